Source: an optimization exercise on an open RTL-to-GDS flow (aim: small area). Production flows keep margins and buffers that such runs may drop.
In this exercise RTL edits were held to simulation tests only and were not proved equivalent to the original.
The runs stand in the order in which they began. Some may have run side by side, so a run need not build on the results above it, and the first need not be the original design.
The series may have gaps, and a smaller design here may also do less where the tests do not look.
The clock port is modelled as an ideal driver; clocking choices that lean on that would not hold on a real chip.
Power figures rest on the tool's default switching activity, not on a simulated workload.

[design/flow/config.mk]
export PLATFORM = sky130hd
export DESIGN_NAME = color_sharp_memory_display_driver
export DESIGN_NICKNAME = color_sharp_memory_display_driver
export VERILOG_FILES = /design/flow/design.v
export SDC_FILE = /design/flow/constraint.sdc
export NUM_CORES = 4
export LEC_CHECK = 0
export CAP_MARGIN = 20
export CORE_MARGIN = 2
export CORE_UTILIZATION = 40
export PLACE_DENSITY = 0.6
export SLEW_MARGIN = 20
[design/flow/constraint.sdc]
create_clock -name core_clock -period 10.0 [get_ports {clk_i}]
set_input_delay 2.0000 -clock core_clock [delete_from_list [all_inputs] [get_ports {clk_i}]]
set_output_delay 2.0000 -clock core_clock [all_outputs]
set_load 0.01 [all_outputs]
[design/flow/design.v]
module color_sharp_memory_display_driver #(
    parameter WIDTH = 240,
    parameter HEIGHT = 320,
    parameter HPADDING = 8,
    parameter VPADDING = 4,
    parameter CLKDIV = 16,
    parameter VCOM_CLKDIV = 200000,
    parameter MEM_DELAY = 1
) (
    input clk_i,
    input reset_i,
    output logic vsync_o,
    output logic [15:0] addr_o,
    output logic read_valid_o,
    input [15:0] pixel_data_i,
    output logic intb_o,
    output logic bsp_o,
    output logic bck_o,
    output logic gsp_o,
    output logic gck_o,
    output logic gen_o,
    output logic vcom_o,
    output logic vb_o,
    output logic va_o,
    output logic [1:0] r_o,
    output logic [1:0] g_o,
    output logic [1:0] b_o
);
    logic sending_reset_frame, reset_frame_started;
    localparam BCK_MAXVAL = ((WIDTH + HPADDING) >> 1) - 1;
    localparam GCK_MAXVAL = ((HEIGHT + VPADDING) << 1) - 1;
    localparam INTB_START_GCK_OFFSET = 397 / (BCK_MAXVAL + 1);
    localparam INTB_START_BCK_OFFSET = 397 % (BCK_MAXVAL + 1);
    localparam INTB_END_BCK_OFFSET = 30;
    localparam INTB_GCK_START = ((HEIGHT << 1) + 2 + INTB_START_GCK_OFFSET);
    localparam INTB_GCK_END = (GCK_MAXVAL);
    localparam GEN_STARTING_BCK_IDX = 20;
    logic [15:0] pixel_latch;
    logic next_pixel_is_in_active_region;
    logic pixel_fetch_pending;
    logic [$clog2(MEM_DELAY)+1:0] mem_dly_count;
    logic [15:0] bck_count, gck_count, bck_count_next;
    logic this_line_valid, prev_line_valid;
    logic sending_msb;
    logic [$clog2(CLKDIV)+1:0] clkcount;
    always_ff @(posedge clk_i) begin
        clkcount <= clkcount + 1;
        read_valid_o <= 0;
        if (clkcount == ((CLKDIV >> 1) - 1)) begin
            clkcount <= 0;
            if (!sending_reset_frame && next_pixel_is_in_active_region) begin
                read_valid_o <= 1;
                pixel_fetch_pending <= 1;
                mem_dly_count <= '0;
                addr_o <= bck_count_next + 256 * (gck_count - 1);
            end
            bck_o <= ~bck_count[0];
            bck_count <= bck_count_next;
        end
        if ((clkcount == 1) && this_line_valid) begin
            if (sending_msb) begin
                r_o <= {pixel_latch[13], pixel_latch[5]};
                g_o <= {pixel_latch[11], pixel_latch[3]};
                b_o <= {pixel_latch[9], pixel_latch[1]};
            end else begin
                r_o <= {pixel_latch[12], pixel_latch[4]};
                g_o <= {pixel_latch[10], pixel_latch[2]};
                b_o <= {pixel_latch[8], pixel_latch[0]};
            end
        end
        if (pixel_fetch_pending) mem_dly_count <= mem_dly_count + 1;
        if (pixel_fetch_pending && (mem_dly_count == MEM_DELAY)) begin
            pixel_latch <= pixel_data_i;
            pixel_fetch_pending <= 0;
        end
        if (gck_count == 1) reset_frame_started <= 1;
        if (gck_count == (HEIGHT << 1)) vsync_o <= 1;
        else vsync_o <= 0;
        if ((clkcount == 1) && (bck_count == (BCK_MAXVAL))) begin
            gck_o <= gck_count[0];
            gck_count <= (gck_count == GCK_MAXVAL) ? 0 : gck_count + 1;
            if ((gck_count == GCK_MAXVAL) && reset_frame_started) sending_reset_frame <= 0;
            sending_msb <= ~gck_count[0];
            this_line_valid <= ((gck_count >= 0) && (gck_count < (HEIGHT << 1)));
            prev_line_valid <= this_line_valid;
        end
        if ((bck_count == (BCK_MAXVAL >> 1)) && (gck_count == GCK_MAXVAL)) gsp_o <= 1;
        if ((bck_count == (BCK_MAXVAL >> 1)) && (gck_count == 1)) gsp_o <= 0;
        if ((bck_count == INTB_START_BCK_OFFSET) && (gck_count == INTB_GCK_START)) intb_o <= 0;
        if ((bck_count == INTB_END_BCK_OFFSET) && (gck_count == INTB_GCK_END)) intb_o <= 1;
        if ((clkcount == 2) && (bck_count == BCK_MAXVAL)) bsp_o <= 1;
        if ((clkcount == 2) && (bck_count == 1)) bsp_o <= 0;
        if (bck_count == GEN_STARTING_BCK_IDX) gen_o <= prev_line_valid;
        if (bck_count == (GEN_STARTING_BCK_IDX + (30 * 2))) gen_o <= 0;
        if (reset_i) begin
            sending_msb <= 1;
            sending_reset_frame <= 1;
            reset_frame_started <= 0;
            bck_count <= BCK_MAXVAL - 2;
            gck_count <= GCK_MAXVAL - 4;
            clkcount <= 0;
            {this_line_valid, prev_line_valid} <= 0;
            mem_dly_count <= 0;
            pixel_fetch_pending <= 0;
            pixel_latch <= '0;
            vsync_o <= '0;
            {addr_o, read_valid_o} <= '0;
            {intb_o, bsp_o, bck_o, gsp_o, gck_o, gen_o, r_o, g_o, b_o} <= '0;
        end
    end
    always_comb begin
        bck_count_next = (bck_count == BCK_MAXVAL) ? 0 : bck_count + 1;
        next_pixel_is_in_active_region = bck_count_next <= BCK_MAXVAL;
    end
    localparam VCOM_SUPPRESS_TIME = 1000;
    logic [15:0] vcom_suppress_counter;
    logic suppress_vcom;
    always_ff @(posedge clk_i) begin
        vcom_suppress_counter <= vcom_suppress_counter + 1;
        if (vcom_suppress_counter > VCOM_SUPPRESS_TIME) suppress_vcom <= 0;
        if (reset_i || sending_reset_frame) begin
            vcom_suppress_counter <= 0;
            suppress_vcom <= 1;
        end
    end
    logic [$clog2(VCOM_CLKDIV)+1:0] vcom_counter;
    always_ff @(posedge clk_i) begin
        logic va;
        vcom_counter <= vcom_counter + 1;
        if (vcom_counter == (VCOM_CLKDIV - 1)) begin
            vcom_counter <= 0;
        end
        va = (vcom_counter < (VCOM_CLKDIV >> 1)) ? 1 : 0;
        va_o <= va;
        vcom_o <= ~va;
        vb_o <= ~va;
        if (reset_i || suppress_vcom) begin
            vcom_counter <= 0;
            {va_o, vcom_o, vb_o} <= '0;
        end
    end
endmodule
[design/flow/run.sh]
#!/bin/bash
# synth_recipe.tcl (not shown) runs the flow's synth.tcl, then flattens the netlist and writes it again
# the make line also repeats each setting of config.mk as NAME=value (left out here)
make -C /OpenROAD-flow-scripts/flow DESIGN_CONFIG=/design/flow/config.mk WORK_HOME=/design/flow/orfs CLKGATE_MAP_FILE= SYNTH_SCRIPT=/design/flow/synth_recipe.tcl finish
==> impl_metrics.yaml, run 1 <==
status:
  status: "timing/DRC/antenna clean"
worst_setup_path:
  cp_top_family: "simple AND/OR/NAND/NOR gates"
  critPathKind: "flop to flop"
  path_cells: "ha_1, nand3_1, nor4_1, xor2_1, ha_1, o21ai_0, nand2b_1, a31oi_1, xnor2_1, a211oi_1"
  crit_top_cell: "ha_1"
  rr_endpoint: "addr_o[15]"
  critPathArrivalTime_ps: 3960
  crit_start: "bck_count[0]"
  r2r_slack_ps: 6370
  endpoint_kind: "flop"
  rr_startpoint: "bck_count[0]"
  cp-start-kind: "flop"
  cp_max_fo: 11
  worstRegToRegCells: 10
  crit_buf_inv: 0
  crit_path_max_incr_delay_ps: 760
  crit_slowest_cell: "nor4_1"
  critPathRequiredTime_ps: 10330
drt:
  routedWlPerCell_um: 14.95
  dr.first_iter.drc_count: 322
  dr_total_vias: 5395
  wirelength_um: 15280
  wl_met1_um: 7483
  firstDrtPassIters: 4
  avgViaCountPerCell: 5.279
  wl_met3_um: 578
  routed.top_layer: "met4"
  final_antenna_net_count: 0
  wl_met2_um: 6977
  drc: 0
die:
  die_h_um: 130.5
  rows: 46
  die_area_sq_um: 17030
  core_region_area_sq_um: 15770
  die_w_um: 130.5
  start_util_pct: 40.59
  num_io_pins: 51
synth:
  synthArstFlopShare_pct: 0
  synth_area_leaders: "dfxtp_1 (40%), xor2_1 (7.3%), nor2_1 (6.0%), nand2_1 (4.6%), xnor2_1 (4.4%)"
  synth_edf_count: 0
  synth_top_cell_by_area: "dfxtp_1"
  synth_flop_cell: "dfxtp_1"
  ys_warn_count: 1
  yosysSeqAreaShare_pct: 39.72
  syn_inst: 768
  synth.top_cell.area_share_pct: 39.72
  syn-num-nets: 809
  synthDistinctLibCells: 62
  post_synth.cell_area_avg_sq_um: 8.335
  synth_seq_cells: 127
  synth.cell_area_sq_um: 6401
power_and_ir_drop:
  leakage_nw: 2.782
  pwr-share-comb_pct: 1.8
  clkPwrFrac_pct: 53.9
  peakVddDrop_v: 0.0001213
  intPower_uw: 892.2
  cellPowerDensity_nw_per_um2: 152.1
  p_seq_share_pct: 44.3
  switching_share_pct: 22.36
  p_sw_uw: 256.9
  power.total_mw: 1.149
flow_run:
  timing.max_cap.violations: 0
global_route:
  grt_max_degree: 74
  gr-total-overflow: 0
  antenna_found_initial: 0
  grt_pass1_wl_um: 24670
  grt_pass1_vias: 5090
  track_usage_pct: 18.34
clock_network:
  clk_latency_ps: 420
  tritoncts: "yes"
  hold_buffers: 0
  cts_resized: 0
  clk_pin_slew_worst_paths_ps: 60
  clkSinkCount: 127
  cts.htree.levels: 4
  post_cts.repair.setup_buffers: 0
  clk_path_buf_depth: 2
  numCtsBuffers: 17
  cts_root_buf: "clkbuf_16"
timing:
  finalHoldViolCount: 0
  maxSlewHeadroom_pct: 46.73
  worst_slew_pin_slew_ps: 791.7
  fin_crit_ps: 3626
  period_share_pct: 36.26
  drv_slew: 0
  tns_ps: 0
  fin_skew_ps: 6.152
  clock.fmax_ghz: 0.2758
  rsz0062_at_grt: "false"
  setup_viol: 0
final_layout:
  antenna_cells: 0
  nets: 834
  syn_to_final_growth_pct: 18.04
  drive_gt1_share_pct: 6.576
min_path:
  hold-path-cell-count: 2
  hold_path.startpoint: "pixel_latch[2]"
  holdCritPathClass: "flop to flop"
  hold_end: "pixel_latch[2]"
placement:
  gp_congestion: 0.9078
  place.detailed.hpwl_um: 10570
  io_buffers: 46
==> logic make-up after synthesis <==
| logic type | count (synthesis) | synth area share [%] |
|---|---|---|
| DFF | 127 | 39.72 |
| and+or+nand+nor | 342 | 26.56 |
| muxes | 6 | 0.9383 |
| xor gates and xnor gates | 85 | 11.63 |
| AOI/OAI and AO/OA | 123 | 12.41 |
| buffers and inverters | 62 | 4.124 |
| adders and majority gates | 23 | 4.613 |
==> per-layer routing <==
layer / track usage [%] / vias to the layer above
li1: - / 2720
met1: 24.19 / 2554
met2: 29.41 / 102
met3: 3.664 / 19
met4: 7.697 / 0
met5: 0 / -
==> final cells by class <==
cell class / count / area, sq um
clock inverters: 14 / 156.4
fillers: 1532 / 8214
multi-input cells: 579 / 3595
clock buffers: 18 / 439.2
flip-flops and latches: 127 / 2542
well taps: 216 / 270.3
inverters: 18 / 67.56
repair buffers: 50 / 485.5
==> worst max path at each step <==
stage | slack [ps] | endpoint | cells after the start
finish | 6370 | addr_o[15] | 10
global route | 6110 | addr_o[15] | 10
CTS | 6420 | addr_o[14] | 13
detailed placement | 6230 | vcom_counter[7] | 6
global placement | 6280 | vcom_counter[8] | 6
floorplan | 6940 | gck_count[10] | 5
==> metrics by stage <==
stage	worst slack, ps	utilization [%]	instance area (sq um)	hold slack (ps)	std cells
global route	6114	47.91	7556	476.0	1022
floorplan	6942	-	6401	417.1	768
CTS	6417	47.91	7556	457.0	1022
finish	6374	47.91	7556	454.7	1022
detailed placement	6232	44.14	6960	448.4	990
global placement	6284	44.14	6960	442.4	990
==> cell usage in the layout (no fill, tap or decap), drive strengths merged, types with 18 or more instances in the layout <==
cell and count:
nor4 19, nand2 79, clkbuf 18, a21oi 52, nor2 102, clkdlybuf4s50 45, dfxtp 127, o21ai 26
ha 22, xor2 53, nand4 18, inv 22, nand3 41, xnor2 32, nor3 20
==> state kept, by name, summed over array words and instances, names as in the netlist, 2 cells and up <==
name,flops
bck_count,16
pixel_latch,12
r_o,2
vcom_counter,20
b_o,2
mem_dly_count,2
clkcount,6
gck_count,16
addr_o,16
vcom_suppress_counter,16
g_o,2
==> worst min-delay path, stage by stage (launching register included) <==
cell and delay [ps]:
dfxtp_1 310, nand2_1 50, a21oi_1 50
==> synthesized netlist by cell type (all sizes together), types with 2 or more instances <==
| master | number |
|---|---|
| a21boi | 2 |
| nand4 | 18 |
| inv | 17 |
| nor4 | 19 |
| o211a | 3 |
| nor3b | 3 |
| or4b | 2 |
| o311ai | 2 |
| a31oi | 4 |
| a311oi | 2 |
| a211o | 2 |
| o211ai | 11 |
| and2 | 8 |
| nor4b | 2 |
| o21ai | 26 |
| and3 | 14 |
| mux2i | 6 |
| o31a | 2 |
| nand3 | 41 |
| a21oi | 52 |
| nand2 | 79 |
| a211oi | 5 |
| or3 | 5 |
| or2 | 4 |
| and3b | 2 |
| o21bai | 2 |
| or4 | 7 |
| nand2b | 5 |
| xnor2 | 32 |
| buf | 16 |
| clkbuf | 28 |
| nor2 | 102 |
| nor2b | 4 |
| and4 | 5 |
| dfxtp | 127 |
| nor3 | 20 |
| ha | 22 |
| a21o | 4 |
| xor2 | 53 |
==> power groups by stage <==
stage	registers (mW)	logic, mW	clock network [mW]
after floorplan	0.520	0.0117	0
after global placement	0.520	0.0200	0
after detailed placement	0.520	0.0203	0
after CTS	0.509	0.0204	0.631
after global routing	0.509	0.0221	0.652
final	0.509	0.0203	0.620
==> run 2, diff against run 1 <==
==> design/flow/design.v (replaced) <==
module color_sharp_memory_display_driver (
    input clk_i,
    input reset_i,
    output logic vsync_o,
    output logic [15:0] addr_o,
    output logic read_valid_o,
    input [15:0] pixel_data_i,
    output logic intb_o,
    output logic bsp_o,
    output logic bck_o,
    output logic gsp_o,
    output logic gck_o,
    output logic gen_o,
    output logic vcom_o,
    output logic vb_o,
    output logic va_o,
    output logic [1:0] r_o,
    output logic [1:0] g_o,
    output logic [1:0] b_o
);
    logic [2:0] c;
    logic [6:0] b;
    logic [9:0] k;
    logic srf, started, sup;
    logic rd;
    logic [11:0] u;
    logic h;
    logic [5:0] cap;
    wire c0 = (c == 3'd0);
    wire c1 = (c == 3'd1);
    wire c7 = (c == 3'd7);
    wire b_last = (b == 7'd123);
    wire win = b_last && (c >= 3'd2);
    wire k646 = (k == 10'd646);
    wire k647 = (k == 10'd647);
    wire k_hi = k[9] && k[7];           
    always_ff @(posedge clk_i) begin
        c <= c + 3'd1;
        if (c7) begin
            b <= b_last ? 7'd0 : b + 7'd1;
            if (b_last) k <= k647 ? 10'd0 : k + 10'd1;
            bck_o <= ~b[0];
            if (!srf) rd <= 1'b1;
        end
        if (!k[9]) started <= 1'b1;
        if (c1 && b_last && k646 && started) srf <= 1'b0;
        if (srf) sup <= 1'b1;
        else if (c == 3'd4 && b == 7'd0 && k == 10'd0) sup <= 1'b0;
        if (c1) begin
            if (srf) cap <= 6'd0;
            else if (k[0] ^ b_last)
                cap <= {pixel_data_i[12], pixel_data_i[4], pixel_data_i[10],
                        pixel_data_i[2], pixel_data_i[8], pixel_data_i[0]};
            else
                cap <= {pixel_data_i[13], pixel_data_i[5], pixel_data_i[11],
                        pixel_data_i[3], pixel_data_i[9], pixel_data_i[1]};
            if (!k_hi) {r_o, g_o, b_o} <= cap;
        end
        if (b == 7'd61 && k646) gsp_o <= 1'b1;
        if (b == 7'd61 && k == 10'd0) gsp_o <= 1'b0;
        if (b == 7'd25 && k == 10'd644) intb_o <= 1'b0;
        if (b == 7'd30 && k646) intb_o <= 1'b1;
        if (b == 7'd20) gen_o <= (k != 10'd0) && !(k_hi && k[2:0] != 3'd0);
        if (b == 7'd80) gen_o <= 1'b0;
        if (sup) begin
            u <= 12'd0;
            h <= 1'b0;
        end else if (c == 3'd4 && b[1:0] == 2'd0) begin
            if (u == 12'd3124) begin
                u <= 12'd0;
                h <= ~h;
            end else begin
                u <= u + 12'd1;
            end
        end
        if (reset_i) begin
            c <= 3'd0;
            b <= 7'd121;
            k <= 10'd642;
            bck_o <= 1'b0;
            rd <= 1'b0;
            started <= 1'b0;
            srf <= 1'b1;
            sup <= 1'b1;
            {r_o, g_o, b_o} <= 6'd0;
            gsp_o <= 1'b0;
            intb_o <= 1'b0;
            gen_o <= 1'b0;
        end
    end
    always_comb begin
        read_valid_o = c0 && !srf;
        addr_o = rd ? {k[7:0] | {8{k647}}, 1'b0, b} : 16'd0;
        gck_o = k[0] ^ win;
        bsp_o = (b_last && c >= 3'd3) || (b == 7'd0) || (b == 7'd1 && c <= 3'd2);
        vsync_o = (k == 10'd638 && b_last && c >= 3'd3) ||
                  (k == 10'd639 && !(b_last && c >= 3'd3));
        va_o = !sup && !h;
        vcom_o = !sup && h;
        vb_o = !sup && h;
    end
endmodule
==> run 2 against run 1 <==
Largest cell class unchanged. Sequential power down 57%. First-iteration DRC count is 63% lower. Clock skew is 0.56 ps lower. Highest routed layer unchanged. Flip-flop and latch count fell by 74. Still clean. Global-route usage fell by 0.45 points. Cell area is 54% lower. Sequential share of layout area fell by 1.6 points. Hold slack improved by 2.8 ps.
==> impl_metrics.yaml, run 2 <==
status:
  status: "timing/DRC/antenna clean"
timing:
  clock.fmax_ghz: 0.2140
  maxSlewHeadroom_pct: 46.46
  fin_crit_ps: 4673
  drv_slew: 0
  rsz0062_at_grt: "false"
  setup_viol: 0
  period_share_pct: 46.73
  tns_ps: 0
  fin_skew_ps: 5.592
  worst_slew_pin_slew_ps: 800.1
  finalHoldViolCount: 0
synth:
  synth_top_cell_by_area: "dfxtp_1"
  synth_flop_cell: "dfxtp_1"
  synth_seq_cells: 53
  synthDistinctLibCells: 52
  synth_edf_count: 6
  ys_warn_count: 1
  synth.top_cell.area_share_pct: 32.22
  post_synth.cell_area_avg_sq_um: 8.249
  yosysSeqAreaShare_pct: 38.39
  syn-num-nets: 387
  syn_inst: 354
  synth.cell_area_sq_um: 2920
  synth_area_leaders: "dfxtp_1 (32%), nand3_1 (7.0%), ha_1 (6.4%), edfxtp_1 (6.2%), xnor2_1 (4.5%)"
  yosysMostFrequentCell: "dfxtp_1"
  synth_commonest_cells: "dfxtp_1 (47), nand3_1 (41), nor2_1 (30), nand2_1 (29), a21oi_1 (20)"
  synthArstFlopShare_pct: 0
worst_setup_path:
  endpoint_kind: "output port"
  critPathKind: "flop to output port"
  worstRegToRegCells: 6
  rr_endpoint: "b[5]"
  cp_max_fo: 17
  critPathArrivalTime_ps: 2670
  r2r_slack_ps: 7620
  rr_startpoint: "c[1]"
  cp-start-kind: "flop"
  critPathRequiredTime_ps: 8000
power_and_ir_drop:
  pwr-share-comb_pct: 4.9
  intPower_uw: 274.4
  clkPwrFrac_pct: 33.6
  leakage_nw: 1.226
  peakVddDrop_v: 0.00004927
  cellPowerDensity_nw_per_um2: 102.1
  power.total_uw: 357.0
  p_seq_share_pct: 61.5
  switching_share_pct: 23.15
  p_sw_uw: 82.63
clock_network:
  cts_root_buf: "clkbuf_8"
  cts.htree.levels: 2
  tritoncts: "yes"
  clk_path_buf_depth: 2
  cts_resized: 0
  hold_buffers: 0
  clk_latency_ps: 310
  clk_pin_slew_worst_paths_ps: 100
  numCtsBuffers: 5
  post_cts.repair.setup_buffers: 0
  clkSinkCount: 53
die:
  die_area_sq_um: 8000
  core_region_area_sq_um: 7176
  start_util_pct: 40.70
  die_h_um: 89.45
  rows: 31
  die_w_um: 89.45
  num_io_pins: 51
placement:
  gp_congestion: 0.8659
  place.detailed.hpwl_um: 4835
  io_buffers: 45
drt:
  routedWlPerCell_um: 13.91
  drc: 0
  final_antenna_net_count: 0
  dr.first_iter.drc_count: 120
  firstDrtPassIters: 5
  avgViaCountPerCell: 5.267
  dr_total_vias: 2560
  wirelength_um: 6762
min_path:
  hold-path-cell-count: 2
  hold_end: "b_o[1]"
  hold_path.startpoint: "b_o[1]"
  holdCritPathClass: "flop to flop"
final_layout:
  largest_register_ffs: 12
  utilization_pct: 48.74
  layout_commonest_cell: "dfxtp_1"
  layout_common_cells: "dfxtp_1 (47), clkdlybuf4s50_1 (45), nand3_1 (41)"
  nets: 419
  antenna_cells: 0
  top_regs: "u (12), k (10), b (7)"
  drive_gt1_share_pct: 3.876
  syn_to_final_growth_pct: 19.75
  largest-register: "u"
global_route:
  grt_pass1_vias: 2291
  grt_pass1_wl_um: 11160
  gr-total-overflow: 0
  use_met2_pct: 28.01
  top_usage_layer: "met2"
  antenna_found_initial: 0
  track_usage_pct: 17.89
  use_met3_pct: 3.139
  grt.met1_usage_pct: 25.56
  grt_max_degree: 24
flow_run:
  timing.max_cap.violations: 0
run 2: cell families (layout without fill, tap and decap cells):
family                   Yosys count  after routing  synth area share (%)
AO/OA/AOI/OAI                     49             49                 10.84
AND/OR/NAND/NOR                  177            177                 32.82
XOR/XNOR                          19             19                 5.698
adder cells (fa/ha/maj)           15             15                 6.427
buffers and inverters             40             73                 5.698
flip-flops                        53             53                 38.39
other                              1              1                0.1284
run 2: metal layers:
layer | part of all wire [%] | vias to the layer above | wire length, um
met5 | 0 | - | 0
met4 | 1.1 | 0 | 75
met3 | 2.4 | 5 | 162
met2 | 45 | 44 | 3065
met1 | 51 | 1201 | 3459
li1 | - | 1310 | -
run 2: power groups by stage:
| stage | Sequential (mW) | Combinational, mW | Clock, mW |
|---|---|---|---|
| final | 0.219 | 0.0176 | 0.120 |
| after global routing | 0.220 | 0.0195 | 0.132 |
| after CTS | 0.219 | 0.0179 | 0.126 |
| after detailed placement | 0.224 | 0.0176 | 0 |
| after global placement | 0.224 | 0.0175 | 0 |
| after floorplan | 0.224 | 0.00860 | 0 |
run 2: how the worst max path moves through the flow:
stage          from  endpoint  depth (start not counted)
2_1_floorplan  b[5]     gck_o                          6
6_report       b[3]     gck_o                          5
3_3_place_gp   b[3]     gck_o                          5
5_1_grt        b[3]     gck_o                          5
3_5_place_dp   b[3]     gck_o                          5
4_1_cts        b[3]     gck_o                          5
run 2: critical path: stages (launching register included):
cell and delay [ps]:
dfxtp_1 510, and4b_1 300, and3_1 610, o31ai_1 190
xnor2_1 180, clkdlybuf4s50_1 570
run 2: final cells by class:
type | instances | area, sq um
fill | 724 | 3679
multi-input combinational | 261 | 1633
sequential | 53 | 1121
timing repair buffer | 47 | 465.4
tap | 99 | 123.9
clock buffer | 5 | 68.82
inverter | 18 | 67.56
clock inverter | 3 | 17.52
run 2: metrics by stage:
step | worst slack (ps) | cell area (sq um) | cells | hold slack (ps)
6_report | 5327 | 3497 | 486 | 457.5
5_1_grt | 5109 | 3497 | 486 | 485.7
4_1_cts | 5310 | 3497 | 486 | 459.6
3_5_place_dp | 5658 | 3411 | 478 | 441.8
3_3_place_gp | 5702 | 3411 | 478 | 438.4
2_1_floorplan | 6613 | 2920 | 354 | 425.7
==> run 3, diff against run 2 <==
==> design/flow/design.v (replaced) <==
module color_sharp_memory_display_driver (
    input clk_i,
    input reset_i,
    output logic vsync_o,
    output logic [15:0] addr_o,
    output logic read_valid_o,
    input [15:0] pixel_data_i,
    output logic intb_o,
    output logic bsp_o,
    output logic bck_o,
    output logic gsp_o,
    output logic gck_o,
    output logic gen_o,
    output logic vcom_o,
    output logic vb_o,
    output logic va_o,
    output logic [1:0] r_o,
    output logic [1:0] g_o,
    output logic [1:0] b_o
);
    logic [2:0] c;
    logic [6:0] b;
    logic [9:0] k;
    logic srf, sup;
    logic [11:0] u;
    logic h;
    logic [5:0] cap;
    wire c1 = (c == 3'd1);
    wire c7 = (c == 3'd7);
    wire b_last = (b == 7'd123);
    wire win = b_last && (c >= 3'd2);
    wire k_hi = k[9] && k[7];                        
    wire k644 = k[9] && (k[7:0] == 8'd132);          
    wire k646 = k[9] && (k[7:0] == 8'd134);          
    wire k647 = k[9] && (k[7:0] == 8'd135);          
    wire k0 = (k == 10'd0);
    wire tick = (c == 3'd4) && (b[1:0] == 2'd0);
    wire [12:0] u_inc = {1'b0, u} + {12'd0, tick};
    always_ff @(posedge clk_i) begin
        c <= c + 3'd1;
        if (c7) begin
            b <= b_last ? 7'd0 : b + 7'd1;
            if (b_last) k <= k647 ? 10'd0 : k + 10'd1;
            bck_o <= ~b[0];
        end
        if (c1 && b_last && k646 && !k[8]) srf <= 1'b0;
        if (c1) begin
            if (k[0] ^ b_last)
                cap <= {pixel_data_i[12], pixel_data_i[4], pixel_data_i[10],
                        pixel_data_i[2], pixel_data_i[8], pixel_data_i[0]};
            else
                cap <= {pixel_data_i[13], pixel_data_i[5], pixel_data_i[11],
                        pixel_data_i[3], pixel_data_i[9], pixel_data_i[1]};
            if (!k_hi && !srf) {r_o, g_o, b_o} <= cap;
        end
        if (b == 7'd61 && k646) gsp_o <= 1'b1;
        if (b == 7'd61 && k0) gsp_o <= 1'b0;
        if (b == 7'd25 && k644) intb_o <= 1'b0;
        if (b == 7'd30 && k646) intb_o <= 1'b1;
        if (b == 7'd20) gen_o <= !k0 && !(k_hi && k[2:0] != 3'd0);
        if (b == 7'd80) gen_o <= 1'b0;
        if (srf) begin
            u <= 12'd4064;
            h <= 1'b1;
            sup <= 1'b1;
        end else begin
            u <= u_inc[11:0] | (u_inc[12] ? 12'd971 : 12'd0);
            h <= h ^ u_inc[12];
            if (u_inc[12]) sup <= 1'b0;
        end
        if (reset_i) begin
            c <= 3'd0;
            b <= 7'd121;
            k <= 10'd898;
            bck_o <= 1'b0;
            srf <= 1'b1;
            sup <= 1'b1;
            u <= 12'd4064;
            h <= 1'b1;
            {r_o, g_o, b_o} <= 6'd0;
            gsp_o <= 1'b0;
            intb_o <= 1'b0;
            gen_o <= 1'b0;
        end
    end
    always_comb begin
        read_valid_o = (c == 3'd0) && !srf;
        addr_o = (srf || (sup && win && !k[0])) ? 16'd0 :
                 {k[7:0] | {8{k647}}, 1'b0, b};
        gck_o = k[0] ^ win;
        bsp_o = (b_last && c >= 3'd3) || (b == 7'd0) || (b == 7'd1 && c <= 3'd2);
        vsync_o = (k[9:1] == 9'b100111111) && (k[0] ^ (b_last && c >= 3'd3));
        va_o = !sup && !h;
        vcom_o = !sup && h;
        vb_o = !sup && h;
    end
endmodule
==> design/flow/flow/run.sh (new file) <==
#!/bin/bash
# Own layout flow: the standard flow (standard.sh) with two changes.
#  1. Synthesis: the same ORFS synthesis script as the standard flow's (-nofsm -noshare,
#     flattened, $func$ nets renamed), but ORFS's adder cell mapping is
#     skipped and ABC maps the logic with an area-oriented script.  ABC does
#     not touch the flip-flops, so the registers (names and cell types) are
#     the standard synthesis's.
#  2. The port buffers are the smallest buffer cell (buf_1).
# Every tool's full output goes to standard.log here and to the ORFS logs
# under orfs/logs.
set -euo pipefail
W=$PWD
cat > $W/area.abc <<'EOT'
strash
ifraig
scorr
dc2
strash
dch -f
amap
topo
EOT
cat > $W/own_synth.tcl <<EOT
set ::env(ADDER_MAP_FILE) ""
proc synth {args} { yosys synth -nofsm -noshare {*}\$args }
proc abc {args} {
  set i [lsearch -exact \$args -script]
  if { \$i >= 0 } { set args [lreplace \$args \$i [expr {\$i + 1}] -script $W/area.abc] }
  set i [lsearch -exact \$args -D]
  if { \$i >= 0 } { set args [lreplace \$args \$i [expr {\$i + 1}]] }
  puts "own abc: \$args"
  yosys abc {*}\$args
}
source \$::env(SCRIPTS_DIR)/synth.tcl
# left out here: clear keep_hierarchy, flatten, clean up
yosys rename -hide {w:*\$func\$*}
write_verilog -noattr -nohex -nodec \$::env(RESULTS_DIR)/1_2_yosys.v
EOT
bash standard.sh finish SYNTH_SCRIPT=$W/own_synth.tcl \
  "BUFFER_PORTS_ARGS=-buffer_cell sky130_fd_sc_hd__buf_1" > standard.log 2>&1
==> design/flow/standard.sh (new file) <==
#!/bin/bash
# synth_recipe.tcl (not shown) runs the flow's synth.tcl, then flattens the netlist and writes it again
# the make line also repeats each setting of config.mk as NAME=value (left out here)
make -C /OpenROAD-flow-scripts/flow DESIGN_CONFIG=/design/flow/config.mk WORK_HOME=/design/flow/orfs CLKGATE_MAP_FILE= SYNTH_SCRIPT=/design/flow/synth_recipe.tcl "${@:-finish}"
removed: design/flow/run.sh
==> run 3 against run 2 <==
First-iteration DRC count decreased by 13%. Final cell count decreased by 16%. Largest cell class is now sequential cells. Highest routed layer unchanged. Cell area decreased by 25%. Combinational power decreased by 43%. Sequential power decreased by 4%. Clock skew increased by 1.1 ps.
==> impl_metrics.yaml, run 3 <==
clock_network:
  clk_pin_slew_worst_paths_ps: 90
  hold_buffers: 0
  tritoncts: "yes"
  clk_latency_ps: 300
  cts_root_buf: "clkbuf_8"
  numCtsBuffers: 5
  cts_resized: 0
  clk_path_buf_depth: 2
  clkSinkCount: 51
  cts.htree.levels: 2
  post_cts.repair.setup_buffers: 0
drt:
  final_antenna_net_count: 0
  wirelength_um: 5017
  dr_total_vias: 2070
  dr.first_iter.drc_count: 105
  drc: 0
  routedWlPerCell_um: 12.30
  firstDrtPassIters: 4
  avgViaCountPerCell: 5.074
worst_setup_path:
  rr_endpoint: "k[9]"
  critPathKind: "flop to output port"
  critPathRequiredTime_ps: 8000
  critPathArrivalTime_ps: 2660
  cp-start-kind: "flop"
  r2r_slack_ps: 6150
  worstRegToRegCells: 15
  cp_max_fo: 15
  endpoint_kind: "output port"
  timing.critical_path.to: "addr_o[14]"
  rr_startpoint: "b[0]"
  crit_start: "b[0]"
timing:
  period_share_pct: 46.59
  maxSlewHeadroom_pct: 46.45
  tns_ps: 0
  drv_slew: 0
  finalHoldViolCount: 0
  fin_skew_ps: 6.651
  fin_crit_ps: 4659
  clock.fmax_ghz: 0.2146
  rsz0062_at_grt: "false"
  worst_slew_pin_slew_ps: 797.2
  setup_viol: 0
placement:
  gp_congestion: 0.8179
  dpl-instance-area_sq_um: 2481
  io_buffers: 45
  place.detailed.hpwl_um: 3783
global_route:
  gr-total-overflow: 0
  track_usage_pct: 16.92
  grt_max_degree: 23
  grt_pass1_vias: 1799
  grt_pass1_wl_um: 8197
  antenna_found_initial: 0
power_and_ir_drop:
  clkPwrFrac_pct: 43.1
  p_sw_uw: 74.78
  power.total_uw: 387.9
  p_seq_share_pct: 54.3
  intPower_uw: 313.1
  pwr-share-comb_pct: 2.6
  leakage_nw: 0.9445
  switching_share_pct: 19.28
  cellPowerDensity_nw_per_um2: 148.4
  peakVddDrop_v: 0.00007183
final_layout:
  seqCellArea_sq_um: 1081
  layout_common_cells: "nor2_1 (74), dfxtp_1 (45), buf_1 (45)"
  fillCellCount: 586
  multi_input_area_sq_um: 1006
  layout_commonest_cell: "nor2_1"
  top_regs: "u (12), k (10), b (7)"
  drive_gt1_share_pct: 2.381
  largest_register_ffs: 12
  largest-register: "u"
  fin_area_sq_um: 2614
  antenna_cells: 0
  nets: 353
  syn_to_final_growth_pct: 17.23
synth:
  syn-num-nets: 302
  yosysSeqAreaShare_pct: 48.48
  yosysMostFrequentCell: "nor2_1"
  syn_inst: 284
  ys_warn_count: 1
  synthArstFlopShare_pct: 0
  synth_commonest_cells: "nor2_1 (74), dfxtp_1 (45), clkinv_1 (34), nand2_1 (24), nor3_1 (15)"
  synth_seq_cells: 51
  synth_edf_count: 6
  synth.cell_area_sq_um: 2230
  synth_flop_cell: "dfxtp_1"
  synth_area_leaders: "dfxtp_1 (40%), nor2_1 (12%), edfxtp_1 (8.1%), clkinv_1 (5.7%), nand2_1 (4.0%)"
  synthDistinctLibCells: 36
  synth.top_cell.area_share_pct: 40.40
  post_synth.cell_area_avg_sq_um: 7.851
  synth_top_cell_by_area: "dfxtp_1"
die:
  rows: 27
  start_util_pct: 40.99
  core_region_area_sq_um: 5439
  die_area_sq_um: 6187
  die_w_um: 78.66
  num_io_pins: 51
  die_h_um: 78.66
min_path:
  holdCritPathClass: "flop to flop"
status:
  status: "timing/DRC/antenna clean"
flow_run:
  timing.max_cap.violations: 0
[run 3: changes by cell type after synthesis, sizes merged, moves of 6 or more]
| cell | delta |
|---|---|
| nand4 | -15 |
| a22oi | +7 |
| inv | -18 |
| ha | -15 |
| clkinv | +34 |
| a21oi | -15 |
| a22o | +6 |
| clkbuf | -15 |
| o21a | -7 |
| and2 | -8 |
| nand3 | -33 |
| xnor2 | -15 |
| nor2 | +43 |
| nor3 | +9 |
[run 3: power groups by stage]
| stage | Combinational [mW] | Sequential (mW) | Clock (mW) |
|---|---|---|---|
| CTS | 0.0102 | 0.211 | 0.172 |
| detailed placement | 0.0101 | 0.216 | 0 |
| floorplan | 0.00551 | 0.215 | 0 |
| finish | 0.0100 | 0.211 | 0.167 |
| global placement | 0.0102 | 0.215 | 0 |
| global route | 0.0115 | 0.211 | 0.180 |
[run 3: area by class of cell]
| type | instances | share of cell area [%] |
|---|---|---|
| sequential | 51 | 41.36 |
| multi-input combinational | 197 | 38.49 |
| timing repair buffer | 46 | 6.750 |
| inverter | 34 | 4.883 |
| tap | 72 | 3.447 |
| clock buffer | 6 | 2.776 |
| clock inverter | 2 | 2.298 |
[run 3: routing by layer]
layer | share of wire, % | vias to the layer above | global-route usage, %
met5 | 0 | - | 0
met4 | 1.3 | 0 | 5.263
met3 | 4.2 | 5 | 3.908
met2 | 44 | 37 | 27.26
met1 | 50 | 937 | 22.47
li1 | - | 1091 | -
[run 3: kinds of logic (layout without fill, tap and decap cells)]
family	Yosys count	in the layout	synth area share, %
AO/OA/AOI/OAI	50	50	16.11
buffers and inverters	36	88	6.397
flip-flops	51	51	48.48
other	1	1	0.1682
AND/OR/NAND/NOR	146	146	28.84
[run 3: worst max-delay path, stage by stage (launching register included)]
cell and delay [ps]:
dfxtp_1 450, nand2_1 110, nor4_1 520, clkinv_1 300
nor2_1 220, a31o_1 510, a21oi_1 80, buf_1 150
[run 3: per-stage QoR]
stage | utilization [%] | setup slack, ps | hold WS (ps) | instances
3_3_place_gp | 45.62 | 5681 | 434.9 | 400
6_report | 48.06 | 5341 | 463.9 | 408
3_5_place_dp | 45.62 | 5672 | 446.0 | 400
2_1_floorplan | - | 6303 | 426.5 | 284
5_1_grt | 48.06 | 5071 | 487.8 | 408
4_1_cts | 48.06 | 5322 | 467.5 | 408
[run 3: worst min-delay path by stage]
stage / from / endpoint / slack (ps) / cells after the start
2_1_floorplan: c[0] / c[0] / 430 / 1
3_3_place_gp: c[0] / c[0] / 430 / 1
6_report: c[0] / c[0] / 460 / 1
3_5_place_dp: c[0] / c[0] / 450 / 1
5_1_grt: c[0] / c[0] / 490 / 1
4_1_cts: c[0] / c[0] / 470 / 1
==> run 4, diff against run 3 <==
--- a/design/flow/design.v
+++ b/design/flow/design.v
@@ -34,6 +34,7 @@
     wire k646 = k[9] && (k[7:0] == 8'd134);          
     wire k647 = k[9] && (k[7:0] == 8'd135);          
     wire k0 = (k == 10'd0);
+    wire p61 = (b > 7'd61) || (b == 7'd61 && c != 3'd0);
     wire tick = (c == 3'd4) && (b[1:0] == 2'd0);
     wire [12:0] u_inc = {1'b0, u} + {12'd0, tick};
     always_ff @(posedge clk_i) begin
@@ -41,7 +42,6 @@
         if (c7) begin
             b <= b_last ? 7'd0 : b + 7'd1;
             if (b_last) k <= k647 ? 10'd0 : k + 10'd1;
-            bck_o <= ~b[0];
         end
         if (c1 && b_last && k646 && !k[8]) srf <= 1'b0;
         if (c1) begin
@@ -53,12 +53,8 @@
                         pixel_data_i[3], pixel_data_i[9], pixel_data_i[1]};
             if (!k_hi && !srf) {r_o, g_o, b_o} <= cap;
         end
-        if (b == 7'd61 && k646) gsp_o <= 1'b1;
-        if (b == 7'd61 && k0) gsp_o <= 1'b0;
         if (b == 7'd25 && k644) intb_o <= 1'b0;
         if (b == 7'd30 && k646) intb_o <= 1'b1;
-        if (b == 7'd20) gen_o <= !k0 && !(k_hi && k[2:0] != 3'd0);
-        if (b == 7'd80) gen_o <= 1'b0;
         if (srf) begin
             u <= 12'd4064;
             h <= 1'b1;
@@ -72,24 +68,25 @@
             c <= 3'd0;
             b <= 7'd121;
             k <= 10'd898;
-            bck_o <= 1'b0;
             srf <= 1'b1;
             sup <= 1'b1;
             u <= 12'd4064;
             h <= 1'b1;
             {r_o, g_o, b_o} <= 6'd0;
-            gsp_o <= 1'b0;
             intb_o <= 1'b0;
-            gen_o <= 1'b0;
         end
     end
     always_comb begin
         read_valid_o = (c == 3'd0) && !srf;
         addr_o = (srf || (sup && win && !k[0])) ? 16'd0 :
                  {k[7:0] | {8{k647}}, 1'b0, b};
+        bck_o = b[0] && !(k[9] && k[8] && k[2:0] == 3'b010 && !b[1]);
         gck_o = k[0] ^ win;
+        gsp_o = (k646 && p61) || k647 || (k0 && !p61);
         bsp_o = (b_last && c >= 3'd3) || (b == 7'd0) || (b == 7'd1 && c <= 3'd2);
         vsync_o = (k[9:1] == 9'b100111111) && (k[0] ^ (b_last && c >= 3'd3));
+        gen_o = !k0 && !(k_hi && k[2:0] != 3'd0) &&
+                ((b == 7'd20 && c != 3'd0) || (b > 7'd20 && b < 7'd80) || (b == 7'd80 && c == 3'd0));
         va_o = !sup && !h;
         vcom_o = !sup && h;
         vb_o = !sup && h;
--- a/design/flow/flow/run.sh
+++ b/design/flow/flow/run.sh
@@ -6,6 +6,7 @@
 #     not touch the flip-flops, so the registers (names and cell types) are
 #     the standard synthesis's.
 #  2. The port buffers are the smallest buffer cell (buf_1).
+#  3. Clock tree synthesis adds no dummy load cells.
 # Every tool's full output goes to standard.log here and to the ORFS logs
 # under orfs/logs.
 set -euo pipefail
@@ -37,4 +38,5 @@
 write_verilog -noattr -nohex -nodec \$::env(RESULTS_DIR)/1_2_yosys.v
 EOT
 bash standard.sh finish SYNTH_SCRIPT=$W/own_synth.tcl \
-  "BUFFER_PORTS_ARGS=-buffer_cell sky130_fd_sc_hd__buf_1" > standard.log 2>&1
+  "BUFFER_PORTS_ARGS=-buffer_cell sky130_fd_sc_hd__buf_1" \
+  "CTS_ARGS=-sink_clustering_enable -repair_clock_nets -dont_use_dummy_load" > standard.log 2>&1
==> run 4 against run 3 <==
Synthesized cell count is 2.1% lower. Routed wire length fell by 1.6%. Critical path type unchanged. Still clean. Sequential power decreased by 6%. Global-route usage down 0.49 points. Final cell count decreased by 2.7%. Combinational power rose by 8%. Hold slack gained 13 ps. Highest routed layer unchanged. Maximum frequency grew 7.5%. First-iteration DRC count fell by 49%. Largest cell class unchanged. Cell area shrank 5.4%.
==> impl_metrics.yaml, run 4 <==
synth:
  synthArstFlopShare_pct: 0
  synth_simple_gate_area_share_pct: 27.18
  post_synth.cell_area_avg_sq_um: 7.750
  synth_seq_cells: 48
  synth.cell_area_sq_um: 2155
  ys_warn_count: 1
  synthDistinctLibCells: 34
  synth_compound_area_share_pct: 18.82
  synth_top_cell_by_area: "dfxtp_1"
  syn-num-nets: 296
  yosysMostFrequentCell: "nor2_1"
  syn_inst: 278
  synth_commonest_cells: "nor2_1 (75), dfxtp_1 (42), clkinv_1 (33), nand2_1 (17), o21ai_0 (17)"
  synth_top_family_by_area: "simple AND/OR/NAND/NOR gates"
  synthMuxAreaShare_pct: 0
  synth_flop_cell: "dfxtp_1"
  synth_area_leaders: "dfxtp_1 (39%), nor2_1 (13%), edfxtp_1 (8.4%), clkinv_1 (5.7%), o21ai_0 (3.9%)"
  synth_fa_ha_area_share_pct: 0
  synth.top_cell.area_share_pct: 39.02
  synth-xor-area-share_pct: 0
  yosysSeqAreaShare_pct: 47.39
  synth_edf_count: 6
final_layout:
  top_regs: "u (12), k (10), b (7)"
  nets: 347
  largest-register: "u"
  fin_area_sq_um: 2472
  layout_common_cells: "nor2_1 (75), buf_1 (45), dfxtp_1 (42)"
  largest_register_ffs: 12
  layout_commonest_cell: "nor2_1"
  drive_gt1_share_pct: 1.835
  antenna_cells: 0
  fillCellCount: 555
  syn_to_final_growth_pct: 14.75
timing:
  setup_ws_ps: 5667
  period_share_pct: 43.33
  tns_ps: 0
  worst_slew_pin_slew_ps: 809.8
  setup_viol: 0
  finalHoldViolCount: 0
  rsz0062_at_grt: "false"
  fin_skew_ps: 16.84
  clock.fmax_ghz: 0.2308
  fin_crit_ps: 4333
  maxSlewHeadroom_pct: 45.60
  drv_slew: 0
drt:
  wirelength_um: 4936
  final_antenna_net_count: 0
  firstDrtPassIters: 4
  routedWlPerCell_um: 12.43
  avgViaCountPerCell: 5.191
  dr_total_vias: 2061
  dr.first_iter.drc_count: 54
  drc: 0
die:
  start_util_pct: 41.92
  die_h_um: 77.39
  rows: 26
  die_w_um: 77.39
  die_area_sq_um: 5989
  num_io_pins: 51
  core_region_area_sq_um: 5140
flow_run:
  timing.max_cap.violations: 0
global_route:
  grt_pass1_wl_um: 8128
  gr-total-overflow: 0
  grt_max_degree: 22
  grt_pass1_vias: 1889
  track_usage_pct: 16.43
  antenna_found_initial: 0
worst_setup_path:
  critPathArrivalTime_ps: 2330
  critPathKind: "flop to output port"
  cp-start-kind: "flop"
  r2r_slack_ps: 7330
  cp_max_fo: 6
  critPathRequiredTime_ps: 8000
  endpoint_kind: "output port"
power_and_ir_drop:
  power.total_uw: 312.5
  cellPowerDensity_nw_per_um2: 126.4
  p_sw_uw: 65.66
  intPower_uw: 246.8
  p_seq_share_pct: 63.7
  pwr-share-comb_pct: 3.5
  switching_share_pct: 21.01
  clkPwrFrac_pct: 32.9
  leakage_nw: 0.8901
  peakVddDrop_v: 0.00005779
clock_network:
  cts.htree.levels: 2
  clkSinkCount: 48
  cts_root_buf: "clkbuf_8"
  clk_path_buf_depth: 2
  post_cts.repair.setup_buffers: 0
  hold_buffers: 0
  cts_resized: 0
  tritoncts: "yes"
  numCtsBuffers: 5
  clk_pin_slew_worst_paths_ps: 90
  clk_latency_ps: 300
placement:
  dpl-instance-area_sq_um: 2404
  io_buffers: 45
  gp_congestion: 0.8433
  place_ws_ps: 6024
  place.detailed.hpwl_um: 3713
status:
  status: "timing/DRC/antenna clean"
min_path:
  holdCritPathClass: "flop to flop"
## run 4: changes by cell type in the layout (fill, tap and decap cells not counted), moves of 2 or more
cell       before  now
nand2_1        24   17
a31oi_1         2    5
dfxtp_1        45   42
bufinv_16       2    0
or4_1           3    1
o21ai_0        10   17
a21oi_1         5    9
nand3_1         8    2
## run 4: logic make-up after synthesis
logic type	after synthesis
AOI/OAI and AO/OA	61
and+or+nand+nor	133
other	1
buffers and inverters	35
DFF	48
## run 4: cell type report
class / instances / area, sq um / share of cell area (%)
Tap cell: 70 / 87.58 / 3.543
Clock buffer: 5 / 68.82 / 2.783
Multi-Input combinational cell: 195 / 994.7 / 40.23
Inverter: 33 / 123.9 / 5.010
Timing Repair Buffer: 46 / 176.4 / 7.136
Sequential cell: 48 / 1021 / 41.30
## run 4: power by group through the flow
stage	Combinational, mW	Clock, mW	Sequential (mW)
floorplan	0.00615	0	0.203
global placement	0.0107	0	0.203
detailed placement	0.0109	0	0.203
CTS	0.0109	0.107	0.199
global route	0.0121	0.113	0.199
finish	0.0108	0.103	0.199
## run 4: path summary, 6_finish.rpt
kind / startpoint / depth (start not counted) / end
min: c[0] / 1 / c[0]
max: k[9] / 8 / addr_o[14]
min reg2reg: c[0] / 1 / c[0]
max reg2reg: b[0] / 11 / h
## run 4: metal layers
| metal | GRT usage, % | vias up | routed length [um] |
|---|---|---|---|
| met2 | 27.30 | 49 | 2226 |
| met5 | 0 | - | 0 |
| met3 | 3.140 | 6 | 191 |
| li1 | - | 1071 | - |
| met1 | 22.17 | 935 | 2479 |
| met4 | 3.750 | 0 | 39 |
## run 4: metrics by stage
step	instances	util (%)	hold slack, ps
floorplan	278	-	429.4
global placement	392	46.76	448.5
detailed placement	392	46.76	461.8
CTS	397	48.10	479.2
global route	397	48.10	496.6
finish	397	48.10	476.7
## run 4: critical path, cell delays in order, from the launching register on
cell      delay (ps)
dfxtp_1          370
clkinv_1         140
nor2_1           200
clkinv_1         110
or3_1            400
nor3_1           230
clkinv_1         230
a21oi_1          190
buf_1            170
==> run 5, diff against run 4 <==
--- a/design/flow/flow/run.sh
+++ b/design/flow/flow/run.sh
@@ -17,6 +17,9 @@
 scorr
 dc2
 strash
+&get -n
+&deepsyn -T 30
+&put
 dch -f
 amap
 topo
==> run 5 against run 4 <==
Maximum frequency is 6.2% lower. Largest power group unchanged. Via count is 2.1% lower. Worst setup slack worse by 290 ps. Critical path type is now input port to flop. Clock skew is 1.4 ps lower. Sequential power hardly changed.
==> impl_metrics.yaml, run 5 <==
placement:
  place.detailed.hpwl_um: 3671
  dp.cells: 381
  gp_congestion: 0.8597
  io_buffers: 45
clock_network:
  clk_pin_slew_worst_paths_ps: 90
  cts_resized: 0
  clk_latency_ps: 300
  tritoncts: "yes"
  hold_buffers: 0
  cts.htree.levels: 2
  post_cts.repair.setup_buffers: 0
  clkSinkCount: 48
  cts_root_buf: "clkbuf_8"
  numCtsBuffers: 5
  clk_path_buf_depth: 2
worst_setup_path:
  rr_startpoint: "b[4]"
  critical_path_depth: 6
  critPathArrivalTime_ps: 4810
  cp-start-kind: "input port"
  critPathRequiredTime_ps: 10200
  r2r_slack_ps: 6300
  cp_top_family: "simple AND/OR/NAND/NOR gates"
  critPathKind: "input port to flop"
  timing.critical_path.to: "r_o[0]"
  cp_max_fo: 14
  path_cells: "buf_1, nor2_1, clkinv_1, nor3_1, clkinv_1, a32o_1"
  crit_slowest_cell: "nor3_1"
  crit_top_cell: "clkinv_1"
  crit_buf_inv: 3
  rr_endpoint: "k[9]"
  crit_path_max_incr_delay_ps: 730
  crit_start: "reset_i"
  worstRegToRegCells: 15
  endpoint_kind: "flop"
synth:
  yosysSeqAreaShare_pct: 48.06
  synth_area_leaders: "dfxtp_1 (40%), nor2_1 (12%), edfxtp_1 (8.5%), clkinv_1 (6.4%), nor3_1 (3.1%)"
  synthDistinctLibCells: 30
  yosysMostFrequentCell: "nor2_1"
  syn_inst: 268
  synth_flop_cell: "dfxtp_1"
  ys_warn_count: 1
  syn-num-nets: 286
  synth_edf_count: 6
  synth.top_cell.area_share_pct: 39.58
  synth_top_cell_by_area: "dfxtp_1"
  synthArstFlopShare_pct: 0
  post_synth.cell_area_avg_sq_um: 7.927
  synth_commonest_cells: "nor2_1 (67), dfxtp_1 (42), clkinv_1 (36), nand2_1 (17), nor3_1 (13)"
  synth_seq_cells: 48
  synth.cell_area_sq_um: 2125
global_route:
  track_usage_pct: 17.23
  grt_pass1_vias: 1847
  grt_pass1_wl_um: 8293
  gr-total-overflow: 0
  antenna_found_initial: 0
  grt_max_degree: 16
timing:
  setup_viol: 0
  fin_crit_ps: 4619
  clock.fmax_ghz: 0.2165
  finalHoldViolCount: 0
  fin_skew_ps: 15.41
  period_share_pct: 46.19
  drv_slew: 0
  worst_slew_pin_slew_ps: 773.3
  rsz0062_at_grt: "false"
  maxSlewHeadroom_pct: 48.05
  tns_ps: 0
drt:
  wirelength_um: 4944
  drc: 0
  firstDrtPassIters: 4
  final_antenna_net_count: 0
  dr_total_vias: 2017
  avgViaCountPerCell: 5.225
  dr.first_iter.drc_count: 72
  routedWlPerCell_um: 12.81
final_layout:
  largest_register_ffs: 12
  nets: 336
  antenna_cells: 0
  drive_gt1_share_pct: 1.582
  largest-register: "u"
  layout_commonest_cell: "nor2_1"
  layout_common_cells: "nor2_1 (67), buf_1 (45), dfxtp_1 (42)"
  fin_cells: 386
  syn_to_final_growth_pct: 14.61
  top_regs: "u (12), k (10), b (7)"
die:
  die_w_um: 76.88
  start_util_pct: 41.60
  die_area_sq_um: 5911
  core_region_area_sq_um: 5107
  rows: 26
  die_h_um: 76.88
  num_io_pins: 51
min_path:
  holdCritPathClass: "flop to flop"
power_and_ir_drop:
  leakage_nw: 0.8579
  peakVddDrop_v: 0.00007414
  cellPowerDensity_nw_per_um2: 129.1
status:
  status: "timing/DRC/antenna clean"
flow_run:
  timing.max_cap.violations: 0
run 5: cell count changes in the layout (fill, tap and decap cells not counted), moves of 5 or more:
cell     before  now
a22o_1        6    0
a22oi_1       6    0
a32o_1        0    6
nor2_1       75   67
o21ai_0      17   12
o22a_1        0    6
run 5: worst min-delay path by stage:
stage / endpoint / cells after the start / from
finish: intb_o / 2 / intb_o
global route: intb_o / 2 / intb_o
CTS: intb_o / 2 / intb_o
detailed placement: intb_o / 2 / intb_o
global placement: b_o[0] / 1 / cap[0]
floorplan: b_o[0] / 1 / cap[0]
run 5: logic make-up after synthesis:
family                 count (synthesis)  share of synthesized area (%)
AO/OA/AOI/OAI                         58                          19.32
buffers and inverters                 38                          7.067
flip-flops                            48                          48.06
other                                  1                         0.1765
AND/OR/NAND/NOR                      123                          25.38
run 5: routing by layer:
layer | vias to the layer above | share of wire (%) | global-route usage (%)
li1 | 1038 | - | -
met1 | 911 | 48 | 22.51
met2 | 62 | 44 | 28.16
met3 | 6 | 6.4 | 4.706
met4 | 0 | 1.2 | 4.364
met5 | - | 0 | 0
run 5: worst min-delay path, cell delays in order, from the launching register on:
cell and delay [ps]:
dfxtp_1 320, nand2_1 50, a21oi_1 50
run 5: where the power goes:
part	internal, mW	switching [mW]
clock	0.0452	0.0586
sequential	0.198	0.00132
combinational	0.00380	0.00769
run 5: metrics by stage:
step | instance area [sq um] | worst slack (ps) | util [%] | power (mW) | hold slack, ps
6_report | 2435 | 5381 | 47.67 | 0.3144 | 455.1
5_1_grt | 2435 | 5066 | 47.67 | 0.3275 | 478.9
3_5_place_dp | 2366 | 5023 | 46.33 | 0.2151 | 447.5
4_1_cts | 2435 | 5330 | 47.67 | 0.3173 | 458.8
2_1_floorplan | 2125 | 6222 | - | 0.2103 | 432.4
3_3_place_gp | 2366 | 5086 | 46.33 | 0.2150 | 435.9
run 5: layout make-up:
type                    instances  area (sq um)
well taps                      70         87.58
inverters                      36         135.1
multi-input cells             182         953.4
flip-flops and latches         48          1021
fillers                       554          2673
clock buffers                   5         68.82
repair buffers                 45         168.9
==> run 6, diff against run 5 <==
--- a/design/flow/design.v
+++ b/design/flow/design.v
@@ -19,11 +19,15 @@
     output logic [1:0] b_o
 );
     logic [2:0] c;
-    logic [6:0] b;
-    logic [9:0] k;
+    logic [6:0] bn;
+    logic [9:0] kn;
+    wire [6:0] b = ~bn;
+    wire [9:0] k = ~kn;
     logic srf, sup;
-    logic [11:0] u;
-    logic h;
+    logic [11:0] un;
+    wire [11:0] u = ~un;
+    logic hn;
+    wire h = ~hn;
     logic [5:0] cap;
     wire c1 = (c == 3'd1);
     wire c7 = (c == 3'd7);
@@ -40,8 +44,8 @@
     always_ff @(posedge clk_i) begin
         c <= c + 3'd1;
         if (c7) begin
-            b <= b_last ? 7'd0 : b + 7'd1;
-            if (b_last) k <= k647 ? 10'd0 : k + 10'd1;
+            bn <= ~(b_last ? 7'd0 : b + 7'd1);
+            if (b_last) kn <= ~(k647 ? 10'd0 : k + 10'd1);
         end
         if (c1 && b_last && k646 && !k[8]) srf <= 1'b0;
         if (c1) begin
@@ -56,22 +60,22 @@
         if (b == 7'd25 && k644) intb_o <= 1'b0;
         if (b == 7'd30 && k646) intb_o <= 1'b1;
         if (srf) begin
-            u <= 12'd4064;
-            h <= 1'b1;
+            un <= ~12'd4064;
+            hn <= 1'b0;
             sup <= 1'b1;
         end else begin
-            u <= u_inc[11:0] | (u_inc[12] ? 12'd971 : 12'd0);
-            h <= h ^ u_inc[12];
+            un <= ~(u_inc[11:0] | (u_inc[12] ? 12'd971 : 12'd0));
+            hn <= ~(h ^ u_inc[12]);
             if (u_inc[12]) sup <= 1'b0;
         end
         if (reset_i) begin
             c <= 3'd0;
-            b <= 7'd121;
-            k <= 10'd898;
+            bn <= ~7'd121;
+            kn <= ~10'd898;
             srf <= 1'b1;
             sup <= 1'b1;
-            u <= 12'd4064;
-            h <= 1'b1;
+            un <= ~12'd4064;
+            hn <= 1'b0;
             {r_o, g_o, b_o} <= 6'd0;
             intb_o <= 1'b0;
         end
==> run 6 against run 5 <==
Routed wire length decreased by 10%. Global-route usage decreased by 1.2 points. Via count decreased by 6.4%. Maximum frequency decreased by 2.5%. Clock power about the same. Final cell count decreased by 1.6%. Total power decreased by 0.65%. Synthesized cell count decreased by 2.6%. Sequential share of layout area increased by 0.61 points. Largest cell class unchanged.
==> impl_metrics.yaml, run 6 <==
synth:
  synth_top_cell_by_area: "dfxtp_1"
  synthArstFlopShare_pct: 0
  synth_simple_gate_area_share_pct: 23.14
  syn_inst: 261
  synth_seq_cells: 48
  synth_compound_area_share_pct: 21.88
  synth_flop_cell: "dfxtp_1"
  synthMuxAreaShare_pct: 0
  synth_fa_ha_area_share_pct: 0
  synth.top_cell.area_share_pct: 40.38
  synth-xor-area-share_pct: 0
  yosysSeqAreaShare_pct: 49.04
  synth_commonest_cells: "nor2_1 (64), dfxtp_1 (42), clkinv_1 (28), nand2_1 (25), o21ai_0 (16)"
  synth.cell_area_sq_um: 2082
  syn-num-nets: 279
  synth_area_leaders: "dfxtp_1 (40%), nor2_1 (12%), edfxtp_1 (8.7%), clkinv_1 (5.0%), nand2_1 (4.5%)"
  synth_edf_count: 6
  yosysMostFrequentCell: "nor2_1"
  synthDistinctLibCells: 31
  synth_top_family_by_area: "simple AND/OR/NAND/NOR gates"
  post_synth.cell_area_avg_sq_um: 7.977
  ys_warn_count: 1
min_path:
  hold_path.startpoint: "un[6]"
  holdCritPathClass: "flop to flop"
  hold-path-cell-count: 2
final_layout:
  syn_to_final_growth_pct: 15.26
  antenna_cells: 0
  largest_register_ffs: 12
  layout_common_cells: "nor2_1 (64), buf_1 (45), dfxtp_1 (42)"
  top_regs: "un (12), kn (10), bn (7)"
  layout_commonest_cell: "nor2_1"
  multi_input_area_sq_um: 940.9
  largest-register: "un"
  drive_gt1_share_pct: 1.935
  nets: 330
  fillCellCount: 555
  seqCellArea_sq_um: 1021
worst_setup_path:
  worstRegToRegCells: 14
  path_cells: "or2_0, nor2_1, clkinv_1, nor4_1, clkinv_1, nor2_1, a31o_1, o21ai_0, buf_1"
  crit_path_max_incr_delay_ps: 520
  cp_top_family: "simple AND/OR/NAND/NOR gates"
  crit_buf_inv: 3
  cp-start-kind: "flop"
  r2r_slack_ps: 6410
  endpoint_kind: "output port"
  critPathArrivalTime_ps: 2740
  cp_max_fo: 14
  critical_path_depth: 9
  crit_slowest_cell: "a31o_1"
  critPathRequiredTime_ps: 8000
  rr_startpoint: "bn[3]"
  crit_start: "bn[3]"
  critPathKind: "flop to output port"
drt:
  final_antenna_net_count: 0
  wirelength_um: 4447
  firstDrtPassIters: 4
  avgViaCountPerCell: 4.968
  dr_total_vias: 1888
  dr.first_iter.drc_count: 74
  routedWlPerCell_um: 11.70
  drc: 0
timing:
  setup_viol: 0
  finalHoldViolCount: 0
  worst_slew_pin_slew_ps: 753.1
  rsz0062_at_grt: "false"
  tns_ps: 0
  fin_crit_ps: 4740
  clock.fmax_ghz: 0.2110
  setup_ws_ps: 5260
  maxSlewHeadroom_pct: 49.41
  drv_slew: 0
  fin_skew_ps: 20.02
  period_share_pct: 47.40
die:
  num_io_pins: 51
  start_util_pct: 41.03
  die_h_um: 76.15
  die_w_um: 76.15
  rows: 26
  die_area_sq_um: 5798
  core_region_area_sq_um: 5075
power_and_ir_drop:
  power.total_uw: 312.4
  leakage_nw: 0.7934
  peakVddDrop_v: 0.00005928
  cellPowerDensity_nw_per_um2: 130.2
placement:
  gp_congestion: 0.8146
  io_buffers: 45
  place_ws_ps: 5521
  place.detailed.hpwl_um: 3353
clock_network:
  post_cts.repair.setup_buffers: 0
  cts_root_buf: "clkbuf_8"
  clk_latency_ps: 300
  cts.htree.levels: 2
  numCtsBuffers: 5
  clk_path_buf_depth: 2
  tritoncts: "yes"
  clkSinkCount: 48
  clk_pin_slew_worst_paths_ps: 70
  cts_resized: 0
  hold_buffers: 0
flow_run:
  timing.max_cap.violations: 0
global_route:
  grt_pass1_vias: 1663
  grt_max_degree: 21
  track_usage_pct: 16.05
  gr-total-overflow: 0
  antenna_found_initial: 0
  grt_pass1_wl_um: 7624
status:
  status: "timing/DRC/antenna clean"
-- run 6: cell count changes in the layout (fill, tap and decap cells not counted), moves of 6 or more --
cell and change:
o22a_1 -6, nor3_1 -6, nand2_1 +8, clkinv_1 -8, and3_1 -10, a22o_1 +6
-- run 6: tightest hold or removal path, stage by stage, from the launching register on --
cell	delay, ps
dfxtp_1	310
nand2_1	50
a21oi_1	50
-- run 6: cell families (layout without fill, tap and decap cells) --
| family | after synthesis | after routing |
|---|---|---|
| compound gates | 67 | 67 |
| buf+inv | 30 | 79 |
| flops | 48 | 48 |
| other cells | 1 | 1 |
| simple gates | 115 | 115 |
-- run 6: per-layer routing --
| metal | vias up | GRT usage (%) | wire [um] |
|---|---|---|---|
| met5 | - | 0 | 0 |
| li1 | 1013 | - | - |
| met3 | 8 | 3.318 | 188 |
| met1 | 827 | 22.22 | 2221 |
| met4 | 0 | 5.636 | 60 |
| met2 | 40 | 25.00 | 1976 |
-- run 6: where the power goes --
part	switching [mW]	internal, mW
Combinational	0.00686	0.00399
Sequential	0.00132	0.198
Clock	0.0574	0.0452
-- run 6: area by class of cell --
cell class,instances,share of cell area [%]
inverters,28,4.380
well taps,70,3.650
clock buffers,5,2.868
flip-flops and latches,48,42.54
multi-input cells,183,39.21
repair buffers,46,7.351
-- run 6: final timing paths --
| path | to |
|---|---|
| max | addr_o[14] |
| min | un[6] |
| max reg2reg | kn[9] |
| min reg2reg | un[6] |
-- run 6: stage by stage --
stage	cells	utilization, %	hold WS (ps)	area, sq um
after floorplan	261	-	430.2	2082
after global placement	375	45.93	439.9	2331
after detailed placement	375	45.93	446.4	2331
after CTS	380	47.29	458.6	2400
after global routing	380	47.29	490.7	2400
final	380	47.29	458.3	2400
==> run 7, diff against run 6 <==
--- a/design/flow/design.v
+++ b/design/flow/design.v
@@ -48,13 +48,13 @@
             if (b_last) kn <= ~(k647 ? 10'd0 : k + 10'd1);
         end
         if (c1 && b_last && k646 && !k[8]) srf <= 1'b0;
+        if (k[0])
+            cap <= {pixel_data_i[12], pixel_data_i[4], pixel_data_i[10],
+                    pixel_data_i[2], pixel_data_i[8], pixel_data_i[0]};
+        else
+            cap <= {pixel_data_i[13], pixel_data_i[5], pixel_data_i[11],
+                    pixel_data_i[3], pixel_data_i[9], pixel_data_i[1]};
         if (c1) begin
-            if (k[0] ^ b_last)
-                cap <= {pixel_data_i[12], pixel_data_i[4], pixel_data_i[10],
-                        pixel_data_i[2], pixel_data_i[8], pixel_data_i[0]};
-            else
-                cap <= {pixel_data_i[13], pixel_data_i[5], pixel_data_i[11],
-                        pixel_data_i[3], pixel_data_i[9], pixel_data_i[1]};
             if (!k_hi && !srf) {r_o, g_o, b_o} <= cap;
         end
         if (b == 7'd25 && k644) intb_o <= 1'b0;
==> run 7 against run 6 <==
Synthesized cell count up 3.1%. Sequential share of layout area fell by 1.9 points. Total power fell by 2.0%. Critical endpoint is now addr_o[11]. Largest cell class unchanged. Largest power group unchanged.
==> impl_metrics.yaml, run 7 <==
status:
  status: "timing/DRC/antenna clean"
flow_run:
  timing.max_cap.violations: 0
power_and_ir_drop:
  cellPowerDensity_nw_per_um2: 129.5
  peakVddDrop_v: 0.00005810
  intPower_uw: 242.1
  pwr-share-comb_pct: 3.1
  clkPwrFrac_pct: 33.4
  p_seq_share_pct: 63.5
  power.total_uw: 306.1
  leakage_nw: 0.7866
  switching_share_pct: 20.89
  p_sw_uw: 63.95
synth:
  synth_top_cell_by_area: "dfxtp_1"
  syn-num-nets: 287
  post_synth.cell_area_avg_sq_um: 7.605
  synth.cell_area_sq_um: 2046
  syn_inst: 269
  synthDistinctLibCells: 28
  synth.top_cell.area_share_pct: 46.97
  synthArstFlopShare_pct: 0
  yosysMostFrequentCell: "nor2_1"
  ys_warn_count: 1
  synth_area_leaders: "dfxtp_1 (47%), nor2_1 (12%), clkinv_1 (6.4%), nand2_1 (4.6%), a21oi_1 (4.2%)"
  synth_commonest_cells: "nor2_1 (64), dfxtp_1 (48), clkinv_1 (35), nand2_1 (25), a21oi_1 (17)"
  synth_flop_cell: "dfxtp_1"
  yosysSeqAreaShare_pct: 46.97
  synth_seq_cells: 48
  synth_edf_count: 0
drt:
  wirelength_um: 4549
  final_antenna_net_count: 0
  avgViaCountPerCell: 4.969
  dr.first_iter.drc_count: 109
  dr_total_vias: 1928
  firstDrtPassIters: 4
  routedWlPerCell_um: 11.72
  drc: 0
die:
  die_area_sq_um: 5703
  core_region_area_sq_um: 5010
  die_h_um: 75.52
  rows: 26
  num_io_pins: 51
  start_util_pct: 40.83
  die_w_um: 75.52
worst_setup_path:
  cp-start-kind: "flop"
  endpoint_kind: "output port"
  critPathRequiredTime_ps: 8000
  cp_max_fo: 14
  critPathArrivalTime_ps: 2290
  critPathKind: "flop to output port"
timing:
  rsz0062_at_grt: "false"
  fin_skew_ps: 18.45
  clock.fmax_ghz: 0.2331
  period_share_pct: 42.89
  tns_ps: 0
  setup_viol: 0
  maxSlewHeadroom_pct: 47.23
  fin_crit_ps: 4289
  worst_slew_pin_slew_ps: 785.5
  finalHoldViolCount: 0
  drv_slew: 0
final_layout:
  syn_to_final_growth_pct: 15.54
  layout_common_cells: "nor2_1 (64), dfxtp_1 (48), buf_1 (45)"
  top_regs: "un (12), kn (10), bn (7)"
  layout_commonest_cell: "nor2_1"
  drive_gt1_share_pct: 1.887
  largest_register_ffs: 12
  multi_input_area_sq_um: 938.4
  fillCellCount: 541
  nets: 338
  seqCellArea_sq_um: 960.9
  antenna_cells: 0
  largest-register: "un"
clock_network:
  clk_pin_slew_worst_paths_ps: 90
  cts_resized: 0
  hold_buffers: 0
  post_cts.repair.setup_buffers: 0
  tritoncts: "yes"
  cts_root_buf: "clkbuf_8"
  cts.htree.levels: 2
  clk_latency_ps: 300
  numCtsBuffers: 5
  clkSinkCount: 48
  clk_path_buf_depth: 2
placement:
  io_buffers: 45
  place.detailed.hpwl_um: 3398
  gp_congestion: 0.8578
global_route:
  grt_pass1_wl_um: 7176
  grt_pass1_vias: 1628
  track_usage_pct: 16.49
  gr-total-overflow: 0
  antenna_found_initial: 0
  grt_max_degree: 20
min_path:
  holdCritPathClass: "flop to flop"
run 7: cell types whose count changed after synthesis, moves of 2 or more:
| cell | previous run | this run |
|---|---|---|
| nand4_1 | 1 | 5 |
| a31oi_1 | 5 | 2 |
| a21oi_1 | 15 | 17 |
| clkinv_1 | 28 | 35 |
| dfxtp_1 | 42 | 48 |
| edfxtp_1 | 6 | 0 |
| nand3_1 | 7 | 3 |
| nor3_1 | 7 | 12 |
run 7: power by group through the flow:
| stage | clock network [mW] | registers [mW] | logic (mW) |
|---|---|---|---|
| detailed placement | 0 | 0.199 | 0.00960 |
| CTS | 0.106 | 0.194 | 0.00964 |
| finish | 0.102 | 0.194 | 0.00960 |
| global placement | 0 | 0.199 | 0.00958 |
| global route | 0.113 | 0.195 | 0.0111 |
| floorplan | 0 | 0.199 | 0.00543 |
run 7: final timing paths:
check	cells past startpoint	slack, ps	end	start
max	8	5710	addr_o[11]	bn[0]
min	1	440	r_o[1]	cap[5]
max reg2reg	17	6430	hn	bn[0]
min reg2reg	1	440	r_o[1]	cap[5]
run 7: through the flow:
step	utilization [%]	hold slack (ps)	setup WS (ps)	instances	area, sq um
final	47.18	443.5	5711	388	2364
after global routing	47.18	470.9	5392	388	2364
after CTS	47.18	448.1	5657	388	2364
after detailed placement	45.80	426.1	5498	383	2295
after global placement	45.80	421.0	5517	383	2295
after floorplan	-	416.3	6425	269	2046
run 7: cell families after synthesis:
group | Yosys count | share of synthesized area (%)
AND/OR/NAND/NOR | 119 | 24.71
AO/OA/AOI/OAI | 64 | 20.98
flip-flops | 48 | 46.97
buffers and inverters | 37 | 7.156
other | 1 | 0.1833
run 7: layer usage:
layer / GRT usage, % / routed length (um) / up-vias
met2: 26.96 / 2095 / 37
met1: 22.02 / 2236 / 862
met3: 3.571 / 159 / 7
met5: 0 / 0 / -
li1: - / - / 1022
met4: 4.678 / 58 / 0
run 7: layout make-up:
cell class | count | area share, %
Tap cell | 70 | 3.706
Clock buffer | 5 | 2.912
Timing Repair Buffer | 46 | 7.464
Sequential cell | 48 | 40.66
Inverter | 35 | 5.558
Multi-Input combinational cell | 184 | 39.70
run 7: critical path: stages, from the launching register on:
cell	delay [ps]
dfxtp_1	390
clkinv_1	90
nand4_1	130
nor3_1	220
nand2_1	170
nor2_1	190
a31o_1	500
o21ai_0	160
buf_1	150
==> run 8, diff against run 7 <==
--- a/design/flow/design.v
+++ b/design/flow/design.v
@@ -36,7 +36,7 @@
     wire k_hi = k[9] && k[7];                        
     wire k644 = k[9] && (k[7:0] == 8'd132);          
     wire k646 = k[9] && (k[7:0] == 8'd134);          
-    wire k647 = k[9] && (k[7:0] == 8'd135);          
+    wire k647 = k[9] && k[8] && k[6];                
     wire k0 = (k == 10'd0);
     wire p61 = (b > 7'd61) || (b == 7'd61 && c != 3'd0);
     wire tick = (c == 3'd4) && (b[1:0] == 2'd0);
@@ -45,7 +45,7 @@
         c <= c + 3'd1;
         if (c7) begin
             bn <= ~(b_last ? 7'd0 : b + 7'd1);
-            if (b_last) kn <= ~(k647 ? 10'd0 : k + 10'd1);
+            if (b_last) kn <= ~(k646 ? 10'd1023 : k + 10'd1);
         end
         if (c1 && b_last && k646 && !k[8]) srf <= 1'b0;
         if (k[0])
@@ -83,7 +83,7 @@
     always_comb begin
         read_valid_o = (c == 3'd0) && !srf;
         addr_o = (srf || (sup && win && !k[0])) ? 16'd0 :
-                 {k[7:0] | {8{k647}}, 1'b0, b};
+                 {k[7:0], 1'b0, b};
         bck_o = b[0] && !(k[9] && k[8] && k[2:0] == 3'b010 && !b[1]);
         gck_o = k[0] ^ win;
         gsp_o = (k646 && p61) || k647 || (k0 && !p61);
==> run 8 against run 7 <==
Still clean on timing, DRC and antenna. Sequential share of layout area rose by 0.55 points. Worst setup slack got worse by 210 ps. First-iteration DRC count fell by 54%. Cell area fell by 1.3%. Clock power barely moved. Critical path depth fell by 2. Critical path type is now input port to flop. Largest cell class unchanged.
==> impl_metrics.yaml, run 8 <==
status:
  status: "timing/DRC/antenna clean"
timing:
  clock.fmax_ghz: 0.2224
  tns_ps: 0
  period_share_pct: 44.97
  finalHoldViolCount: 0
  rsz0062_at_grt: "false"
  maxSlewHeadroom_pct: 40.46
  fin_crit_ps: 4497
  setup_ws_ps: 5503
  setup_viol: 0
  drv_slew: 0
  worst_slew_pin_slew_ps: 893.1
  fin_skew_ps: 13.18
worst_setup_path:
  critPathKind: "input port to flop"
  rr_startpoint: "c[0]"
  critPathArrivalTime_ps: 4680
  crit_start: "reset_i"
  endpoint_kind: "flop"
  critPathRequiredTime_ps: 10190
  cp-start-kind: "input port"
  cp_max_fo: 18
final_layout:
  fillCellCount: 506
  nets: 332
  largest-register: "un"
  layout_common_cells: "nor2_1 (67), dfxtp_1 (48), buf_1 (45)"
  drive_gt1_share_pct: 1.603
  utilization_pct: 48.42
  syn_to_final_growth_pct: 15.13
  largest_register_ffs: 12
  top_regs: "un (12), kn (10), bn (7)"
  antenna_cells: 0
  layout_commonest_cell: "nor2_1"
clock_network:
  cts_root_buf: "clkbuf_8"
  tritoncts: "yes"
  clkSinkCount: 48
  hold_buffers: 0
  clk_latency_ps: 300
  cts_resized: 0
  cts.htree.levels: 2
  numCtsBuffers: 5
  clk_path_buf_depth: 2
  clk_pin_slew_worst_paths_ps: 90
  post_cts.repair.setup_buffers: 0
min_path:
  hold_path.startpoint: "cap[1]"
  holdCritPathClass: "flop to flop"
placement:
  io_buffers: 45
  place_ws_ps: 5177
  place.detailed.hpwl_um: 3354
  gp_congestion: 0.8469
die:
  rows: 25
  num_io_pins: 51
  start_util_pct: 42.05
  die_area_sq_um: 5650
  core_region_area_sq_um: 4817
  die_h_um: 75.17
  die_w_um: 75.17
drt:
  firstDrtPassIters: 4
  final_antenna_net_count: 0
  avgViaCountPerCell: 4.908
  wirelength_um: 4478
  drc: 0
  dr_total_vias: 1860
  routedWlPerCell_um: 11.82
  dr.first_iter.drc_count: 50
global_route:
  gr-total-overflow: 0
  track_usage_pct: 17.09
  grt_max_degree: 19
  antenna_found_initial: 0
  grt_pass1_wl_um: 7389
  grt_pass1_vias: 1671
power_and_ir_drop:
  intPower_uw: 241.6
  leakage_nw: 0.8030
  p_seq_share_pct: 63.4
  peakVddDrop_v: 0.00006937
  cellPowerDensity_nw_per_um2: 131.6
  pwr-share-comb_pct: 2.9
  switching_share_pct: 21.29
  clkPwrFrac_pct: 33.8
  p_sw_uw: 65.36
synth:
  synth_edf_count: 0
  synth_top_family_by_area: "simple AND/OR/NAND/NOR gates"
  synth_flop_cell: "dfxtp_1"
  synthDistinctLibCells: 30
  synthArstFlopShare_pct: 0
  synthMuxAreaShare_pct: 0
  synth_commonest_cells: "nor2_1 (67), dfxtp_1 (48), clkinv_1 (32), nand2_1 (29)"
  synth.top_cell.area_share_pct: 47.44
  ys_warn_count: 1
  syn-num-nets: 282
  synth_seq_cells: 48
  synth.cell_area_sq_um: 2026
  syn_inst: 264
  synth_area_leaders: "dfxtp_1 (47%), nor2_1 (12%), clkinv_1 (5.9%), nand2_1 (5.4%), a32o_1 (3.5%)"
  synth_simple_gate_area_share_pct: 25.08
  post_synth.cell_area_avg_sq_um: 7.673
  synth-xor-area-share_pct: 0
  synth_compound_area_share_pct: 20.63
  synth_top_cell_by_area: "dfxtp_1"
  yosysSeqAreaShare_pct: 47.44
  yosysMostFrequentCell: "nor2_1"
  synth_fa_ha_area_share_pct: 0
flow_run:
  timing.max_cap.violations: 0
[run 8: final timing paths]
| kind | end | slack (ps) | cells past startpoint |
|---|---|---|---|
| setup / recovery | g_o[0] | 5500 | 6 |
| hold / removal | b_o[1] | 450 | 1 |
| setup reg to reg | hn | 6560 | 16 |
| hold reg to reg | b_o[1] | 450 | 1 |
[run 8: logic make-up after synthesis]
| family | after synthesis |
|---|---|
| simple gates | 122 |
| compound gates | 59 |
| flops | 48 |
| buf+inv | 34 |
| other cells | 1 |
[run 8: layer usage]
layer | vias to the layer above | GRT usage, % | part of all wire, %
li1 | 999 | - | -
met1 | 809 | 22.53 | 50
met2 | 46 | 26.90 | 43
met3 | 6 | 4.953 | 5.0
met4 | 0 | 5.848 | 1.4
met5 | - | 0 | 0
[run 8: power groups by stage]
stage	Clock, mW	Combinational [mW]	Sequential, mW
after floorplan	0	0.00502	0.199
after global placement	0	0.00872	0.199
after detailed placement	0	0.00881	0.199
after CTS	0.109	0.00890	0.194
after global routing	0.114	0.0101	0.195
final	0.104	0.00881	0.195
[run 8: worst max-delay path, cell delays in order]
cell and delay, ps:
buf_1 360, nor2_1 520, clkinv_1 340, nor3_1 720
clkinv_1 390, a32o_1 340
[run 8: area by class of cell]
type | instances | area [sq um] | share of cell area, %
Clock buffer | 5 | 68.82 | 2.951
Timing Repair Buffer | 45 | 168.9 | 7.242
Sequential cell | 48 | 960.9 | 41.20
Inverter | 32 | 120.1 | 5.150
Multi-Input combinational cell | 182 | 929.6 | 39.86
Tap cell | 67 | 83.83 | 3.594
[run 8: through the flow]
step                      hold WS [ps]  instance area, sq um  total power, mW  instances
final                            449.2                  2332           0.3070        379
after global routing             470.1                  2332           0.3191        379
after CTS                        454.0                  2332           0.3126        379
after detailed placement         429.6                  2263           0.2078        374
after global placement           419.6                  2263           0.2077        374
after floorplan                  416.3                  2026           0.2037        264
==> run 9, diff against run 8 <==
--- a/design/flow/flow/run.sh
+++ b/design/flow/flow/run.sh
@@ -1,12 +1,15 @@
 #!/bin/bash
-# Own layout flow: the standard flow (standard.sh) with two changes.
+# Own layout flow: the standard flow (standard.sh) with these changes.
 #  1. Synthesis: the same ORFS synthesis script as the standard flow's (-nofsm -noshare,
 #     flattened, $func$ nets renamed), but ORFS's adder cell mapping is
 #     skipped and ABC maps the logic with an area-oriented script.  ABC does
 #     not touch the flip-flops, so the registers (names and cell types) are
 #     the standard synthesis's.
 #  2. The port buffers are the smallest buffer cell (buf_1).
-#  3. Clock tree synthesis adds no dummy load cells.
+#  3. Clock tree synthesis adds no dummy load cells, and after it each clock
+#     buffer is downsized (clk_resize.tcl) to the smallest clkbuf that keeps
+#     the flip-flop clock-pin slew under 100 ps; then the standard flow goes
+#     on from the resized clock tree.
 # Every tool's full output goes to standard.log here and to the ORFS logs
 # under orfs/logs.
 set -euo pipefail
@@ -16,6 +19,12 @@
 ifraig
 scorr
 dc2
+strash
+&get -n
+&deepsyn -T 30
+&put
+dch -f
+amap
 strash
 &get -n
 &deepsyn -T 30
@@ -40,6 +49,11 @@
 yosys rename -hide {w:*\$func\$*}
 write_verilog -noattr -nohex -nodec \$::env(RESULTS_DIR)/1_2_yosys.v
 EOT
+bash standard.sh cts SYNTH_SCRIPT=$W/own_synth.tcl \
+  "BUFFER_PORTS_ARGS=-buffer_cell sky130_fd_sc_hd__buf_1" \
+  "CTS_ARGS=-sink_clustering_enable -repair_clock_nets -dont_use_dummy_load" > standard_cts.log 2>&1
+RES=$W/orfs/results/sky130hd/color_sharp_memory_display_driver/base LIB=$FLOW_HOME/platforms/sky130hd/lib/sky130_fd_sc_hd__tt_025C_1v80.lib \
+  openroad -no_init -exit $W/flow/clk_resize.tcl > clk_resize.log 2>&1
 bash standard.sh finish SYNTH_SCRIPT=$W/own_synth.tcl \
   "BUFFER_PORTS_ARGS=-buffer_cell sky130_fd_sc_hd__buf_1" \
   "CTS_ARGS=-sink_clustering_enable -repair_clock_nets -dont_use_dummy_load" > standard.log 2>&1
==> design/flow/flow/clk_resize.tcl (new file) <==
# Downsize each clock tree buffer to the smallest clkbuf whose flip-flop clock
# pins still see a slew below the target (placement parasitics).
set res $::env(RES)
read_db $res/4_cts.odb
read_liberty $::env(LIB)
read_sdc $res/4_cts.sdc
source $::env(FLOW_HOME)/platforms/sky130hd/setRC.tcl
set_propagated_clock [all_clocks]
set target 0.100
proc max_clk_slew {} {
  estimate_parasitics -placement
  set mx 0
  foreach p [get_pins -hierarchical */CLK] {
    foreach prop {slew_max_rise slew_max_fall} {
      set s [get_property $p $prop]
      if {$s > $mx} {set mx $s}
    }
  }
  return $mx
}
puts "start max clock-pin slew [max_clk_slew]"
set bufs {}
foreach inst [[ord::get_db_block] getInsts] {
  set m [[$inst getMaster] getName]
  if {[string match sky130_fd_sc_hd__clkbuf_* $m]} { lappend bufs [list [$inst getName] $m] }
}
foreach b $bufs {
  lassign $b name orig
  set best $orig
  foreach size {sky130_fd_sc_hd__clkbuf_2 sky130_fd_sc_hd__clkbuf_4 sky130_fd_sc_hd__clkbuf_8} {
    if {$size eq $orig} break
    replace_cell [get_cells $name] $size
    set s [max_clk_slew]
    if {$s < $target} { set best $size; break }
  }
  replace_cell [get_cells $name] $best
  puts "clock buffer $name: $orig -> $best"
}
puts "end max clock-pin slew [max_clk_slew]"
write_db $res/4_cts.odb
==> run 9 against run 8 <==
Clock-buffer cell count is the same. Non-clock buffer count grew 1. Critical path depth shrank 1. Clock power shrank 7%. Flip-flop and latch count is the same. Utilization is essentially flat. Routed wire length shrank 0.49%. Synthesized cell count shrank 0.76%. Critical path type is now flop to output port.
==> impl_metrics.yaml, run 9 <==
final_layout:
  largest-register: "un"
  largest_register_ffs: 12
  layout_commonest_cell: "nor2_1"
  nets: 331
  antenna_cells: 0
  layout_common_cells: "nor2_1 (63), dfxtp_1 (48), buf_1 (45)"
  drive_gt1_share_pct: 1.929
  syn_to_final_growth_pct: 15.16
  top_regs: "un (12), kn (10), bn (7)"
worst_setup_path:
  endpoint_kind: "output port"
  critPathArrivalTime_ps: 2750
  cp_max_fo: 14
  cp-start-kind: "flop"
  critPathRequiredTime_ps: 8000
  critPathKind: "flop to output port"
drt:
  final_antenna_net_count: 0
  wirelength_um: 4456
  drc: 0
  dr.first_iter.drc_count: 116
  routedWlPerCell_um: 11.79
  avgViaCountPerCell: 4.944
  firstDrtPassIters: 4
  dr_total_vias: 1869
global_route:
  gr-total-overflow: 0
  grt_pass1_vias: 1576
  antenna_found_initial: 0
  grt_max_degree: 18
  track_usage_pct: 16.98
  grt_pass1_wl_um: 7272
synth:
  post_synth.cell_area_avg_sq_um: 7.684
  synth_edf_count: 0
  syn-num-nets: 280
  synthArstFlopShare_pct: 0
  yosysSeqAreaShare_pct: 47.73
  synth_flop_cell: "dfxtp_1"
  synth_top_cell_by_area: "dfxtp_1"
  yosysMostFrequentCell: "nor2_1"
  synth_seq_cells: 48
  synth_commonest_cells: "nor2_1 (63), dfxtp_1 (48), clkinv_1 (31), nand2_1 (28), a21oi_1 (16)"
  ys_warn_count: 1
  synth.top_cell.area_share_pct: 47.73
  syn_inst: 262
  synth.cell_area_sq_um: 2013
  synthDistinctLibCells: 27
  synth_area_leaders: "dfxtp_1 (48%), nor2_1 (12%), clkinv_1 (5.8%), nand2_1 (5.2%), a21oi_1 (4.0%)"
placement:
  place.detailed.hpwl_um: 3318
  io_buffers: 45
  gp_congestion: 0.8746
timing:
  fin_crit_ps: 4753
  tns_ps: 0
  worst_slew_pin_slew_ps: 815.7
  rsz0062_at_grt: "false"
  clock.fmax_ghz: 0.2104
  setup_viol: 0
  fin_skew_ps: 15.78
  finalHoldViolCount: 0
  period_share_pct: 47.53
  maxSlewHeadroom_pct: 45.20
  drv_slew: 0
die:
  start_util_pct: 42.07
  core_region_area_sq_um: 4786
  die_w_um: 74.95
  die_area_sq_um: 5617
  rows: 25
  die_h_um: 74.95
  num_io_pins: 51
flow_run:
  timing.max_cap.violations: 0
clock_network:
  clk_pin_slew_worst_paths_ps: 90
  clk_path_buf_depth: 2
  hold_buffers: 0
  cts_root_buf: "clkbuf_8"
  clk_latency_ps: 380
  clkSinkCount: 48
  cts.htree.levels: 2
  numCtsBuffers: 5
  tritoncts: "yes"
  post_cts.repair.setup_buffers: 0
  cts_resized: 0
power_and_ir_drop:
  leakage_nw: 0.8015
  cellPowerDensity_nw_per_um2: 129.3
  power.total_uw: 299.8
  peakVddDrop_v: 0.00006000
status:
  status: "timing/DRC/antenna clean"
min_path:
  holdCritPathClass: "flop to flop"
==> run 9: power breakdown <==
part	leakage (nW)	internal, mW	switching (mW)
Combinational	0.378	0.00375	0.00526
Clock	0.0329	0.0382	0.0581
Sequential	0.390	0.193	0.00136
==> run 9: final timing paths <==
kind	depth (start not counted)	startpoint	to	slack [ps]
worst min-delay path	1	cap[2]	g_o[0]	440
worst max register to register	17	bn[0]	hn	6390
worst max-delay path	5	kn[0]	gsp_o	5250
worst min register to register	1	cap[2]	g_o[0]	440
==> run 9: logic make-up after synthesis <==
kind of cell,count (synthesis),synth area share (%)
buf+inv,33,6.525
other cells,1,0.1863
flops,48,47.73
compound gates,59,19.83
simple gates,120,25.30
xor+xnor,1,0.4351
==> run 9: cell type report <==
cell class / instances / area, sq um
clock buffer: 5 / 60.06
sequential: 48 / 960.9
timing repair buffer: 46 / 176.4
tap: 67 / 83.83
multi-input combinational: 181 / 920.9
fill: 495 / 2467
inverter: 31 / 116.4
==> run 9: metrics by stage <==
stage	utilization (%)	setup WS, ps	hold WS (ps)	std cells	instance area [sq um]
detailed placement	47.19	5548	425.7	373	2258
global placement	47.19	5557	417.7	373	2258
floorplan	-	6191	416.3	262	2013
CTS	48.63	5316	446.9	378	2327
global route	48.44	5094	453.9	378	2318
finish	48.44	5247	443.8	378	2318
==> run 9: worst max-delay path, cell delays in order, from the launching register on <==
cell      delay, ps
dfxtp_1         660
clkinv_1        430
or4_1           630
or2_0           260
o21ai_0         220
buf_1           180
==> run 9: layer usage <==
| layer | track usage [%] | part of all wire (%) |
|---|---|---|
| met3 | 2.811 | 3.8 |
| met2 | 24.66 | 43 |
| met1 | 24.90 | 52 |
| met5 | 0 | 0 |
| met4 | 7.143 | 1.7 |
==> run 10, diff against run 9 <==
--- a/design/flow/design.v
+++ b/design/flow/design.v
@@ -48,13 +48,13 @@
             if (b_last) kn <= ~(k646 ? 10'd1023 : k + 10'd1);
         end
         if (c1 && b_last && k646 && !k[8]) srf <= 1'b0;
-        if (k[0])
-            cap <= {pixel_data_i[12], pixel_data_i[4], pixel_data_i[10],
-                    pixel_data_i[2], pixel_data_i[8], pixel_data_i[0]};
-        else
-            cap <= {pixel_data_i[13], pixel_data_i[5], pixel_data_i[11],
-                    pixel_data_i[3], pixel_data_i[9], pixel_data_i[1]};
         if (c1) begin
+            if (k[0] ^ b_last)
+                cap <= {pixel_data_i[12], pixel_data_i[4], pixel_data_i[10],
+                        pixel_data_i[2], pixel_data_i[8], pixel_data_i[0]};
+            else
+                cap <= {pixel_data_i[13], pixel_data_i[5], pixel_data_i[11],
+                        pixel_data_i[3], pixel_data_i[9], pixel_data_i[1]};
             if (!k_hi && !srf) {r_o, g_o, b_o} <= cap;
         end
         if (b == 7'd25 && k644) intb_o <= 1'b0;
==> run 10 against run 9 <==
Still clean on timing, DRC and antenna. Critical path depth grew 5. Global-route usage is 0.26 points lower. First-iteration DRC count rose by 0.86%. Flip-flop and latch count stayed put.
==> impl_metrics.yaml, run 10 <==
placement:
  gp_congestion: 0.8539
  io_buffers: 45
  place.detailed.hpwl_um: 3457
  dp.cells: 383
  dpl-instance-area_sq_um: 2352
die:
  die_h_um: 76.52
  core_region_area_sq_um: 5075
  die_area_sq_um: 5855
  start_util_pct: 41.44
  die_w_um: 76.52
  num_io_pins: 51
  rows: 26
timing:
  finalHoldViolCount: 0
  setup_viol: 0
  rsz0062_at_grt: "false"
  worst_slew_pin_slew_ps: 773.8
  clock.fmax_ghz: 0.1820
  fin_crit_ps: 5496
  maxSlewHeadroom_pct: 48.02
  tns_ps: 0
  drv_slew: 0
  period_share_pct: 54.96
  fin_skew_ps: 12.56
clock_network:
  clk_pin_slew_worst_paths_ps: 90
  numCtsBuffers: 5
  hold_buffers: 0
  clkSinkCount: 48
  clk_latency_ps: 360
  cts.htree.levels: 2
  tritoncts: "yes"
  cts_resized: 0
  post_cts.repair.setup_buffers: 0
  cts_root_buf: "clkbuf_8"
  clk_path_buf_depth: 2
final_layout:
  layout_common_cells: "nor2_1 (68), buf_1 (45), dfxtp_1 (42)"
  antenna_cells: 0
  fin_cells: 388
  drive_gt1_share_pct: 1.887
  largest_register_ffs: 12
  top_regs: "un (12), kn (10), bn (7)"
  syn_to_final_growth_pct: 14.69
  fillCellCount: 555
  largest-register: "un"
  fin_area_sq_um: 2412
  utilization_pct: 47.53
  nets: 338
  layout_commonest_cell: "nor2_1"
global_route:
  antenna_found_initial: 0
  grt_pass1_vias: 1786
  grt_pass1_wl_um: 8024
  track_usage_pct: 16.73
  grt_max_degree: 18
  gr-total-overflow: 0
worst_setup_path:
  crit_top_cell: "nor2_1"
  cp_max_fo: 14
  crit_slowest_cell: "o22ai_1"
  rr_endpoint: "hn"
  crit_path_max_incr_delay_ps: 580
  critPathRequiredTime_ps: 8000
  critPathKind: "flop to output port"
  r2r_slack_ps: 6130
  path_cells: "or2_0, nor2_1, nand3_1, nor2_1, clkinv_1, o22ai_1, clkinv_1, a41o_1, nor2_1, buf_1"
  endpoint_kind: "output port"
  cp-start-kind: "flop"
  worstRegToRegCells: 19
  rr_startpoint: "bn[0]"
  critPathArrivalTime_ps: 3500
min_path:
  holdCritPathClass: "flop to flop"
  hold-path-cell-count: 2
  hold_end: "un[9]"
  hold_path.startpoint: "un[9]"
power_and_ir_drop:
  switching_share_pct: 21.45
  leakage_nw: 0.7856
  p_seq_share_pct: 65.0
  pwr-share-comb_pct: 3.8
  intPower_uw: 240.1
  peakVddDrop_v: 0.00005103
  power.total_uw: 305.7
  cellPowerDensity_nw_per_um2: 126.7
  p_sw_uw: 65.58
  clkPwrFrac_pct: 31.1
drt:
  final_antenna_net_count: 0
  wirelength_um: 4546
  drc: 0
  routedWlPerCell_um: 11.72
  dr.first_iter.drc_count: 117
  firstDrtPassIters: 4
  avgViaCountPerCell: 5.039
  dr_total_vias: 1955
synth:
  synth.top_cell.area_share_pct: 39.98
  synth_top_cell_by_area: "dfxtp_1"
  syn-num-nets: 287
  synthArstFlopShare_pct: 0
  yosysMostFrequentCell: "nor2_1"
  syn_inst: 269
  synthDistinctLibCells: 32
  post_synth.cell_area_avg_sq_um: 7.819
  synth.cell_area_sq_um: 2103
  synth_edf_count: 6
  synth_commonest_cells: "nor2_1 (68), dfxtp_1 (42), clkinv_1 (33), nand2_1 (22), a21oi_1 (21)"
  synth_flop_cell: "dfxtp_1"
  yosysSeqAreaShare_pct: 48.54
  ys_warn_count: 1
  synth_area_leaders: "dfxtp_1 (40%), nor2_1 (12%), edfxtp_1 (8.6%), clkinv_1 (5.9%), a21oi_1 (5.0%)"
  synth_seq_cells: 48
status:
  status: "timing/DRC/antenna clean"
flow_run:
  timing.max_cap.violations: 0
run 10: kinds of logic (layout without fill, tap and decap cells):
group                  count (synthesis)  in the layout  synth area share [%]
DFF                                   48             48                 48.54
AOI/OAI and AO/OA                     64             64                 20.40
and+or+nand+nor                      121            121                 24.27
other                                  1              1                0.1783
buffers and inverters                 35             84                 6.603
run 10: power groups by stage:
| stage | Sequential (mW) | Combinational (mW) | Clock [mW] |
|---|---|---|---|
| 2_1_floorplan | 0.203 | 0.00700 | 0 |
| 3_3_place_gp | 0.203 | 0.0116 | 0 |
| 3_5_place_dp | 0.203 | 0.0118 | 0 |
| 4_1_cts | 0.199 | 0.0118 | 0.106 |
| 5_1_grt | 0.199 | 0.0134 | 0.109 |
| 6_report | 0.199 | 0.0118 | 0.0951 |
run 10: worst max-delay path by stage:
stage	start	to	slack (ps)	depth (start not counted)
floorplan	bn[3]	addr_o[0]	5660	9
global placement	bn[3]	addr_o[1]	4870	10
detailed placement	bn[3]	addr_o[1]	4860	10
CTS	bn[3]	addr_o[3]	4530	10
global route	bn[3]	addr_o[0]	4180	10
finish	bn[3]	addr_o[3]	4500	10
run 10: worst max-delay path, delay by kind of cell (launching register included):
family,cells,cell delay (ps)
simple gates,5,920
flops,1,370
compound gates,2,1080
buf+inv,3,780
run 10: through the flow:
| step | hold slack (ps) | worst slack, ps |
|---|---|---|
| floorplan | 430.2 | 5658 |
| global route | 478.5 | 4180 |
| CTS | 454.0 | 4534 |
| global placement | 435.5 | 4869 |
| finish | 451.8 | 4504 |
| detailed placement | 443.1 | 4864 |
run 10: per-layer routing:
| metal | global-route usage, % | routed length (um) |
|---|---|---|
| met2 | 27.26 | 2066 |
| met5 | 0 | 0 |
| met1 | 22.11 | 2248 |
| met4 | 5.455 | 42 |
| met3 | 3.555 | 188 |
run 10: final cells by class:
cell class                 count  area [sq um]  area share (%)
multi-input combinational    186         943.4           39.11
inverter                      33         123.9           5.135
clock buffer                   5         60.06           2.490
tap                           70         87.58           3.631
timing repair buffer          46         176.4           7.313
sequential                    48          1021           42.32
==> run 11, diff against run 10 <==
--- a/design/flow/design.v
+++ b/design/flow/design.v
@@ -48,13 +48,13 @@
             if (b_last) kn <= ~(k646 ? 10'd1023 : k + 10'd1);
         end
         if (c1 && b_last && k646 && !k[8]) srf <= 1'b0;
+        if (k[0])
+            cap <= {pixel_data_i[12], pixel_data_i[4], pixel_data_i[10],
+                    pixel_data_i[2], pixel_data_i[8], pixel_data_i[0]};
+        else
+            cap <= {pixel_data_i[13], pixel_data_i[5], pixel_data_i[11],
+                    pixel_data_i[3], pixel_data_i[9], pixel_data_i[1]};
         if (c1) begin
-            if (k[0] ^ b_last)
-                cap <= {pixel_data_i[12], pixel_data_i[4], pixel_data_i[10],
-                        pixel_data_i[2], pixel_data_i[8], pixel_data_i[0]};
-            else
-                cap <= {pixel_data_i[13], pixel_data_i[5], pixel_data_i[11],
-                        pixel_data_i[3], pixel_data_i[9], pixel_data_i[1]};
             if (!k_hi && !srf) {r_o, g_o, b_o} <= cap;
         end
         if (b == 7'd25 && k644) intb_o <= 1'b0;
--- a/design/flow/flow/run.sh
+++ b/design/flow/flow/run.sh
@@ -26,9 +26,6 @@
 dch -f
 amap
 strash
-&get -n
-&deepsyn -T 30
-&put
 dch -f
 amap
 topo
==> run 11 against run 10 <==
Non-clock buffer count unchanged. Worst setup slack improved by 910 ps. Critical endpoint is now gsp_o. Via count decreased by 4.8%. Clock skew increased by 1.0 ps. Area after synthesis decreased by 4.9%. Still clean. Global-route usage about the same. Combinational power decreased by 21%. Maximum frequency increased by 20%. Largest cell class unchanged. Final cell count decreased by 2.8%. Total power decreased by 2.2%.
==> impl_metrics.yaml, run 11 <==
synth:
  syn-num-nets: 279
  synth_commonest_cells: "nor2_1 (62), dfxtp_1 (48), nand2_1 (32), clkinv_1 (26), a21oi_1 (19)"
  syn_inst: 261
  synthArstFlopShare_pct: 0
  synth.cell_area_sq_um: 1999
  synth_edf_count: 0
  synth_seq_cells: 48
  post_synth.cell_area_avg_sq_um: 7.661
  yosysMostFrequentCell: "nor2_1"
  synth_area_leaders: "dfxtp_1 (48%), nor2_1 (12%), nand2_1 (6.0%), clkinv_1 (4.9%), a21oi_1 (4.8%)"
  synth_flop_cell: "dfxtp_1"
  yosysSeqAreaShare_pct: 48.06
  synth_top_cell_by_area: "dfxtp_1"
  synth.top_cell.area_share_pct: 48.06
  ys_warn_count: 1
  synthDistinctLibCells: 30
power_and_ir_drop:
  power.total_uw: 299.0
  cellPowerDensity_nw_per_um2: 129.7
  clkPwrFrac_pct: 31.8
  pwr-share-comb_pct: 3.1
  leakage_nw: 0.8066
  p_seq_share_pct: 65.1
  p_sw_uw: 63.87
  peakVddDrop_v: 0.00006675
  switching_share_pct: 21.36
  intPower_uw: 235.1
timing:
  fin_skew_ps: 13.56
  finalHoldViolCount: 0
  worst_slew_pin_slew_ps: 641.7
  rsz0062_at_grt: "false"
  tns_ps: 0
  hold_slack_ps: 441.2
  clock.fmax_ghz: 0.2182
  setup_viol: 0
  drv_slew: 0
  setup_ws_ps: 5418
  maxSlewHeadroom_pct: 57.06
  period_share_pct: 45.82
  fin_crit_ps: 4582
drt:
  routedWlPerCell_um: 11.91
  firstDrtPassIters: 4
  drc: 0
  dr_total_vias: 1862
  wirelength_um: 4491
  avgViaCountPerCell: 4.939
  dr.first_iter.drc_count: 57
  final_antenna_net_count: 0
final_layout:
  top_regs: "un (12), kn (10), bn (7)"
  seqCellArea_sq_um: 960.9
  largest-register: "un"
  multi_input_area_sq_um: 925.9
  fin_cells: 377
  fillCellCount: 512
  layout_common_cells: "nor2_1 (62), dfxtp_1 (48), buf_1 (45)"
  antenna_cells: 0
  utilization_pct: 48.16
  fin_area_sq_um: 2305
  largest_register_ffs: 12
  drive_gt1_share_pct: 1.935
  layout_commonest_cell: "nor2_1"
  nets: 330
  syn_to_final_growth_pct: 15.27
die:
  start_util_pct: 41.78
  die_w_um: 74.70
  die_area_sq_um: 5580
  core_region_area_sq_um: 4786
  die_h_um: 74.70
  rows: 25
  num_io_pins: 51
min_path:
  holdCritPathClass: "flop to flop"
  hold-path-cell-count: 1
  hold_end: "b_o[1]"
  hold_path.startpoint: "cap[1]"
worst_setup_path:
  worstRegToRegCells: 17
  rr_endpoint: "hn"
  critPathRequiredTime_ps: 8000
  r2r_slack_ps: 6430
  cp_max_fo: 15
  critPathArrivalTime_ps: 2580
  critPathKind: "flop to output port"
  endpoint_kind: "output port"
  rr_startpoint: "bn[1]"
  cp-start-kind: "flop"
clock_network:
  clkSinkCount: 48
  cts_root_buf: "clkbuf_8"
  tritoncts: "yes"
  clk_latency_ps: 370
  post_cts.repair.setup_buffers: 0
  cts.htree.levels: 2
  clk_path_buf_depth: 2
  numCtsBuffers: 5
  clk_pin_slew_worst_paths_ps: 80
  hold_buffers: 0
  cts_resized: 0
global_route:
  grt_max_degree: 18
  grt_pass1_wl_um: 7189
  track_usage_pct: 16.76
  grt_pass1_vias: 1629
  gr-total-overflow: 0
  antenna_found_initial: 0
placement:
  dpl-instance-area_sq_um: 2245
  dp.cells: 372
  place.detailed.hpwl_um: 3346
  io_buffers: 45
  gp_congestion: 0.8112
  place_ws_ps: 5798
status:
  status: "timing/DRC/antenna clean"
flow_run:
  timing.max_cap.violations: 0
-- run 11: final cells by class --
class / count / area share, %
clock buffers: 5 / 2.606
flip-flops and latches: 48 / 41.69
inverters: 26 / 4.235
well taps: 67 / 3.637
repair buffers: 46 / 7.655
multi-input cells: 185 / 40.17
-- run 11: critical path, stage by stage, from the launching register on --
cell	delay, ps
dfxtp_1	680
clkinv_1	400
or4_1	500
or2_0	270
o221ai_1	190
buf_1	180
-- run 11: worst max path at each step --
stage             to  slack, ps  startpoint
3_5_place_dp   gsp_o       5800       kn[0]
6_report       gsp_o       5420       kn[0]
2_1_floorplan  gsp_o       6290       kn[0]
3_3_place_gp   gsp_o       5770       kn[0]
4_1_cts        gsp_o       5460       kn[0]
5_1_grt        gsp_o       5230       kn[0]
-- run 11: power by group through the flow --
stage                     Combinational (mW)  Clock, mW  Sequential (mW)
final                                0.00927     0.0951            0.195
after global routing                  0.0105      0.107            0.195
after CTS                            0.00933      0.106            0.194
after detailed placement             0.00926          0            0.199
after global placement               0.00924          0            0.199
after floorplan                      0.00516          0            0.199
-- run 11: cell families (layout without fill, tap and decap cells) --
group	count (synthesis)	after routing	share of synthesized area, %
AO/OA/AOI/OAI	62	62	20.46
XOR/XNOR	1	1	0.4381
buffers and inverters	28	77	5.632
flip-flops	48	48	48.06
other	1	1	0.1876
AND/OR/NAND/NOR	121	121	25.22
-- run 11: routing by layer --
layer / routed length (um) / part of all wire, % / GRT usage, %
met2: 1976 / 44 / 26.45
met5: 0 / 0 / 0
met4: 46 / 1.0 / 6.349
met3: 218 / 4.9 / 4.552
met1: 2249 / 50 / 22.04
==> run 12, diff against run 11 <==
--- a/design/flow/design.v
+++ b/design/flow/design.v
@@ -36,7 +36,7 @@
     wire k_hi = k[9] && k[7];                        
     wire k644 = k[9] && (k[7:0] == 8'd132);          
     wire k646 = k[9] && (k[7:0] == 8'd134);          
-    wire k647 = k[9] && k[8] && k[6];                
+    wire k647 = k[9] && (k[7:0] == 8'd135);          
     wire k0 = (k == 10'd0);
     wire p61 = (b > 7'd61) || (b == 7'd61 && c != 3'd0);
     wire tick = (c == 3'd4) && (b[1:0] == 2'd0);
@@ -45,16 +45,16 @@
         c <= c + 3'd1;
         if (c7) begin
             bn <= ~(b_last ? 7'd0 : b + 7'd1);
-            if (b_last) kn <= ~(k646 ? 10'd1023 : k + 10'd1);
+            if (b_last) kn <= ~(k647 ? 10'd0 : k + 10'd1);
         end
         if (c1 && b_last && k646 && !k[8]) srf <= 1'b0;
-        if (k[0])
-            cap <= {pixel_data_i[12], pixel_data_i[4], pixel_data_i[10],
-                    pixel_data_i[2], pixel_data_i[8], pixel_data_i[0]};
-        else
-            cap <= {pixel_data_i[13], pixel_data_i[5], pixel_data_i[11],
-                    pixel_data_i[3], pixel_data_i[9], pixel_data_i[1]};
         if (c1) begin
+            if (k[0] ^ b_last)
+                cap <= {pixel_data_i[12], pixel_data_i[4], pixel_data_i[10],
+                        pixel_data_i[2], pixel_data_i[8], pixel_data_i[0]};
+            else
+                cap <= {pixel_data_i[13], pixel_data_i[5], pixel_data_i[11],
+                        pixel_data_i[3], pixel_data_i[9], pixel_data_i[1]};
             if (!k_hi && !srf) {r_o, g_o, b_o} <= cap;
         end
         if (b == 7'd25 && k644) intb_o <= 1'b0;
@@ -83,7 +83,7 @@
     always_comb begin
         read_valid_o = (c == 3'd0) && !srf;
         addr_o = (srf || (sup && win && !k[0])) ? 16'd0 :
-                 {k[7:0], 1'b0, b};
+                 {k[7:0] | {8{k647}}, 1'b0, b};
         bck_o = b[0] && !(k[9] && k[8] && k[2:0] == 3'b010 && !b[1]);
         gck_o = k[0] ^ win;
         gsp_o = (k646 && p61) || k647 || (k0 && !p61);
==> run 12 against run 11 <==
Synthesized cell count is 2.3% higher. Still clean on timing, DRC and antenna. Utilization is 0.67 points lower. Flip-flop and latch count stayed put. Register-to-register slack worse by 80 ps. Via count is 4.2% higher. Combinational power is about 20% higher.
==> impl_metrics.yaml, run 12 <==
synth:
  synthArstFlopShare_pct: 0
  synth_commonest_cells: "nor2_1 (68), dfxtp_1 (42), clkinv_1 (30), nand2_1 (23), a21oi_1 (17)"
  yosysMostFrequentCell: "nor2_1"
  yosysSeqAreaShare_pct: 48.77
  synth_area_leaders: "dfxtp_1 (40%), nor2_1 (12%), edfxtp_1 (8.6%), clkinv_1 (5.4%), nand2_1 (4.1%)"
  synthDistinctLibCells: 32
  synth.top_cell.area_share_pct: 40.17
  synth_edf_count: 6
  synth.cell_area_sq_um: 2093
  synth_flop_cell: "dfxtp_1"
  synth_seq_cells: 48
  syn_inst: 267
  syn-num-nets: 285
  post_synth.cell_area_avg_sq_um: 7.840
  ys_warn_count: 1
  synth_top_cell_by_area: "dfxtp_1"
worst_setup_path:
  critPathKind: "flop to output port"
  endpoint_kind: "output port"
  cp_max_fo: 14
  critPathArrivalTime_ps: 2760
  cp-start-kind: "flop"
  rr_endpoint: "hn"
  r2r_slack_ps: 6350
  worstRegToRegCells: 17
  rr_startpoint: "bn[0]"
  critPathRequiredTime_ps: 8000
clock_network:
  clk_pin_slew_worst_paths_ps: 70
  clk_latency_ps: 390
  cts_root_buf: "clkbuf_8"
  cts.htree.levels: 2
  cts_resized: 0
  hold_buffers: 0
  clk_path_buf_depth: 2
  tritoncts: "yes"
  numCtsBuffers: 5
  clkSinkCount: 48
  post_cts.repair.setup_buffers: 0
timing:
  finalHoldViolCount: 0
  setup_viol: 0
  period_share_pct: 47.62
  tns_ps: 0
  worst_slew_pin_slew_ps: 712.6
  fin_crit_ps: 4762
  maxSlewHeadroom_pct: 52.49
  drv_slew: 0
  setup_ws_ps: 5238
  hold_slack_ps: 451.2
  rsz0062_at_grt: "false"
  clock.fmax_ghz: 0.2100
  fin_skew_ps: 20.94
drt:
  dr.first_iter.drc_count: 145
  drc: 0
  dr_total_vias: 1940
  routedWlPerCell_um: 12.11
  firstDrtPassIters: 4
  wirelength_um: 4686
  final_antenna_net_count: 0
  avgViaCountPerCell: 5.013
die:
  die_h_um: 76.34
  num_io_pins: 51
  rows: 26
  die_area_sq_um: 5828
  die_w_um: 76.34
  start_util_pct: 41.25
  core_region_area_sq_um: 5075
min_path:
  hold_end: "un[7]"
  holdCritPathClass: "flop to flop"
  hold-path-cell-count: 2
  hold_path.startpoint: "un[7]"
placement:
  place.detailed.hpwl_um: 3517
  dp.cells: 382
  gp_congestion: 0.8027
  place_ws_ps: 5589
  dpl-instance-area_sq_um: 2350
  io_buffers: 45
power_and_ir_drop:
  p_sw_uw: 67.02
  pwr-share-comb_pct: 3.6
  cellPowerDensity_nw_per_um2: 127.3
  power.total_uw: 306.8
  switching_share_pct: 21.85
  leakage_nw: 0.8077
  clkPwrFrac_pct: 31.5
  intPower_uw: 239.8
  p_seq_share_pct: 64.8
  peakVddDrop_v: 0.00005249
global_route:
  gr-total-overflow: 0
  grt_pass1_vias: 1795
  grt_max_degree: 19
  grt_pass1_wl_um: 8004
  antenna_found_initial: 0
  track_usage_pct: 16.86
flow_run:
  timing.max_cap.violations: 0
final_layout:
  drive_gt1_share_pct: 2.208
  layout_commonest_cell: "nor2_1"
  antenna_cells: 0
  nets: 337
  fin_cells: 387
  fin_area_sq_um: 2410
  largest-register: "un"
  syn_to_final_growth_pct: 15.12
  layout_common_cells: "nor2_1 (68), buf_1 (45), dfxtp_1 (42)"
  largest_register_ffs: 12
  utilization_pct: 47.49
  fillCellCount: 556
  top_regs: "un (12), kn (10), bn (7)"
status:
  status: "timing/DRC/antenna clean"
-- run 12: cell count changes in the layout (fill, tap and decap cells not counted), moves of 3 or more --
| cell | previous run | this run |
|---|---|---|
| dfxtp_1 | 48 | 42 |
| nor3_1 | 9 | 12 |
| nand2_1 | 32 | 23 |
| o22a_1 | 0 | 6 |
| a22o_1 | 6 | 0 |
| edfxtp_1 | 0 | 6 |
| clkinv_1 | 26 | 30 |
| o211ai_1 | 1 | 4 |
| nor2_1 | 62 | 68 |
-- run 12: worst max-delay path, stage by stage, from the launching register on --
cell	delay, ps
dfxtp_1	370
or2_0	260
nor2_1	140
clkinv_1	100
nor4_1	270
clkinv_1	210
nor2_1	210
a31o_1	490
o21ai_0	180
buf_1	160
-- run 12: how the worst max path moves through the flow --
| stage | from | endpoint | slack, ps | cells past startpoint |
|---|---|---|---|---|
| floorplan | bn[3] | addr_o[11] | 6090 | 8 |
| global placement | bn[3] | addr_o[12] | 5580 | 9 |
| detailed placement | bn[3] | addr_o[12] | 5590 | 9 |
| CTS | bn[3] | addr_o[12] | 5260 | 9 |
| global route | bn[3] | addr_o[12] | 4920 | 9 |
| finish | bn[3] | addr_o[12] | 5240 | 9 |
-- run 12: kinds of logic after synthesis --
logic type	count (synthesis)	share of synthesized area (%)
other cells	1	0.1791
flops	48	48.77
buf+inv	32	6.097
compound gates	62	19.67
simple gates	124	25.28
-- run 12: metal layers --
metal / share of wire, % / global-route usage (%)
met5: 0 / 0
met4: 0.90 / 4.364
met3: 4.9 / 3.910
met2: 44 / 27.70
met1: 50 / 22.40
-- run 12: power groups by stage --
| stage | Clock (mW) | Combinational [mW] | Sequential, mW |
|---|---|---|---|
| finish | 0.0968 | 0.0111 | 0.199 |
| global placement | 0 | 0.0111 | 0.203 |
| detailed placement | 0 | 0.0113 | 0.203 |
| floorplan | 0 | 0.00642 | 0.203 |
| global route | 0.108 | 0.0129 | 0.199 |
| CTS | 0.108 | 0.0113 | 0.199 |
-- run 12: layout make-up --
class / instances / area, sq um / area share (%)
timing repair buffer: 47 / 183.9 / 7.632
multi-input combinational: 187 / 944.7 / 39.20
clock buffer: 5 / 60.06 / 2.492
tap: 70 / 87.58 / 3.634
sequential: 48 / 1021 / 42.37
inverter: 30 / 112.6 / 4.673
==> run 13, diff against run 12 <==
--- a/design/flow/design.v
+++ b/design/flow/design.v
@@ -36,7 +36,7 @@
     wire k_hi = k[9] && k[7];                        
     wire k644 = k[9] && (k[7:0] == 8'd132);          
     wire k646 = k[9] && (k[7:0] == 8'd134);          
-    wire k647 = k[9] && (k[7:0] == 8'd135);          
+    wire k647 = k[9] && k[8] && k[6];                
     wire k0 = (k == 10'd0);
     wire p61 = (b > 7'd61) || (b == 7'd61 && c != 3'd0);
     wire tick = (c == 3'd4) && (b[1:0] == 2'd0);
@@ -45,7 +45,7 @@
         c <= c + 3'd1;
         if (c7) begin
             bn <= ~(b_last ? 7'd0 : b + 7'd1);
-            if (b_last) kn <= ~(k647 ? 10'd0 : k + 10'd1);
+            if (b_last) kn <= ~(k646 ? 10'd1023 : k + 10'd1);
         end
         if (c1 && b_last && k646 && !k[8]) srf <= 1'b0;
         if (c1) begin
@@ -83,7 +83,7 @@
     always_comb begin
         read_valid_o = (c == 3'd0) && !srf;
         addr_o = (srf || (sup && win && !k[0])) ? 16'd0 :
-                 {k[7:0] | {8{k647}}, 1'b0, b};
+                 {k[7:0], 1'b0, b};
         bck_o = b[0] && !(k[9] && k[8] && k[2:0] == 3'b010 && !b[1]);
         gck_o = k[0] ^ win;
         gsp_o = (k646 && p61) || k647 || (k0 && !p61);
==> run 13 against run 12 <==
Sequential power about the same. Global-route usage increased by 0.31 points. Utilization decreased by 0.32 points. Die area decreased by 0.34%. Largest cell class unchanged. Highest routed layer unchanged.
==> impl_metrics.yaml, run 13 <==
synth:
  synthDistinctLibCells: 29
  syn-num-nets: 289
  synth_edf_count: 6
  yosysMostFrequentCell: "nor2_1"
  synth_seq_cells: 48
  ys_warn_count: 1
  syn_inst: 271
  synth_commonest_cells: "nor2_1 (73), dfxtp_1 (42), clkinv_1 (32), nand2_1 (26), a21oi_1 (23)"
  yosysSeqAreaShare_pct: 48.95
  synthArstFlopShare_pct: 0
  post_synth.cell_area_avg_sq_um: 7.696
  synth.cell_area_sq_um: 2086
  synth_flop_cell: "dfxtp_1"
  synth_area_leaders: "dfxtp_1 (40%), nor2_1 (13%), edfxtp_1 (8.6%), clkinv_1 (5.8%), a21oi_1 (5.5%)"
  synth_top_cell_by_area: "dfxtp_1"
  synth.top_cell.area_share_pct: 40.31
drt:
  avgViaCountPerCell: 4.902
  drc: 0
  wl_met2_um: 2074
  wirelength_um: 4617
  dr.first_iter.drc_count: 52
  wl_met1_um: 2266
  wl_met3_um: 172
  final_antenna_net_count: 0
  routedWlPerCell_um: 11.87
  dr_total_vias: 1907
  firstDrtPassIters: 4
  routed.top_layer: "met4"
global_route:
  gr-total-overflow: 0
  track_usage_pct: 17.16
  grt_pass1_vias: 1872
  antenna_found_initial: 0
  grt_max_degree: 16
  grt_pass1_wl_um: 8204
final_layout:
  largest_register_ffs: 12
  utilization_pct: 47.16
  layout_commonest_cell: "nor2_1"
  top_regs: "un (12), kn (10), bn (7)"
  fin_area_sq_um: 2394
  nets: 339
  antenna_cells: 0
  drive_gt1_share_pct: 1.881
  largest-register: "un"
  layout_common_cells: "nor2_1 (73), buf_1 (45), dfxtp_1 (42)"
  syn_to_final_growth_pct: 14.76
worst_setup_path:
  critPathKind: "flop to output port"
  r2r_slack_ps: 5960
  crit_slowest_cell: "o22ai_1"
  cp-start-kind: "flop"
  critPathArrivalTime_ps: 3040
  path_cells: "or2_0, nor2_1, nand3_1, nor2_1, clkinv_1, o22ai_1, clkinv_1, o22ai_1, buf_1"
  cp_top_family: "compound AO/OA/AOI/OAI gates"
  crit_buf_inv: 3
  rr_endpoint: "hn"
  crit_start: "bn[3]"
  worstRegToRegCells: 19
  endpoint_kind: "output port"
  critPathRequiredTime_ps: 8000
  cp_max_fo: 8
  rr_startpoint: "bn[0]"
  crit_path_max_incr_delay_ps: 550
clock_network:
  cts_resized: 0
  tritoncts: "yes"
  clk_path_buf_depth: 2
  numCtsBuffers: 5
  clk_latency_ps: 380
  hold_buffers: 0
  clk_pin_slew_worst_paths_ps: 90
  clkSinkCount: 48
  cts.htree.levels: 2
  post_cts.repair.setup_buffers: 0
  cts_root_buf: "clkbuf_8"
timing:
  fin_crit_ps: 5038
  finalHoldViolCount: 0
  clock.fmax_ghz: 0.1985
  tns_ps: 0
  drv_slew: 0
  maxSlewHeadroom_pct: 53.64
  fin_skew_ps: 20.65
  worst_slew_pin_slew_ps: 695.4
  hold_slack_ps: 456.4
  setup_ws_ps: 4962
  rsz0062_at_grt: "false"
  period_share_pct: 50.38
  setup_viol: 0
power_and_ir_drop:
  switching_share_pct: 21.56
  leakage_nw: 0.7956
  peakVddDrop_v: 0.00005148
  cellPowerDensity_nw_per_um2: 127.6
  intPower_uw: 239.6
  p_seq_share_pct: 65.1
  clkPwrFrac_pct: 31.2
  pwr-share-comb_pct: 3.7
  p_sw_uw: 65.83
placement:
  place_ws_ps: 4991
  place.detailed.hpwl_um: 3476
  gp_congestion: 0.7880
  io_buffers: 45
  dpl-instance-area_sq_um: 2327
die:
  start_util_pct: 41.10
  num_io_pins: 51
  die_h_um: 76.21
  core_region_area_sq_um: 5075
  die_w_um: 76.21
  die_area_sq_um: 5808
  rows: 26
min_path:
  holdCritPathClass: "flop to flop"
  hold-path-cell-count: 1
  hold_end: "r_o[1]"
  hold_path.startpoint: "cap[5]"
flow_run:
  timing.max_cap.violations: 0
status:
  status: "timing/DRC/antenna clean"
[run 13: cell count changes in the layout (fill, tap and decap cells not counted), moves of 3 or more]
cell      previous run  this run
o21ai_0             15         9
a21oi_1             17        23
nand2_1             23        26
nor2_1              68        73
o211ai_1             4         1
[run 13: power groups by stage]
| stage | Clock [mW] | Sequential [mW] | Combinational, mW |
|---|---|---|---|
| final | 0.0953 | 0.199 | 0.0112 |
| after detailed placement | 0 | 0.203 | 0.0111 |
| after global routing | 0.104 | 0.199 | 0.0128 |
| after floorplan | 0 | 0.203 | 0.00674 |
| after CTS | 0.105 | 0.199 | 0.0111 |
| after global placement | 0 | 0.203 | 0.0110 |
[run 13: area by class of cell]
class / count / area, sq um
clock buffer: 5 / 60.06
fill: 556 / 2681
inverter: 32 / 120.1
multi-input combinational: 189 / 935.9
sequential: 48 / 1021
tap: 70 / 87.58
timing repair buffer: 45 / 168.9
[run 13: logic make-up (layout without fill, tap and decap cells)]
kind of cell,after synthesis,count (layout),synth area share [%]
compound gates,61,61,19.32
buf+inv,34,82,6.479
flops,48,48,48.95
other cells,1,1,0.1798
simple gates,127,127,25.07
[run 13: worst max-delay path by stage]
stage	to	slack, ps	depth (start not counted)
6_report	gck_o	4960	9
5_1_grt	gck_o	4730	9
4_1_cts	gck_o	5050	9
3_5_place_dp	b_o[0]	4990	6
3_3_place_gp	b_o[1]	5050	6
2_1_floorplan	gck_o	5960	8
[run 13: metal layers]
layer	up-vias	global-route usage, %
li1	1029	-
met1	834	21.44
met2	35	28.85
met3	9	2.962
met4	0	8.000
met5	-	0
[run 13: per-stage QoR]
step           total power [mW]  std cells
2_1_floorplan            0.2098        271
3_3_place_gp             0.2144        384
3_5_place_dp             0.2145        384
4_1_cts                  0.3145        389
5_1_grt                  0.3163        389
6_report                 0.3054        389
==> run 14, diff against run 13 <==
--- a/design/flow/design.v
+++ b/design/flow/design.v
@@ -38,6 +38,9 @@
     wire k646 = k[9] && (k[7:0] == 8'd134);          
     wire k647 = k[9] && k[8] && k[6];                
     wire k0 = (k == 10'd0);
+    wire k645 = k[9] && (k[7:0] == 8'd133);
+    wire p25 = (b > 7'd25) || (b == 7'd25 && c != 3'd0);
+    wire p30 = (b > 7'd30) || (b == 7'd30 && c != 3'd0);
     wire p61 = (b > 7'd61) || (b == 7'd61 && c != 3'd0);
     wire tick = (c == 3'd4) && (b[1:0] == 2'd0);
     wire [12:0] u_inc = {1'b0, u} + {12'd0, tick};
@@ -48,17 +51,15 @@
             if (b_last) kn <= ~(k646 ? 10'd1023 : k + 10'd1);
         end
         if (c1 && b_last && k646 && !k[8]) srf <= 1'b0;
+        if (k[0])
+            cap <= {pixel_data_i[12], pixel_data_i[4], pixel_data_i[10],
+                    pixel_data_i[2], pixel_data_i[8], pixel_data_i[0]};
+        else
+            cap <= {pixel_data_i[13], pixel_data_i[5], pixel_data_i[11],
+                    pixel_data_i[3], pixel_data_i[9], pixel_data_i[1]};
         if (c1) begin
-            if (k[0] ^ b_last)
-                cap <= {pixel_data_i[12], pixel_data_i[4], pixel_data_i[10],
-                        pixel_data_i[2], pixel_data_i[8], pixel_data_i[0]};
-            else
-                cap <= {pixel_data_i[13], pixel_data_i[5], pixel_data_i[11],
-                        pixel_data_i[3], pixel_data_i[9], pixel_data_i[1]};
             if (!k_hi && !srf) {r_o, g_o, b_o} <= cap;
         end
-        if (b == 7'd25 && k644) intb_o <= 1'b0;
-        if (b == 7'd30 && k646) intb_o <= 1'b1;
         if (srf) begin
             un <= ~12'd4064;
             hn <= 1'b0;
@@ -77,7 +78,6 @@
             un <= ~12'd4064;
             hn <= 1'b0;
             {r_o, g_o, b_o} <= 6'd0;
-            intb_o <= 1'b0;
         end
     end
     always_comb begin
@@ -86,6 +86,8 @@
                  {k[7:0], 1'b0, b};
         bck_o = b[0] && !(k[9] && k[8] && k[2:0] == 3'b010 && !b[1]);
         gck_o = k[0] ^ win;
+        intb_o = !((k644 && p25) || k645 || (k646 && !p30) ||
+                   (k[9] && k[8] && !(k[2] && k[1])));
         gsp_o = (k646 && p61) || k647 || (k0 && !p61);
         bsp_o = (b_last && c >= 3'd3) || (b == 7'd0) || (b == 7'd1 && c <= 3'd2);
         vsync_o = (k[9:1] == 9'b100111111) && (k[0] ^ (b_last && c >= 3'd3));
==> run 14 against run 13 <==
Largest cell class unchanged. Critical endpoint is now addr_o[11]. Routed wire length fell by 3.3%. Critical path depth shrank 1. Clock-buffer cell count did not move. Still clean on timing, DRC and antenna. Sequential power fell by 4%. First-iteration DRC count grew 83%. Clock skew increased by 1.0 ps. Hold slack lost 17 ps. Sequential share of layout area is 1.7 points lower. Cell area down 3.9%.
==> impl_metrics.yaml, run 14 <==
synth:
  synth_area_leaders: "dfxtp_1 (47%), nor2_1 (11%), a21oi_1 (5.5%), clkinv_1 (5.1%), nand2_1 (4.3%)"
  ys_warn_count: 1
  synth_commonest_cells: "nor2_1 (61), dfxtp_1 (47), clkinv_1 (27), nand2_1 (23), a21oi_1 (22)"
  synth.cell_area_sq_um: 1994
  synth_top_cell_by_area: "dfxtp_1"
  synth_edf_count: 0
  syn-num-nets: 277
  synthDistinctLibCells: 30
  yosysMostFrequentCell: "nor2_1"
  synthArstFlopShare_pct: 0
  synth_seq_cells: 47
  synth_flop_cell: "dfxtp_1"
  post_synth.cell_area_avg_sq_um: 7.700
  yosysSeqAreaShare_pct: 47.18
  synth.top_cell.area_share_pct: 47.18
  syn_inst: 259
min_path:
  holdCritPathClass: "flop to flop"
clock_network:
  cts_resized: 0
  numCtsBuffers: 5
  clk_pin_slew_worst_paths_ps: 90
  clk_latency_ps: 370
  clk_path_buf_depth: 2
  cts_root_buf: "clkbuf_8"
  post_cts.repair.setup_buffers: 0
  clkSinkCount: 47
  cts.htree.levels: 2
  tritoncts: "yes"
  hold_buffers: 0
global_route:
  grt_pass1_vias: 1616
  track_usage_pct: 16.98
  gr-total-overflow: 0
  grt_pass1_wl_um: 7265
  antenna_found_initial: 0
  grt_max_degree: 16
worst_setup_path:
  crit_start: "bn[3]"
  crit_path_max_incr_delay_ps: 500
  cp_max_fo: 14
  worstRegToRegCells: 17
  path_cells: "nor2_1, clkinv_1, nor3_1, nand4_1, nor2_1, a31o_1, nor2_1, buf_1"
  rr_startpoint: "c[1]"
  critPathRequiredTime_ps: 8000
  critPathKind: "flop to output port"
  r2r_slack_ps: 6240
  rr_endpoint: "hn"
  crit_top_cell: "nor2_1"
  cp-start-kind: "flop"
  endpoint_kind: "output port"
  timing.critical_path.to: "addr_o[11]"
  crit_slowest_cell: "a31o_1"
  critPathArrivalTime_ps: 2620
die:
  core_region_area_sq_um: 4755
  rows: 25
  die_area_sq_um: 5567
  die_h_um: 74.61
  start_util_pct: 41.95
  die_w_um: 74.61
  num_io_pins: 51
final_layout:
  top_regs: "un (12), kn (10), bn (7)"
  seqCellArea_sq_um: 940.9
  fillCellCount: 501
  largest-register: "un"
  layout_commonest_cell: "nor2_1"
  layout_common_cells: "nor2_1 (61), dfxtp_1 (47), buf_1 (45)"
  multi_input_area_sq_um: 937.1
  largest_register_ffs: 12
  drive_gt1_share_pct: 1.948
  antenna_cells: 0
  nets: 328
  syn_to_final_growth_pct: 15.31
  fin_area_sq_um: 2300
drt:
  firstDrtPassIters: 4
  avgViaCountPerCell: 4.923
  wirelength_um: 4463
  dr_total_vias: 1846
  final_antenna_net_count: 0
  routedWlPerCell_um: 11.90
  drc: 0
  dr.first_iter.drc_count: 95
timing:
  setup_ws_ps: 5385
  setup_viol: 0
  clock.fmax_ghz: 0.2167
  finalHoldViolCount: 0
  drv_slew: 0
  fin_crit_ps: 4615
  period_share_pct: 46.15
  rsz0062_at_grt: "false"
  maxSlewHeadroom_pct: 44.97
  hold_slack_ps: 439.0
  worst_slew_pin_slew_ps: 819.1
  tns_ps: 0
  fin_skew_ps: 21.67
placement:
  place.detailed.hpwl_um: 3295
  gp_congestion: 0.8053
  dpl-instance-area_sq_um: 2240
  io_buffers: 45
  place_ws_ps: 5754
status:
  status: "timing/DRC/antenna clean"
power_and_ir_drop:
  cellPowerDensity_nw_per_um2: 127.8
  peakVddDrop_v: 0.00006930
  leakage_nw: 0.7750
flow_run:
  timing.max_cap.violations: 0
-- run 14: worst min path at each step --
stage	slack, ps	cells past startpoint	start	end
finish	440	1	cap[3]	g_o[1]
global route	470	1	cap[3]	g_o[1]
CTS	440	1	cap[3]	g_o[1]
detailed placement	430	1	cap[1]	b_o[1]
global placement	420	1	cap[3]	g_o[1]
floorplan	420	1	cap[0]	b_o[0]
-- run 14: per-stage QoR --
step                util (%)  total power, mW  cells
floorplan                  -           0.2005    259
CTS                    48.55           0.3062    375
global route           48.37           0.3055    375
global placement       47.11           0.2048    370
finish                 48.37           0.2939    375
detailed placement     47.11           0.2049    370
-- run 14: area by class of cell --
type                    instances  share of cell area, %
clock buffers                   5                  2.612
inverters                      27                  4.407
multi-input cells             183                  40.75
flip-flops and latches         47                  40.91
well taps                      67                  3.645
repair buffers                 46                  7.671
-- run 14: cell families after synthesis --
kind of cell / count (synthesis) / share of synthesized area (%)
AND/OR/NAND/NOR: 114 / 24.34
AO/OA/AOI/OAI: 68 / 22.46
flip-flops: 47 / 47.18
buffers and inverters: 29 / 5.834
other: 1 / 0.1880
-- run 14: routing by layer --
| metal | share of wire [%] | up-vias | track usage (%) |
|---|---|---|---|
| li1 | - | 1003 | - |
| met1 | 52 | 806 | 23.96 |
| met2 | 43 | 30 | 25.86 |
| met3 | 3.9 | 7 | 4.016 |
| met4 | 1.2 | 0 | 5.357 |
| met5 | 0 | - | 0 |
-- run 14: power breakdown --
| part | internal (mW) | switching, mW | total (mW) | leakage [nW] |
|---|---|---|---|---|
| clock | 0.0382 | 0.0552 | 0.0934 | 0.0329 |
| combinational | 0.00403 | 0.00593 | 0.00996 | 0.360 |
| sequential | 0.189 | 0.00130 | 0.191 | 0.382 |
| total | 0.232 | 0.0624 | 0.294 | 0.775 |
-- run 14: worst max-delay path: cells and delay by family, from the launching register on --
kind | cells | cell delay [ps]
and+or+nand+nor | 5 | 1100
AOI/OAI and AO/OA | 1 | 500
DFF | 1 | 370
buffers and inverters | 2 | 290
==> run 15, diff against run 14 <==
--- a/design/flow/design.v
+++ b/design/flow/design.v
@@ -51,13 +51,13 @@
             if (b_last) kn <= ~(k646 ? 10'd1023 : k + 10'd1);
         end
         if (c1 && b_last && k646 && !k[8]) srf <= 1'b0;
-        if (k[0])
-            cap <= {pixel_data_i[12], pixel_data_i[4], pixel_data_i[10],
-                    pixel_data_i[2], pixel_data_i[8], pixel_data_i[0]};
-        else
-            cap <= {pixel_data_i[13], pixel_data_i[5], pixel_data_i[11],
-                    pixel_data_i[3], pixel_data_i[9], pixel_data_i[1]};
         if (c1) begin
+            if (k[0] ^ b_last)
+                cap <= {pixel_data_i[12], pixel_data_i[4], pixel_data_i[10],
+                        pixel_data_i[2], pixel_data_i[8], pixel_data_i[0]};
+            else
+                cap <= {pixel_data_i[13], pixel_data_i[5], pixel_data_i[11],
+                        pixel_data_i[3], pixel_data_i[9], pixel_data_i[1]};
             if (!k_hi && !srf) {r_o, g_o, b_o} <= cap;
         end
         if (srf) begin
==> run 15 against run 14 <==
Final cell count up 1.9%. Combinational power is 17% higher. Maximum frequency shrank 8.0%. Worst setup slack worse by 400 ps. Critical endpoint is now vsync_o. Largest power group unchanged.
==> impl_metrics.yaml, run 15 <==
power_and_ir_drop:
  peakVddDrop_v: 0.00005074
  cellPowerDensity_nw_per_um2: 126.6
  leakage_nw: 0.7984
global_route:
  gr-total-overflow: 0
  grt_pass1_vias: 1696
  track_usage_pct: 16.92
  use_met3_pct: 3.436
  use_met2_pct: 26.16
  grt_max_degree: 17
  antenna_found_initial: 0
  top_usage_layer: "met2"
  grt.met1_usage_pct: 23.18
  grt_pass1_wl_um: 7983
drt:
  routedWlPerCell_um: 12.04
  dr.first_iter.drc_count: 69
  dr_total_vias: 1864
  final_antenna_net_count: 0
  wirelength_um: 4600
  firstDrtPassIters: 4
  avgViaCountPerCell: 4.880
  drc: 0
synth:
  synth_commonest_cells: "nor2_1 (61), dfxtp_1 (41), clkinv_1 (32), nand2_1 (26), a21oi_1 (19)"
  yosysMostFrequentCell: "nor2_1"
  synth_top_cell_by_area: "dfxtp_1"
  synthArstFlopShare_pct: 0
  ys_warn_count: 1
  syn-num-nets: 282
  post_synth.cell_area_avg_sq_um: 7.877
  synth.top_cell.area_share_pct: 39.47
  synth_seq_cells: 47
  syn_inst: 264
  synth.cell_area_sq_um: 2079
  synth_area_leaders: "dfxtp_1 (39%), nor2_1 (11%), edfxtp_1 (8.7%), clkinv_1 (5.8%), nand2_1 (4.7%)"
  synthDistinctLibCells: 33
  yosysSeqAreaShare_pct: 48.13
  synth_flop_cell: "dfxtp_1"
  synth_edf_count: 6
clock_network:
  clk_path_buf_depth: 2
  cts.htree.levels: 2
  post_cts.repair.setup_buffers: 0
  clk_latency_ps: 380
  hold_buffers: 0
  clkSinkCount: 47
  cts_root_buf: "clkbuf_8"
  numCtsBuffers: 5
  cts_resized: 0
  clk_pin_slew_worst_paths_ps: 80
  tritoncts: "yes"
worst_setup_path:
  critPathRequiredTime_ps: 8000
  cp-start-kind: "flop"
  crit_slowest_cell: "a21oi_1"
  crit_top_cell: "nor2_1"
  crit_buf_inv: 2
  critPathArrivalTime_ps: 3020
  r2r_slack_ps: 6130
  cp_max_fo: 8
  cp_top_family: "compound AO/OA/AOI/OAI gates"
  endpoint_kind: "output port"
  critPathKind: "flop to output port"
  crit_path_max_incr_delay_ps: 670
  path_cells: "nor2_1, nand2_1, nor2_1, nand4_1, a21oi_1, clkinv_1, o211a_1, buf_1"
die:
  core_region_area_sq_um: 5075
  die_w_um: 76.10
  num_io_pins: 51
  start_util_pct: 40.98
  rows: 26
  die_area_sq_um: 5791
  die_h_um: 76.10
timing:
  setup_viol: 0
  setup_ws_ps: 4983
  fin_skew_ps: 15.41
  fin_crit_ps: 5017
  period_share_pct: 50.17
  rsz0062_at_grt: "false"
  maxSlewHeadroom_pct: 46.32
  clock.fmax_ghz: 0.1993
  finalHoldViolCount: 0
  tns_ps: 0
  drv_slew: 0
  worst_slew_pin_slew_ps: 805.1
flow_run:
  timing.max_cap.violations: 0
final_layout:
  fin_cells: 382
  antenna_cells: 0
  fillCellCount: 543
  nets: 332
  largest-register: "un"
  layout_common_cells: "nor2_1 (61), buf_1 (45), dfxtp_1 (41)"
  syn_to_final_growth_pct: 14.50
  drive_gt1_share_pct: 1.603
  top_regs: "un (12), kn (10), bn (7)"
  layout_commonest_cell: "nor2_1"
  largest_register_ffs: 12
  fin_area_sq_um: 2381
status:
  status: "timing/DRC/antenna clean"
placement:
  dpl-instance-area_sq_um: 2321
  gp_congestion: 0.7590
  place_ws_ps: 5341
  place.detailed.hpwl_um: 3453
  io_buffers: 45
  dp.cells: 377
min_path:
  holdCritPathClass: "flop to flop"
## run 15: changes by cell type in the layout (fill, tap and decap cells not counted), sizes merged, moves of 2 or more
cell and delta:
o22a +6, a21oi -3, a22o -6, nand2 +3, nand4 -2, edfxtp +6, o21ai -2, o211ai +2
dfxtp -6, clkinv +5
## run 15: kinds of logic (layout without fill, tap and decap cells)
| kind of cell | after synthesis | in the layout | share of synthesized area, % |
|---|---|---|---|
| AO/OA/AOI/OAI | 68 | 68 | 22.14 |
| buffers and inverters | 34 | 82 | 6.498 |
| flip-flops | 47 | 47 | 48.13 |
| other | 1 | 1 | 0.1803 |
| AND/OR/NAND/NOR | 114 | 114 | 23.04 |
## run 15: final cells by class
type / count / area [sq um] / share of cell area [%]
Timing Repair Buffer: 45 / 168.9 / 7.094
Sequential cell: 47 / 1001 / 42.04
Multi-Input combinational cell: 183 / 943.4 / 39.62
Clock buffer: 5 / 60.06 / 2.522
Tap cell: 70 / 87.58 / 3.678
Inverter: 32 / 120.1 / 5.045
## run 15: final timing paths
check	start	end	depth (start not counted)
setup / recovery	bn[3]	vsync_o	8
setup reg to reg	c[1]	un[0]	19
hold / removal	un[6]	un[6]	2
hold reg to reg	un[6]	un[6]	2
## run 15: where the power goes
group / total (mW) / internal (mW) / switching (mW)
Clock: 0.0948 / 0.0382 / 0.0566
Combinational: 0.0117 / 0.00404 / 0.00761
Sequential: 0.195 / 0.194 / 0.00134
## run 15: metal layers
layer,vias up,share of wire (%)
met1,820,51
li1,1007,-
met4,0,1.5
met5,-,0
met3,5,4.0
met2,32,44
## run 15: through the flow
stage	utilization (%)	power, mW	hold slack (ps)
2_1_floorplan	-	0.2064	431.0
3_3_place_gp	45.73	0.2110	434.7
3_5_place_dp	45.73	0.2112	443.3
4_1_cts	47.09	0.3135	460.6
5_1_grt	46.92	0.3139	477.4
6_report	46.92	0.3015	456.8
## run 15: worst min-delay path: cells and delay by family, from the launching register on
kind / cells / cell delay (ps)
flip-flops: 1 / 310
AND/OR/NAND/NOR: 1 / 50
AO/OA/AOI/OAI: 1 / 50

[afterwards: timing with drivers on the ports]
Ports are ideal in the flow. The routed layouts listed here were re-timed in OpenROAD. Step 1 sets driving cells, clkbuf_16 on the clock port and buf_2 on the other inputs (assumed; they add their load-dependent delay and slew). Step 2 also shifts input and output timing later by t, the mid clock arrival at the registers, as if the neighbouring blocks saw the same clock. a / b / c = no drivers / after step 1 / after step 2; a / b = the first two.
run | t (ns) | slack for setup (ns) | worst setup path at the end | clock arrival spread, ns
run 1 | 0.458 | 6.374 / 6.374 / 6.289 | input to register | 0.006 / 0.006
run 2 | 0.333 | 5.327 / 5.297 / 5.630 | register to output | 0.006 / 0.006
run 3 | 0.327 | 5.341 / 5.311 / 5.637 | register to output | 0.007 / 0.007
run 4 | 0.316 | 5.667 / 5.640 / 5.956 | register to output | 0.017 / 0.017
run 5 | 0.312 | 5.381 / 5.385 / 5.072 | input to register | 0.016 / 0.017
run 6 | 0.319 | 5.260 / 5.235 / 5.554 | register to output | 0.020 / 0.020
run 7 | 0.318 | 5.711 / 5.683 / 5.566 | input to register | 0.019 / 0.019
run 8 | 0.322 | 5.503 / 5.512 / 5.191 | input to register | 0.013 / 0.013
run 9 | 0.400 | 5.247 / 5.222 / 5.570 | input to register | 0.017 / 0.017
run 10 | 0.384 | 4.504 / 4.480 / 4.864 | register to output | 0.013 / 0.013
run 11 | 0.387 | 5.418 / 5.394 / 5.781 | register to output | 0.014 / 0.014
run 12 | 0.397 | 5.238 / 5.215 / 5.612 | register to output | 0.021 / 0.021
run 13 | 0.400 | 4.962 / 4.936 / 5.336 | register to output | 0.020 / 0.020
run 14 | 0.386 | 5.385 / 5.360 / 5.746 | register to output | 0.021 / 0.022
run 15 | 0.394 | 4.983 / 4.957 / 5.351 | register to output | 0.016 / 0.016
After both steps every run listed still meets setup and hold. For run 8, which loses most, drivers alone change the setup slack by +0.009 ns; drivers and shift together by -0.312 ns.
